This design comes from an exercise in tuning for small area on the open sky130 flow, not from production work.
RTL that was checked went through simulation tests only; none was proved equivalent to the original.
Order is by start time. A run may have started before the one above it ended, and the first run may already hold edits.
Some runs may be left out. An edit can pass the tests and still lose a function that they never use.
For runs 3 and 4, only the layout was checked, not whether the RTL still works.
The flow treats the clock pin as an ideal source, which a real chip does not have.

File: config.mk
export PLATFORM = sky130hd
export DESIGN_NAME = multifunction_watch_top
export DESIGN_NICKNAME = multifunction_watch_top
export VERILOG_FILES = /design/flow/design.v
export SDC_FILE = /design/flow/constraint.sdc
export NUM_CORES = 4
export LEC_CHECK = 0
export CAP_MARGIN = 20
export CORE_MARGIN = 2
export CORE_UTILIZATION = 40
export SLEW_MARGIN = 20
File: constraint.sdc
create_clock -name core_clock -period 10.0 [get_ports {clk}]
set_input_delay 2.0000 -clock core_clock [delete_from_list [all_inputs] [get_ports {clk}]]
set_output_delay 2.0000 -clock core_clock [all_outputs]
set_load 0.01 [all_outputs]
File: design.v
`timescale 1ns / 1ps
module edge_detector_n(
    input clk, reset_p,
    input cp,
    output p_edge, n_edge);
    reg ff_cur, ff_old;
    always @(posedge clk, posedge reset_p)begin
        if(reset_p)begin
            ff_cur <= 0;
            ff_old <= 0;
        end
        else begin
            ff_old <= ff_cur;
            ff_cur <= cp;
        end
    end
    assign p_edge = ({ff_cur, ff_old} == 2'b10) ? 1 : 0;
    assign n_edge = ({ff_cur, ff_old} == 2'b01) ? 1 : 0;
endmodule
`timescale 1ns / 1ps
module seg_decoder(
    input [3:0] hex_value,
    output reg [7:0] seg);
    always @(hex_value)begin
        case(hex_value)
            4'd0: seg = 8'b1100_0000;    
            4'd1: seg = 8'b1111_1001;    
            4'd2: seg = 8'b1010_0100;    
            4'd3: seg = 8'b1011_0000;    
            4'd4: seg = 8'b1001_1001;    
            4'd5: seg = 8'b1001_0010;    
            4'd6: seg = 8'b1000_0010;    
            4'd7: seg = 8'b1111_1000;    
            4'd8: seg = 8'b1000_0000;    
            4'd9: seg = 8'b1001_0000;    
            4'd10: seg = 8'b1000_1000;    
            4'd11: seg = 8'b1000_0011;    
            4'd12: seg = 8'b1100_0110;    
            4'd13: seg = 8'b1010_0001;    
            4'd14: seg = 8'b1000_0110;    
            4'd15: seg = 8'b1000_1110;    
        endcase
    end
endmodule
module bin_to_dec(
    input [11:0] bin,
    output reg [15:0] bcd);
    integer i;
    always @(bin)begin
        bcd = 0;
        for(i=0;i<12;i=i+1)begin
            if(bcd[3:0] >= 5) bcd[3:0] = bcd[3:0] + 3;
            if(bcd[7:4] >= 5) bcd[7:4] = bcd[7:4] + 3;
            if(bcd[11:8] >= 5) bcd[11:8] = bcd[11:8] + 3;
            if(bcd[15:12] >= 5) bcd[15:12] = bcd[15:12] + 3;
            bcd = {bcd[14:0], bin[11-i]};
        end
    end
endmodule
`timescale 1ns / 1ps
module FND_cntr #(
    parameter DIV_BIT = 16)(
    input clk, reset_p,
    input [15:0] fnd_value,
    output [7:0] seg,
    output reg [3:0] com);
    reg [DIV_BIT:0] clk_div;
    always @(posedge clk, posedge reset_p)begin
        if(reset_p)clk_div <= 0;
        else clk_div <= clk_div + 1;
    end
    wire clk_div_ed;
    edge_detector_n ed_com(.clk(clk), .reset_p(reset_p),
                    .cp(clk_div[DIV_BIT]), .p_edge(clk_div_ed));
    always @(posedge clk or posedge reset_p)begin
        if(reset_p)com <= 4'b1110;
        else if(clk_div_ed)begin
            if(com[0] + com[1] + com[2] + com[3] != 3) com <= 4'b1110;
            else com <= {com[2:0], com[3]};
        end
    end
    reg [3:0] digit_value;
    always @(posedge clk, posedge reset_p)begin
        if(reset_p)digit_value <= 0;
        else begin
            case(com)
                4'b1110: digit_value <= fnd_value[3:0];
                4'b1101: digit_value <= fnd_value[7:4];
                4'b1011: digit_value <= fnd_value[11:8];
                4'b0111: digit_value <= fnd_value[15:12];
            endcase
        end
    end
    seg_decoder dec(.hex_value(digit_value), .seg(seg));
endmodule
module button_cntr #(
    parameter SAMPLE_BIT = 15)(
    input clk, reset_p, btn,
    output btn_pedge, btn_nedge);
    reg [15:0] cnt_sysclk;
    reg debounced_btn;
    always @(posedge clk, posedge reset_p)begin
        if(reset_p)begin
            cnt_sysclk <= 0;
            debounced_btn <= 0;
        end
        else begin
            if(cnt_sysclk[SAMPLE_BIT])begin
                debounced_btn <= btn;
                cnt_sysclk <= 0;
            end
            else cnt_sysclk <= cnt_sysclk + 1;
        end
    end
    edge_detector_n ed(.clk(clk), .reset_p(reset_p),
                       .cp(debounced_btn), .p_edge(btn_pedge), .n_edge(btn_nedge));
endmodule
`timescale 1ns / 1ps
module watch #(
    parameter SEC_TICKS = 100_000_000)(
    input clk, reset_p,
    input [2:0] btn,
    output reg [7:0] sec, min);
    reg set_watch;
    always @(posedge clk, posedge reset_p)begin
        if(reset_p)set_watch <= 0;
        else if(btn[0])set_watch <= ~set_watch;
    end
    integer cnt_sysclk;
    always @(posedge clk, posedge reset_p)begin
        if(reset_p)begin
            cnt_sysclk <= 0;
            sec <= 0;
            min <= 0;
        end
        else begin
            if(set_watch)begin
                if(btn[1])begin
                    if(sec >= 59)sec <= 0;
                    else sec <= sec + 1;
                end
                if(btn[2])begin
                    if(min >= 59)min <= 0;
                    else min <= min + 1;
                end
            end
            else begin
                if(cnt_sysclk >= SEC_TICKS - 1)begin
                    cnt_sysclk <= 0;
                    if(sec >= 59)begin
                        sec <= 0;
                        if(min >= 59)min <= 0;
                        else min <= min + 1;
                    end
                    else sec <= sec + 1;
                end
                else cnt_sysclk <= cnt_sysclk + 1;
            end
        end
    end
endmodule
module cook_timer #(
    parameter SEC_TICKS = 100_000_000)(
    input clk, reset_p,
    input btn_start, inc_sec, inc_min, alarm_off,
    output reg [7:0] sec, min,
    output reg alarm);
    reg [7:0] set_sec, set_min;
    reg dcnt_set;
    always @(posedge clk, posedge reset_p)begin
        if(reset_p)begin
            dcnt_set <= 0;
            alarm <= 0;
            set_sec <= 0;
            set_min <= 0;
        end
        else begin
            if(btn_start && !(sec==0 && min==0))begin
                dcnt_set <= ~dcnt_set;
                set_sec <= sec;
                set_min <= min;
            end
            if(sec == 0 && min == 0 && dcnt_set)begin
                dcnt_set <= 0;
                alarm <= 1;
            end
            if(alarm_off || inc_sec || inc_min)alarm <= 0;
        end
    end
    integer cnt_sysclk;
    always @(posedge clk, posedge reset_p)begin
        if(reset_p)begin
            cnt_sysclk <= 0;
            sec <= 0;
            min <= 0;
        end
        else begin
            if(dcnt_set)begin
                if(cnt_sysclk >= SEC_TICKS - 1)begin
                    cnt_sysclk <= 0;
                    if(sec == 0 && min)begin
                        sec <= 59;
                        min <= min - 1;
                    end
                    else sec <= sec - 1;
                end
                else cnt_sysclk <= cnt_sysclk + 1;
            end
            else if(alarm && (alarm_off || inc_sec || inc_min))begin
                sec <= set_sec;
                min <= set_min;
            end
            else begin
                if(inc_sec)begin
                    if(sec >=59)sec <= 0;
                    else sec <= sec + 1;
                end
                if(inc_min)begin
                    if(min >=59)min <= 0;
                    else min <= min + 1;
                end
            end
        end
    end
endmodule
module stop_watch #(
    parameter CSEC_TICKS = 1_000_000)(
    input clk, reset_p,
    input btn_start, btn_lap, btn_clear,
    output reg [7:0] fnd_sec, fnd_csec,
    output reg start_stop, lap);
    reg btn_start_prev, btn_lap_prev, btn_clear_prev;
    wire btn_start_edge, btn_lap_edge, btn_clear_edge;
    assign btn_start_edge = btn_start && !btn_start_prev;
    assign btn_lap_edge = btn_lap && !btn_lap_prev;
    assign btn_clear_edge = btn_clear && !btn_clear_prev;
    always @(posedge clk or posedge reset_p) begin
        if(reset_p) begin
            btn_start_prev <= 0;
            btn_lap_prev <= 0;
            btn_clear_prev <= 0;
        end
        else begin
            btn_start_prev <= btn_start;
            btn_lap_prev <= btn_lap;
            btn_clear_prev <= btn_clear;
        end
    end
    always @(posedge clk, posedge reset_p)begin
        if(reset_p)begin
            start_stop <= 0;
        end
        else begin
            if(btn_start_edge) start_stop <= ~start_stop;
            else if(btn_clear_edge) start_stop <= 0;
        end
    end
    reg [7:0] sec, csec, lap_sec, lap_csec;
    integer cnt_sysclk;
    always @(posedge clk, posedge reset_p)begin
        if(reset_p)begin
            cnt_sysclk <= 0;
            sec <= 0;
            csec <= 0;
        end
        else begin
            if(btn_clear_edge) begin
                sec <= 0;
                csec <= 0;
                cnt_sysclk <= 0;
            end
            else if(start_stop) begin
                if(cnt_sysclk >= CSEC_TICKS - 1)begin
                    cnt_sysclk <= 0;
                    if(csec >= 99)begin
                        csec <= 0;
                        if(sec >= 59)begin
                            sec <= 0;
                        end
                        else sec <= sec + 1;
                    end
                    else csec <= csec + 1;
                end
                else cnt_sysclk <= cnt_sysclk + 1;
            end
        end
    end
    always @(posedge clk, posedge reset_p)begin
        if(reset_p)begin
            lap_sec <= 0;
            lap_csec <= 0;
            lap <= 0;
        end
        else begin
            if(btn_clear_edge)begin
                lap <= 0;
                lap_sec <= 0;
                lap_csec <= 0;
            end
            else if(btn_lap_edge && start_stop)begin
                lap <= ~lap;
                lap_sec <= sec;
                lap_csec <= csec;
            end
        end
    end
    always @(posedge clk, posedge reset_p)begin
        if(reset_p)begin
            fnd_sec <= 0;
            fnd_csec <= 0;
        end
        else begin
            if(lap)begin
                fnd_sec <= lap_sec;
                fnd_csec <= lap_csec;
            end
            else begin
                fnd_sec <= sec;
                fnd_csec <= csec;
            end
        end
    end
endmodule
`timescale 1ns / 1ps
module multifunction_watch_top(
    input clk, reset_p,
    input [3:0] button,
    input [15:0] slide,
    output [7:0] seg,
    output [3:0] com,
    output [15:0] led,
    output buz);
    localparam WATCH = 3'b001;
    localparam COOK_TIMER = 3'b010;
    localparam STOPWATCH = 3'b100;
    localparam SEC_TICKS = 2000;
    localparam CSEC_TICKS = 20;
    localparam BTN_SAMPLE_BIT = 3;
    localparam FND_DIV_BIT = 4;
    wire [3:0] btn_pedge, btn_nedge;
    button_cntr #(.SAMPLE_BIT(BTN_SAMPLE_BIT)) btncntr0(.clk(clk), .reset_p(reset_p),
        .btn(button[0]), .btn_pedge(btn_pedge[0]), .btn_nedge(btn_nedge[0]));
    button_cntr #(.SAMPLE_BIT(BTN_SAMPLE_BIT)) btncntr1(.clk(clk), .reset_p(reset_p),
        .btn(button[1]), .btn_pedge(btn_pedge[1]), .btn_nedge(btn_nedge[1]));
    button_cntr #(.SAMPLE_BIT(BTN_SAMPLE_BIT)) btncntr2(.clk(clk), .reset_p(reset_p),
        .btn(button[2]), .btn_pedge(btn_pedge[2]), .btn_nedge(btn_nedge[2]));
    button_cntr #(.SAMPLE_BIT(BTN_SAMPLE_BIT)) btncntr3(.clk(clk), .reset_p(reset_p),
        .btn(button[3]), .btn_pedge(btn_pedge[3]), .btn_nedge(btn_nedge[3]));
    reg [2:0] mode, next_mode;
    assign led[7:5] = mode;
    always @(*)begin
        case(mode)
            WATCH: next_mode = COOK_TIMER;
            COOK_TIMER: next_mode = STOPWATCH;
            default: next_mode = WATCH;
        endcase
    end
    always @(posedge clk, posedge reset_p)begin
        if(reset_p)mode <= WATCH;
        else if(btn_pedge[3])begin
            mode <= next_mode;
        end
    end
    reg [2:0] watch_btn, cook_btn, stopwatch_btn;
    always @(*)begin
        case(mode)
            WATCH: begin
                watch_btn = btn_pedge[2:0];
                cook_btn = 0;
                stopwatch_btn = 0;
            end
            COOK_TIMER: begin
                watch_btn = 0;
                cook_btn = btn_pedge[2:0];
                stopwatch_btn = 0;
            end
            STOPWATCH: begin
                watch_btn = 0;
                cook_btn = 0;
                stopwatch_btn = btn_pedge[2:0];
            end
            default: begin
                watch_btn = 0;
                cook_btn = 0;
                stopwatch_btn = 0;
            end
        endcase
    end
    wire [7:0] watch_sec, watch_min;
    watch #(.SEC_TICKS(SEC_TICKS)) watch0(.clk(clk), .reset_p(reset_p),
                 .btn(watch_btn), .sec(watch_sec), .min(watch_min));
    wire [7:0] cook_sec, cook_min;
    wire alarm;
    cook_timer #(.SEC_TICKS(SEC_TICKS)) ctimer(.clk(clk), .reset_p(reset_p),
                      .btn_start(cook_btn[0]), .inc_sec(cook_btn[1]),
                      .inc_min(cook_btn[2]), .alarm_off(slide[0]),
                      .sec(cook_sec), .min(cook_min), .alarm(alarm));
    wire [7:0] stopwatch_sec, stopwatch_csec;
    wire start_stop, lap;
    assign led[0] = start_stop;
    assign led[1] = lap;
    stop_watch #(.CSEC_TICKS(CSEC_TICKS)) sw0(.clk(clk), .reset_p(reset_p),
                   .btn_start(stopwatch_btn[0]), .btn_lap(stopwatch_btn[1]),
                   .btn_clear(stopwatch_btn[2]),
                   .fnd_sec(stopwatch_sec), .fnd_csec(stopwatch_csec),
                   .start_stop(start_stop), .lap(lap));
    wire [15:0] bcd_low, bcd_high;
    wire [7:0] bin_low, bin_high;
    assign bin_low = mode == COOK_TIMER ? cook_sec :
                     mode == STOPWATCH ? stopwatch_csec : watch_sec;
    assign bin_high = mode == COOK_TIMER ? cook_min :
                      mode == STOPWATCH ? stopwatch_sec : watch_min;
    bin_to_dec btd_sec(.bin({4'd0, bin_low}), .bcd(bcd_low));
    bin_to_dec btd_min(.bin({4'd0, bin_high}), .bcd(bcd_high));
    FND_cntr #(.DIV_BIT(FND_DIV_BIT)) fnd(.clk(clk), .reset_p(reset_p),
                .fnd_value({bcd_high[7:0], bcd_low[7:0]}), .seg(seg), .com(com));
    assign buz = alarm;
    assign led[15] = alarm;
    assign led[4:2] = 3'b000;
    assign led[14:8] = 7'b0000000;
endmodule
File: run.sh
#!/bin/bash
# synth_recipe.tcl (not shown) runs the flow's synth.tcl, then flattens the netlist and writes it again
# the make line also repeats each setting of config.mk as NAME=value (left out here)
make -C /OpenROAD-flow-scripts/flow DESIGN_CONFIG=/design/flow/config.mk WORK_HOME=/design/flow/orfs CLKGATE_MAP_FILE= SYNTH_SCRIPT=/design/flow/synth_recipe.tcl finish
==> flow_metrics.py, run 1 <==
metrics = {
    "clocking": {
        "clock-sinks": 246,
        "numCtsBuffers": 28,
        "h-tree-depth": 1,
        "cts_resized": 0,
        "hold_buffers": 0,
        "clock_path_buffers": 3,
        "cts_tree": "built",
        "clk_latency_ns": 0.56,
        "cts.reportedPaths.clkPinSlew_ns": 0.06,
        "post_cts_buffers": 0,
        "root_buffer": "clkbuf_16",
    },
    "setup_path": {
        "cp-end-kind": "register",
        "start_kind": "register",
        "critPathMaxStageDelay_ns": 0.93,
        "cp.arrival_ns": 8.11,
        "cpMostUsedCell": "ha_1",
        "cpMaxStageDelayCell": "dfrtp_1",
        "worstPathMaxFanout": 26,
        "worstPathRequired_ns": 10.41,
        "path_class": "reg2reg",
    },
    "final_layout": {
        "final_cell_area_mm2": 0.0161,
        "fillers": 3457,
        "area_growth_syn_to_layout_pct": 10.4,
        "drive_above_1_share_pct": 8.98,
        "fin_nets": 1681,
        "num_antenna_cells": 0,
    },
    "run_status": {
        "outcome": "finished clean",
    },
    "yosys": {
        "yosysSeqAreaShare_pct": 42.3,
        "synth_edf_count": 0,
        "synth_cells": 1605,
        "synth.distinct_cells": 104,
        "ys_ff_latch": 246,
        "yosysTopAreaCellShare_pct": 41.6,
        "synth_area_leaders": "dfrtp_1 42%, ha_1 4.6%, nand2_1 4.6%",
        "synth_ff_type": "dfrtp_1",
        "async_flop_share_pct": 100,
        "synth_area_leader_cell": "dfrtp_1",
        "yosysWarnings": 9,
        "synth_area_per_cell_um2": 9.07,
        "syn_area_mm2": 0.0146,
    },
    "floorplanning": {
        "die_w_um": 195,
        "die-area_mm2": 0.0380,
        "ios": 51,
        "chipHeight_um": 195,
        "start_util_pct": 40.8,
        "rows": 69,
        "placeableCoreArea_mm2": 0.0357,
    },
    "global_route": {
        "grt_pass1_wl_um": 55200,
        "antenna_found_initial": 0,
        "grt_max_degree": 112,
        "grt-ovfl-total": 0,
        "grt.total_usage_pct": 17.0,
        "grt_pass1_vias": 11100,
    },
    "timing": {
        "tightest_slew_ns": 0.952,
        "maxSlewViolCount": 0,
        "fin_crit_ns": 7.69,
        "period_share_pct": 76.9,
        "tns_ns": 0,
        "finalSetupViolCount": 0,
        "fmax_ghz": 0.130,
        "fin_skew_ns": 0.0121,
        "hold_viol": 0,
        "rsz0062_at_grt": "false",
        "relSlewSlack_pct": 36.2,
        "layout_setup_ws_ns": 2.31,
        "holdWs_ns": 0.370,
    },
    "drt": {
        "drt_iter0_drc": 737,
        "num_vias": 11700,
        "vias_per_cell": 5.60,
        "ant_nets": 0,
        "wl_um": 32200,
        "drt_pass1_iterations": 5,
        "drc_errors": 0,
        "routedWlPerCell_um": 15.5,
    },
    "hold_path": {
        "hold_path.class": "reg2reg",
    },
    "placement": {
        "routabilityCongestion": 0.848,
        "place_ws_ns": 2.36,
        "numPortBuffers": 24,
        "place_area_mm2": 0.0151,
        "dpl.hpwl_um": 22000,
    },
    "job": {
        "drv_cap": 0,
    },
}
## cell usage after synthesis (5+ instances only)
cell       number
xnor2_1        38
a21oi_1        99
o31ai_1        20
nand2_1       178
a31o_2          6
a311oi_1        5
mux2i_1        22
a211oi_1       11
and4b_1         5
o211ai_1        8
a32oi_1         5
buf_4          16
nand4_1        20
or3_1          22
or4_1           5
a31oi_1        26
and3b_1         5
o21a_1          5
clkbuf_1       44
and3_1         43
mux2_2         37
o22a_1          5
o2111ai_1      11
dfrtp_1       242
ha_1           54
and2_1         12
nor2_1        153
nor3b_1         5
a221oi_1        6
a21o_1          7
o21ai_1         6
nor2b_1        24
nand2b_1       21
o21ai_0       121
nor3_1         33
nor4_1         19
xor2_1         29
inv_1          61
nand3_1        58
## routing by layer
metal	wire (µm)	track usage (%)
met5	0	0
met4	716	4.95
met3	1200	2.20
met2	14900	27.8
met1	15400	23.8
## worst max-delay path: cells and delay by family, from the launching register on
| family | cells | cell delay, ns |
|---|---|---|
| AOI/OAI and AO/OA | 5 | 1.36 |
| adders and majority gates | 6 | 1.42 |
| muxes | 2 | 0.56 |
| xor gates and xnor gates | 3 | 0.95 |
| buffers and inverters | 5 | 0.51 |
| DFF | 1 | 0.93 |
| and+or+nand+nor | 10 | 1.79 |
## stage by stage
stage	utilization [%]	instances
global route	45.0	2086
detailed placement	42.4	2035
floorplan	-	1614
global placement	42.4	2035
CTS	45.0	2086
finish	45.0	2086
## cells by family (layout without fill, tap and decap cells)
group | after synthesis | count (layout) | share of synthesized area [%]
AO/OA/AOI/OAI | 403 | 403 | 18.0
XOR/XNOR | 68 | 68 | 4.14
adder cells (fa/ha/maj) | 55 | 55 | 4.78
buffers and inverters | 134 | 145 | 4.10
flip-flops | 246 | 246 | 42.3
multiplexers | 64 | 64 | 4.93
other | 2 | 11 | 0.0516
AND/OR/NAND/NOR | 633 | 633 | 21.7
## final cells by class
type | instances | area [µm²] | area share (%)
Sequential cell | 246 | 6160 | 38.3
Clock buffer | 40 | 806 | 5.01
Inverter | 63 | 244 | 1.52
Clock inverter | 11 | 120 | 0.747
Multi-Input combinational cell | 1234 | 7880 | 49.0
Tap cell | 461 | 577 | 3.59
Timing Repair Buffer | 31 | 297 | 1.84
## layout by cell type, fill, tap and decap left out, drive strengths merged, types with 11 or more instances in the layout
cell type      instances
a211oi                13
a21oi                101
a31oi                 26
and2                  12
and3                  44
clkbuf                40
clkdlybuf4s50         24
conb                  11
dfrtp                242
ha                    54
inv                   63
mux2                  40
mux2i                 24
nand2                178
nand2b                21
nand3                 60
nand4                 20
nor2                 155
nor2b                 24
nor3                  35
nor4                  19
o2111ai               11
o21ai                129
o31ai                 21
or3                   22
xnor2                 39
xor2                  29
## sequential cells by signal, indices dropped and copies added, names as in the netlist, 5 cells and up
register and flops:
sw0.lap_csec 8, sw0.csec 8, ctimer.min 8, sw0.cnt_sysclk 32
watch0.min 8, ctimer.cnt_sysclk 32, sw0.sec 8, watch0.cnt_sysclk 32
ctimer.set_sec 8, sw0.lap_sec 8, sw0.fnd_csec 8, ctimer.sec 8
ctimer.set_min 8, sw0.fnd_sec 8, watch0.sec 8, fnd.clk_div 5
## final timing paths
kind / startpoint / endpoint / slack (ns) / cells past startpoint
setup / recovery: mode[2] / fnd.digit_value[3] / 2.31 / 31
hold / removal: btncntr2.debounced_btn / btncntr2.ed.ff_cur / 0.37 / 0
setup reg to reg: mode[2] / fnd.digit_value[3] / 2.31 / 31
hold reg to reg: btncntr2.debounced_btn / btncntr2.ed.ff_cur / 0.37 / 0
max in group asynchronous: reset_p / fnd.com[0] / 6.68 / 3
min in group asynchronous: reset_p / btncntr2.cnt_sysclk[0] / 2.00 / 2
Power of run 1 is not shown: the default activity estimate is doubtful for this run.
==> inputs of run 2 (changes only) <==
==> design.v (replaced) <==
`timescale 1ns / 1ps
module multifunction_watch_top(
    input clk, reset_p,
    input [3:0] button,
    input [15:0] slide,
    output [7:0] seg,
    output [3:0] com,
    output [15:0] led,
    output buz);
    reg [3:0] bc;
    wire bc8 = bc[3];
    wire bc1 = (bc == 4'd1);
    always @(posedge clk, posedge reset_p) begin
        if (reset_p) bc <= 0;
        else if (bc8) bc <= 0;
        else bc <= bc + 1'b1;
    end
    reg [3:0] bd, br;    
    always @(posedge clk, posedge reset_p) begin
        if (reset_p) begin
            bd <= 0;
            br <= 0;
        end
        else if (bc8) begin
            br <= button & ~bd;
            bd <= button;
        end
    end
    wire [3:0] pe = br & {4{bc1}};
    reg [2:0] mode;     
    always @(posedge clk, posedge reset_p) begin
        if (reset_p) mode <= 3'b001;
        else if (pe[3]) mode <= {mode[1], mode[0], mode[2]};
    end
    wire m_w = mode[0], m_c = mode[1], m_s = mode[2];
    wire [2:0] wb = pe[2:0] & {3{m_w}};
    wire [2:0] cb = pe[2:0] & {3{m_c}};
    wire [2:0] sb = pe[2:0] & {3{m_s}};
    reg set_watch;
    reg [10:0] wcnt;                 
    reg [3:0] ws1, wm1;              
    reg [2:0] ws10, wm10;            
    wire wtick = &{wcnt[10:6], wcnt[3:0]};
    wire ws59 = ws10[2] & ws10[0] & ws1[3] & ws1[0];
    wire wm59 = wm10[2] & wm10[0] & wm1[3] & wm1[0];
    wire ws_inc = set_watch ? wb[1] : wtick;
    wire wm_inc = set_watch ? wb[2] : (wtick & ws59);
    always @(posedge clk, posedge reset_p) begin
        if (reset_p) begin
            set_watch <= 0;
            wcnt <= 0;
            ws1 <= 0; ws10 <= 0; wm1 <= 0; wm10 <= 0;
        end
        else begin
            if (wb[0]) set_watch <= ~set_watch;
            if (!set_watch) wcnt <= wtick ? 11'd0 : wcnt + 1'b1;
            if (ws_inc) begin
                if (ws1[3] & ws1[0]) begin
                    ws1 <= 0;
                    ws10 <= ws59 ? 3'd0 : ws10 + 1'b1;
                end
                else ws1 <= ws1 + 1'b1;
            end
            if (wm_inc) begin
                if (wm1[3] & wm1[0]) begin
                    wm1 <= 0;
                    wm10 <= wm59 ? 3'd0 : wm10 + 1'b1;
                end
                else wm1 <= wm1 + 1'b1;
            end
        end
    end
    reg dcnt, alarm;
    reg [10:0] ccnt;
    reg [1:0] cs100;
    reg [3:0] cs10, cs1, cm1;
    reg [2:0] cm10;
    reg [1:0] ss100;                 
    reg [3:0] ss10, ss1, sm1;        
    reg [2:0] sm10;
    wire ctick = &{ccnt[10:6], ccnt[3:0]};
    wire cs_zero = (cs100 == 0) & (cs10 == 0) & (cs1 == 0);
    wire cm_zero = (cm10 == 0) & (cm1 == 0);
    wire c_zero = cs_zero & cm_zero;
    wire c_clr = slide[0] | cb[1] | cb[2];
    wire c_start = cb[0] & ~c_zero;
    wire cs_ge59 = (cs100 != 0) | (cs10 > 5) | ((cs10 == 5) & cs1[3] & cs1[0]);
    wire cm59 = cm10[2] & cm10[0] & cm1[3] & cm1[0];
    always @(posedge clk) begin
        if (c_start) begin
            ss100 <= cs100; ss10 <= cs10; ss1 <= cs1;
            sm10 <= cm10; sm1 <= cm1;
        end
    end
    always @(posedge clk, posedge reset_p) begin
        if (reset_p) begin
            dcnt <= 0;
            alarm <= 0;
        end
        else begin
            if (c_zero & dcnt) dcnt <= 0;
            else if (c_start) dcnt <= ~dcnt;
            if (c_clr) alarm <= 0;
            else if (c_zero & dcnt) alarm <= 1;
        end
    end
    always @(posedge clk, posedge reset_p) begin
        if (reset_p) begin
            ccnt <= 0;
            cs100 <= 0; cs10 <= 0; cs1 <= 0;
            cm10 <= 0; cm1 <= 0;
        end
        else if (dcnt) begin
            if (ctick) begin
                ccnt <= 0;
                if (cs_zero) begin
                    cs100 <= cm_zero ? 2'd2 : 2'd0;
                    cs10 <= 4'd5;
                    cs1 <= cm_zero ? 4'd5 : 4'd9;
                    if (!cm_zero) begin
                        if (cm1 == 0) begin
                            cm1 <= 4'd9;
                            cm10 <= cm10 - 1'b1;
                        end
                        else cm1 <= cm1 - 1'b1;
                    end
                end
                else begin
                    if (cs1 == 0) begin
                        cs1 <= 4'd9;
                        if (cs10 == 0) begin
                            cs10 <= 4'd9;
                            cs100 <= cs100 - 1'b1;
                        end
                        else cs10 <= cs10 - 1'b1;
                    end
                    else cs1 <= cs1 - 1'b1;
                end
            end
            else ccnt <= ccnt + 1'b1;
        end
        else if (alarm & c_clr) begin
            cs100 <= ss100; cs10 <= ss10; cs1 <= ss1;
            cm10 <= sm10; cm1 <= sm1;
        end
        else begin
            if (cb[1]) begin
                if (cs_ge59) begin
                    cs100 <= 0; cs10 <= 0; cs1 <= 0;
                end
                else if (cs1[3] & cs1[0]) begin
                    cs1 <= 0;
                    cs10 <= cs10 + 1'b1;
                end
                else cs1 <= cs1 + 1'b1;
            end
            if (cb[2]) begin
                if (cm1[3] & cm1[0]) begin
                    cm1 <= 0;
                    cm10 <= cm59 ? 3'd0 : cm10 + 1'b1;
                end
                else cm1 <= cm1 + 1'b1;
            end
        end
    end
    reg start_stop, lap;
    reg [4:0] scnt;                  
    reg [3:0] s1, c10, c1;
    reg [2:0] s10;
    reg [3:0] ls1, lc10, lc1;        
    reg [2:0] ls10;                  
    wire stick = scnt[4] & scnt[1] & scnt[0];
    wire c99 = c10[3] & c10[0] & c1[3] & c1[0];
    wire s59 = s10[2] & s10[0] & s1[3] & s1[0];
    always @(posedge clk, posedge reset_p) begin
        if (reset_p) start_stop <= 0;
        else if (sb[0]) start_stop <= ~start_stop;
        else if (sb[2]) start_stop <= 0;
    end
    always @(posedge clk, posedge reset_p) begin
        if (reset_p) begin
            scnt <= 0;
            s1 <= 0; s10 <= 0; c10 <= 0; c1 <= 0;
        end
        else if (sb[2]) begin
            scnt <= 0;
            s1 <= 0; s10 <= 0; c10 <= 0; c1 <= 0;
        end
        else if (start_stop) begin
            if (stick) begin
                scnt <= 0;
                if (c1[3] & c1[0]) begin
                    c1 <= 0;
                    if (c99) begin
                        c10 <= 0;
                        if (s1[3] & s1[0]) begin
                            s1 <= 0;
                            s10 <= s59 ? 3'd0 : s10 + 1'b1;
                        end
                        else s1 <= s1 + 1'b1;
                    end
                    else c10 <= c10 + 1'b1;
                end
                else c1 <= c1 + 1'b1;
            end
            else scnt <= scnt + 1'b1;
        end
    end
    always @(posedge clk, posedge reset_p) begin
        if (reset_p) lap <= 0;
        else if (sb[2]) lap <= 0;
        else if (sb[1] & start_stop) lap <= ~lap;
    end
    always @(posedge clk) begin
        if (sb[1] & start_stop) begin
            ls1 <= s1; ls10 <= s10; lc10 <= c10; lc1 <= c1;
        end
    end
    reg [6:0] fc;
    wire [6:0] fc_n = fc + 1'b1;
    always @(posedge clk, posedge reset_p) begin
        if (reset_p) fc <= 7'd14;
        else fc <= fc_n;
    end
    assign com = ~(4'b0001 << fc[6:5]);
    reg [3:0] sw_dig;
    wire lp = lap;
    always @(posedge clk) begin
        case (fc_n[6:5])
            2'd0: sw_dig <= lp ? lc1 : c1;
            2'd1: sw_dig <= lp ? lc10 : c10;
            2'd2: sw_dig <= lp ? ls1 : s1;
            default: sw_dig <= lp ? {1'b0, ls10} : {1'b0, s10};
        endcase
    end
    reg [3:0] dig_n;
    always @(*) begin
        case (fc[6:5])
            2'd0: dig_n = m_c ? cs1 : ws1;
            2'd1: dig_n = m_c ? cs10 : {1'b0, ws10};
            2'd2: dig_n = m_c ? cm1 : wm1;
            default: dig_n = m_c ? {1'b0, cm10} : {1'b0, wm10};
        endcase
        if (m_s) dig_n = sw_dig;
    end
    reg [3:0] digit;
    always @(posedge clk, posedge reset_p) begin
        if (reset_p) digit <= 0;
        else digit <= dig_n;
    end
    wire A = digit[3], B = digit[2], C = digit[1], D = digit[0];
    wire [6:0] lit;
    assign lit[0] = A | C | (B & D) | (~B & ~D);
    assign lit[1] = ~B | (~C & ~D) | (C & D);
    assign lit[2] = B | ~C | D;
    assign lit[3] = A | (~B & ~D) | (C & ~B) | (B & ~C & D) | (C & ~D);
    assign lit[4] = (~B & ~D) | (C & ~D);
    assign lit[5] = A | (~C & ~D) | (B & ~C) | (B & ~D);
    assign lit[6] = A | (~B & C) | (B & ~C) | (C & ~D);
    wire [6:0] seg7 = ~lit;
    assign seg = {1'b1, seg7};
    assign led = {alarm, 7'd0, mode, 3'd0, lap, start_stop};
    assign buz = alarm;
endmodule
==> flow_metrics.py, run 2 <==
metrics = {
    "clocking": {
        "hold_buffers": 0,
        "clock-sinks": 140,
        "numCtsBuffers": 17,
        "clock_path_buffers": 2,
        "post_cts_buffers": 0,
        "cts_tree": "built",
        "h-tree-depth": 4,
        "root_buffer": "clkbuf_16",
        "cts_resized": 0,
        "cts.reportedPaths.clkPinSlew_ns": 0.06,
        "clk_latency_ns": 0.42,
    },
    "timing": {
        "finalSetupViolCount": 0,
        "fin_crit_ns": 4.06,
        "layout_setup_ws_ns": 5.94,
        "hold_viol": 0,
        "maxSlewViolCount": 0,
        "tightest_slew_ns": 1.02,
        "relSlewSlack_pct": 31.8,
        "rsz0062_at_grt": "false",
        "fin_skew_ns": 0.0106,
        "tns_ns": 0,
        "period_share_pct": 40.6,
        "fmax_ghz": 0.246,
    },
    "drt": {
        "drt_pass1_iterations": 5,
        "num_vias": 5224,
        "met2WireLength_um": 6990,
        "wl_met3_um": 657,
        "top_layer_used": "met4",
        "ant_nets": 0,
        "drt_iter0_drc": 305,
        "vias_per_cell": 5.48,
        "routedWlPerCell_um": 16.0,
        "drc_errors": 0,
        "wl_um": 15200,
        "wl_met1_um": 7310,
    },
    "yosys": {
        "synth_ff_type": "dfrtp_1",
        "synth_cells": 696,
        "synth_area_leaders": "dfrtp_1 33%, edfxtp_1 13%, ha_1 4.2%",
        "yosysWarnings": 1,
        "async_flop_share_pct": 74.3,
        "yosysTopAreaCellShare_pct": 33.5,
        "synth_area_per_cell_um2": 10.7,
        "ys_ff_latch": 140,
        "synth_edf_count": 32,
        "synth_area_leader_cell": "dfrtp_1",
        "synthTopCellsByCount": "100 x dfrtp_1, 73 x nand2_1, 54 x nor2_1",
        "syn_area_mm2": 0.00747,
        "yosysMostFrequentCell": "dfrtp_1",
        "yosysSeqAreaShare_pct": 48.8,
        "synth.distinct_cells": 77,
    },
    "placement": {
        "routabilityCongestion": 0.840,
        "place_area_mm2": 0.00783,
        "numPortBuffers": 24,
        "place_ws_ns": 6.04,
        "dpl.hpwl_um": 10800,
    },
    "floorplanning": {
        "die_w_um": 141,
        "rows": 49,
        "ios": 51,
        "placeableCoreArea_mm2": 0.0181,
        "die-area_mm2": 0.0198,
        "chipHeight_um": 141,
        "start_util_pct": 41.2,
    },
    "final_layout": {
        "num_antenna_cells": 0,
        "top_regs": "ccnt: 11 flops, wcnt: 11 flops, fc: 7 flops",
        "final_common_cell": "dfrtp_1",
        "drive_above_1_share_pct": 11.0,
        "final_cell_area_mm2": 0.00840,
        "fin_nets": 759,
        "final_util_pct": 46.3,
        "layout_common_cells": "100 x dfrtp_1, 73 x nand2_1, 53 x nor2_1",
        "area_growth_syn_to_layout_pct": 12.4,
    },
    "setup_path": {
        "crit_chain": "nand2b_1, or2_2, a21oi_1, clkdlybuf4s50_1",
        "cpMaxStageDelayCell": "clkdlybuf4s50_1",
        "critPathBufInv": 1,
        "worstPathRequired_ns": 8.00,
        "crit_family": "buffers and inverters",
        "cp-end-kind": "output pin",
        "critPathMaxStageDelay_ns": 0.55,
        "worstPathMaxFanout": 6,
        "path_class": "reg2out",
        "start_kind": "register",
        "cp.arrival_ns": 2.06,
    },
    "global_route": {
        "grt_max_degree": 69,
        "grt_pass1_wl_um": 25900,
        "antenna_found_initial": 0,
        "grt_pass1_vias": 5141,
        "grt-ovfl-total": 0,
        "grt.total_usage_pct": 16.3,
    },
    "job": {
        "drv_cap": 0,
    },
    "hold_path": {
        "hold_path.class": "reg2reg",
    },
    "run_status": {
        "outcome": "finished clean",
    },
}
[run 2: cell types whose count changed after synthesis, sizes merged, moves of 26 or more]
cell	change
dfrtp	-142
edfxtp	+32
nor2	-101
nor3	-26
o21ai	-94
nand3	-38
a21oi	-71
and3	-36
inv	-29
clkbuf	-29
mux2	-27
ha	-29
nand2	-102
[run 2: layout make-up]
cell class	count	area [µm²]
clock buffers	18	429
clock inverters	14	134
fillers	1653	9750
inverters	35	134
multi-input cells	489	3490
flip-flops and latches	140	3650
well taps	229	287
repair buffers	29	278
[run 2: per-layer routing]
metal | vias to the layer above | GRT usage (%)
met3 | 18 | 3.74
met5 | - | 0
met2 | 111 | 25.5
met4 | 0 | 6.47
li1 | 2528 | -
met1 | 2567 | 22.1
[run 2: worst register-to-register path: cells and delay by family, from the launching register on]
family | cells | cell delay (ns)
fa+ha+maj | 1 | 0.30
compound gates | 1 | 0.69
mux | 1 | 0.33
buf+inv | 1 | 0.19
simple gates | 3 | 0.59
flops | 1 | 0.49
[run 2: per-stage QoR]
| stage | hold slack [ns] | instances |
|---|---|---|
| after floorplan | 0.414 | 705 |
| after global placement | 0.429 | 922 |
| after detailed placement | 0.426 | 922 |
| after CTS | 0.441 | 954 |
| after global routing | 0.460 | 954 |
| final | 0.438 | 954 |
[run 2: kinds of logic after synthesis]
family / share of synthesized area (%)
flip-flops: 48.8
other: 0.101
AND/OR/NAND/NOR: 16.5
multiplexers: 8.32
buffers and inverters: 4.97
adder cells (fa/ha/maj): 4.19
XOR/XNOR: 3.87
AO/OA/AOI/OAI: 13.2
[run 2: path summary, 6_finish.rpt]
kind | startpoint | end | slack, ns | cells after the start
max | digit[1] | seg[3] | 5.94 | 4
min | sw_dig[0] | digit[0] | 0.44 | 2
max reg2reg | cs1[0] | cm1[0] | 7.32 | 7
min reg2reg | sw_dig[0] | digit[0] | 0.44 | 2
max in group asynchronous | reset_p | cm1[3] | 6.80 | 3
min in group asynchronous | reset_p | ccnt[0] | 1.94 | 2
Power of run 2 is not shown: the default activity estimate is doubtful for this run.
==> inputs of run 3 (changes only) <==
--- a/design.v
+++ b/design.v
@@ -7,6 +7,8 @@
     output [3:0] com,
     output [15:0] led,
     output buz);
+    localparam [10:0] SEC_LAST = 11'd1999;   
+    localparam [4:0] CSEC_LAST = 5'd19;      
     reg [3:0] bc;
     wire bc8 = bc[3];
     wire bc1 = (bc == 4'd1);
@@ -40,7 +42,7 @@
     reg [10:0] wcnt;                 
     reg [3:0] ws1, wm1;              
     reg [2:0] ws10, wm10;            
-    wire wtick = &{wcnt[10:6], wcnt[3:0]};
+    wire wtick = (wcnt & SEC_LAST) == SEC_LAST;    
     wire ws59 = ws10[2] & ws10[0] & ws1[3] & ws1[0];
     wire wm59 = wm10[2] & wm10[0] & wm1[3] & wm1[0];
     wire ws_inc = set_watch ? wb[1] : wtick;
@@ -78,7 +80,7 @@
     reg [1:0] ss100;                 
     reg [3:0] ss10, ss1, sm1;        
     reg [2:0] sm10;
-    wire ctick = &{ccnt[10:6], ccnt[3:0]};
+    wire ctick = (ccnt & SEC_LAST) == SEC_LAST;
     wire cs_zero = (cs100 == 0) & (cs10 == 0) & (cs1 == 0);
     wire cm_zero = (cm10 == 0) & (cm1 == 0);
     wire c_zero = cs_zero & cm_zero;
@@ -169,7 +171,7 @@
     reg [2:0] s10;
     reg [3:0] ls1, lc10, lc1;        
     reg [2:0] ls10;                  
-    wire stick = scnt[4] & scnt[1] & scnt[0];
+    wire stick = (scnt & CSEC_LAST) == CSEC_LAST;
     wire c99 = c10[3] & c10[0] & c1[3] & c1[0];
     wire s59 = s10[2] & s10[0] & s1[3] & s1[0];
     always @(posedge clk, posedge reset_p) begin
--- a/config.mk
+++ b/config.mk
@@ -8,4 +8,5 @@
 export CAP_MARGIN = 20
 export CORE_MARGIN = 2
 export CORE_UTILIZATION = 40
+export CTS_BUF_LIST = sky130_fd_sc_hd__clkbuf_8
 export SLEW_MARGIN = 20
==> flow_metrics.py, run 3 <==
metrics = {
    "run_status": {
        "outcome": "finished clean",
    },
    "final_layout": {
        "layout_common_cells": "100 x dfrtp_1, 71 x nand2_1, 44 x nor2_1",
        "top_regs": "ccnt: 11 flops, wcnt: 11 flops, fc: 7 flops",
        "num_antenna_cells": 0,
        "fillers": 1747,
        "drive_above_1_share_pct": 9.61,
        "fin_nets": 783,
        "area_growth_syn_to_layout_pct": 9.57,
        "final_common_cell": "dfrtp_1",
    },
    "floorplanning": {
        "die_w_um": 141,
        "ios": 51,
        "chipHeight_um": 141,
        "start_util_pct": 40.5,
        "die-area_mm2": 0.0200,
        "rows": 50,
        "placeableCoreArea_mm2": 0.0186,
    },
    "job": {
        "drv_cap": 0,
    },
    "timing": {
        "fin_crit_ns": 4.07,
        "rsz0062_at_grt": "false",
        "finalSetupViolCount": 0,
        "hold_viol": 0,
        "period_share_pct": 40.7,
        "tightest_slew_ns": 1.08,
        "fmax_ghz": 0.246,
        "tns_ns": 0,
        "fin_skew_ns": 0.0114,
        "maxSlewViolCount": 0,
        "relSlewSlack_pct": 28.2,
    },
    "setup_path": {
        "cp.arrival_ns": 2.07,
        "worstPathRequired_ns": 8.00,
        "worstPathMaxFanout": 6,
        "start_kind": "register",
        "cp-end-kind": "output pin",
        "path_class": "reg2out",
    },
    "clocking": {
        "clock-sinks": 140,
        "hold_buffers": 0,
        "cts_resized": 0,
        "cts_tree": "built",
        "clock_path_buffers": 2,
        "h-tree-depth": 4,
        "numCtsBuffers": 17,
        "root_buffer": "clkbuf_8",
        "clk_latency_ns": 0.46,
        "cts.reportedPaths.clkPinSlew_ns": 0.08,
        "post_cts_buffers": 0,
    },
    "yosys": {
        "synth_area_leader_cell": "dfrtp_1",
        "syn_area_mm2": 0.00756,
        "synth_area_per_cell_um2": 10.3,
        "yosysMostFrequentCell": "dfrtp_1",
        "yosysWarnings": 1,
        "synth_edf_count": 32,
        "yosysSeqAreaShare_pct": 48.3,
        "synth_area_leaders": "dfrtp_1 33%, edfxtp_1 13%, ha_1 4.1%",
        "ys_ff_latch": 140,
        "synth_ff_type": "dfrtp_1",
        "synth_cells": 731,
        "async_flop_share_pct": 74.3,
        "synthTopCellsByCount": "100 x dfrtp_1, 71 x nand2_1, 45 x nor2_1",
        "yosysTopAreaCellShare_pct": 33.1,
        "synth.distinct_cells": 78,
    },
    "drt": {
        "vias_per_cell": 5.58,
        "ant_nets": 0,
        "drt_pass1_iterations": 5,
        "routedWlPerCell_um": 16.6,
        "drt_iter0_drc": 329,
        "wl_um": 16300,
        "drc_errors": 0,
        "num_vias": 5486,
    },
    "global_route": {
        "grt-ovfl-total": 0,
        "grt_max_degree": 73,
        "grt_pass1_vias": 5461,
        "antenna_found_initial": 0,
        "grt.total_usage_pct": 17.3,
        "grt_pass1_wl_um": 27600,
    },
    "placement": {
        "numPortBuffers": 24,
        "dpl.hpwl_um": 11500,
        "routabilityCongestion": 0.829,
    },
    "hold_path": {
        "hold_path.class": "reg2reg",
    },
}
run 3: cell count changes after synthesis, moves of 5 or more:
| cell | before | now |
|---|---|---|
| a21oi_1 | 30 | 36 |
| buf_2 | 6 | 1 |
| clkbuf_1 | 15 | 27 |
| nor2_1 | 54 | 45 |
| nor3_1 | 9 | 15 |
| o21ai_0 | 33 | 41 |
| or3_1 | 6 | 1 |
| xnor2_1 | 21 | 16 |
run 3: logic make-up after synthesis:
logic type               Yosys count  synth area share, %
multiplexers                      41                 7.22
buffers and inverters             81                 5.03
adder cells (fa/ha/maj)           25                 4.14
XOR/XNOR                          27                 3.13
AND/OR/NAND/NOR                  246                 17.0
AO/OA/AOI/OAI                    169                 15.1
other                              2               0.0994
flip-flops                       140                 48.3
run 3: layout make-up:
cell class / count / area [µm²] / area share [%]
Clock buffer: 17 / 234 / 2.83
Clock inverter: 15 / 163 / 1.96
Inverter: 32 / 123 / 1.48
Multi-Input combinational cell: 519 / 3560 / 43.0
Sequential cell: 140 / 3650 / 44.1
Tap cell: 234 / 293 / 3.54
Timing Repair Buffer: 26 / 255 / 3.08
run 3: path summary, 6_finish.rpt:
| path | startpoint | end | slack, ns | depth (start not counted) |
|---|---|---|---|---|
| hold / removal | sw_dig[0] | digit[0] | 0.45 | 2 |
| min in group asynchronous | reset_p | wcnt[7] | 1.89 | 2 |
| hold reg to reg | sw_dig[0] | digit[0] | 0.45 | 2 |
| setup reg to reg | mode[1] | cm10[1] | 7.05 | 5 |
| setup / recovery | digit[1] | seg[3] | 5.93 | 4 |
| max in group asynchronous | reset_p | cs100[0] | 6.85 | 3 |
run 3: critical path, cell delays in order (launching register included):
cell             delay, ns
dfrtp_1               0.44
nand2b_1              0.21
or2_2                 0.29
a21oi_1               0.14
clkdlybuf4s50_1       0.54
run 3: metal layers:
metal / GRT usage [%] / vias up / routed length [µm]
met3: 3.41 / 13 / 590
met5: 0 / - / 0
met2: 28.9 / 115 / 7960
li1: - / 2654 / -
met1: 23.0 / 2704 / 7610
met4: 5.21 / 0 / 177
run 3: per-stage QoR:
step           cells  hold WS (ns)  area, µm²  worst slack [ns]  utilization (%)
3_3_place_gp     951         0.425       7880              6.11             42.3
4_1_cts          983         0.453       8280              5.91             44.4
2_1_floorplan    740         0.414       7590              5.27                -
5_1_grt          983         0.481       8280              5.82             44.4
6_report         983         0.447       8280              5.93             44.4
3_5_place_dp     951         0.424       7880              6.08             42.3
Power of run 3 is not shown: the default activity estimate is doubtful for this run.
==> inputs of run 4 (changes only) <==
==> flow/run.sh (new file) <==
#!/bin/bash
# Standard ORFS layout, with an area-oriented ABC mapping in synthesis, small
# port buffers and a clock tree without dummy loads.
set -euo pipefail
here=$(pwd)
rm -rf "$here/scripts_area"
cp -r "$FLOW_HOME/scripts" "$here/scripts_area"
cp "$here/flow/abc_area.script" "$here/scripts_area/abc_speed.script"
bash standard.sh "SCRIPTS_DIR=$here/scripts_area" \
  "BUFFER_PORTS_ARGS=-buffer_cell sky130_fd_sc_hd__buf_1" \
  "CTS_ARGS=-sink_clustering_enable -repair_clock_nets -buf_list sky130_fd_sc_hd__clkbuf_8 -dont_use_dummy_load" \
  finish > "$here/make_finish.log" 2>&1
==> flow/abc_area.script (new file) <==
strash
&get -n
&deepsyn -T 30
&dch
&nf -R 1000 -p -a
&put
==> standard.sh (new file) <==
#!/bin/bash
# synth_recipe.tcl (not shown) runs the flow's synth.tcl, then flattens the netlist and writes it again
# the make line also repeats each setting of config.mk as NAME=value (left out here)
make -C /OpenROAD-flow-scripts/flow DESIGN_CONFIG=/design/flow/config.mk WORK_HOME=/design/flow/orfs CLKGATE_MAP_FILE= SYNTH_SCRIPT=/design/flow/synth_recipe.tcl "${@:-finish}"
--- a/config.mk
+++ b/config.mk
@@ -8,5 +8,4 @@
 export CAP_MARGIN = 20
 export CORE_MARGIN = 2
 export CORE_UTILIZATION = 40
-export CTS_BUF_LIST = sky130_fd_sc_hd__clkbuf_8
 export SLEW_MARGIN = 20
removed: run.sh
==> flow_metrics.py, run 4 <==
metrics = {
    "setup_path": {
        "worstRegToRegCells": 14,
        "worstPathMaxFanout": 9,
        "cp.arrival_ns": 4.26,
        "start_kind": "input pin",
        "r2r-end": "cs10[2]",
        "rr_startpoint": "bc[1]",
        "r2r_setup_slack_ns": 6.67,
        "cp-end-kind": "register",
        "worstPathRequired_ns": 10.31,
        "path_class": "in2reg",
    },
    "timing": {
        "rsz0062_at_grt": "false",
        "tightest_slew_ns": 0.930,
        "period_share_pct": 39.5,
        "hold_viol": 0,
        "finalSetupViolCount": 0,
        "fin_skew_ns": 0.0297,
        "maxSlewViolCount": 0,
        "tns_ns": 0,
        "relSlewSlack_pct": 37.5,
        "fin_crit_ns": 3.95,
        "fmax_ghz": 0.253,
    },
    "final_layout": {
        "final_common_cell": "dfrtp_1",
        "fillers": 1589,
        "fin_nets": 721,
        "seq_area_mm2": 0.00365,
        "drive_above_1_share_pct": 3.87,
        "multi_input_area_mm2": 0.00274,
        "top_regs": "ccnt: 11 flops, wcnt: 11 flops, fc: 7 flops",
        "area_growth_syn_to_layout_pct": 8.14,
        "num_antenna_cells": 0,
        "layout_common_cells": "100 x dfrtp_1, 63 x nor2_1, 59 x nand2_1",
    },
    "clocking": {
        "cts.reportedPaths.clkPinSlew_ns": 0.07,
        "cts_resized": 0,
        "clock-sinks": 140,
        "hold_buffers": 0,
        "cts_tree": "built",
        "numCtsBuffers": 17,
        "root_buffer": "clkbuf_8",
        "clock_path_buffers": 2,
        "clk_latency_ns": 0.45,
        "post_cts_buffers": 0,
        "h-tree-depth": 4,
    },
    "global_route": {
        "grt_pass1_vias": 4668,
        "antenna_found_initial": 0,
        "grt.total_usage_pct": 16.1,
        "grt-ovfl-total": 0,
        "grt_max_degree": 75,
        "grt_pass1_wl_um": 22700,
    },
    "yosys": {
        "syn_area_mm2": 0.00661,
        "yosysWarnings": 1,
        "yosysSeqAreaShare_pct": 55.2,
        "synth_area_leader_cell": "dfrtp_1",
        "synthTopCellsByCount": "100 x dfrtp_1, 63 x nor2_1, 59 x nand2_1",
        "synth.distinct_cells": 51,
        "async_flop_share_pct": 74.3,
        "yosysTopAreaCellShare_pct": 37.9,
        "synth_area_leaders": "dfrtp_1 38%, edfxtp_1 15%, ha_1 4.7%",
        "synth_edf_count": 32,
        "yosysMostFrequentCell": "dfrtp_1",
        "synth_cells": 635,
        "synth_area_per_cell_um2": 10.4,
        "ys_ff_latch": 140,
        "synth_ff_type": "dfrtp_1",
    },
    "hold_path": {
        "hp-start": "bd[3]",
        "min_to": "br[3]",
        "holdPathStages": 1,
        "hold_path.class": "reg2reg",
    },
    "floorplanning": {
        "chipHeight_um": 133,
        "ios": 51,
        "die_w_um": 133,
        "die-area_mm2": 0.0176,
        "placeableCoreArea_mm2": 0.0163,
        "start_util_pct": 40.4,
        "rows": 47,
    },
    "placement": {
        "routabilityCongestion": 0.840,
        "numPortBuffers": 24,
        "dpl.hpwl_um": 9420,
    },
    "job": {
        "drv_cap": 0,
    },
    "drt": {
        "wl_um": 13200,
        "num_vias": 4766,
        "routedWlPerCell_um": 14.8,
        "drt_iter0_drc": 289,
        "drt_pass1_iterations": 5,
        "vias_per_cell": 5.34,
        "drc_errors": 0,
        "ant_nets": 0,
    },
    "run_status": {
        "outcome": "finished clean",
    },
}
## run 4: per-stage QoR
stage	area (µm²)	hold WS (ns)	setup slack [ns]	utilization, %	instances
floorplan	6650	0.414	6.18	-	644
global placement	6920	0.438	5.68	42.3	875
detailed placement	6920	0.447	5.61	42.3	875
CTS	7150	0.451	6.07	43.7	892
global route	7150	0.467	5.87	43.7	892
finish	7150	0.447	6.05	43.7	892
## run 4: final cells by class
type                    instances  area share [%]
flip-flops and latches        140            51.0
multi-input cells             453            38.3
well taps                     220            3.85
clock buffers                  17            3.27
inverters                      34            1.82
repair buffers                 28            1.68
## run 4: kinds of logic (layout without fill, tap and decap cells)
kind of cell	count (synthesis)	after routing	share of synthesized area (%)
fa+ha+maj	25	25	4.73
buf+inv	51	79	3.86
compound gates	150	150	14.2
xor+xnor	23	23	3.05
mux	13	13	2.08
simple gates	231	231	16.8
flops	140	140	55.2
other cells	2	11	0.114
## run 4: layer usage
layer  routed length [µm]  share of wire [%]  track usage (%)  vias up
met3                  549                4.1             4.71       13
met5                    0                  0                0        -
met4                  161                1.2             4.54        0
met1                 6120                 46             20.8     2320
met2                 6410                 48             26.4       98
li1                     -                  -                -     2335
## run 4: how the worst max path moves through the flow
stage	start	to	depth (start not counted)
2_1_floorplan	slide[0]	cs10[2]	9
3_3_place_gp	slide[0]	cs10[2]	10
3_5_place_dp	slide[0]	cs10[2]	10
4_1_cts	slide[0]	cs10[2]	10
5_1_grt	slide[0]	cs10[2]	10
6_report	slide[0]	cs10[2]	10
## run 4: critical path, cell delays in order
cell	delay (ns)
buf_1	0.07
nand3b_1	0.15
and2_0	0.19
or2_0	0.30
nor3_1	0.80
nand2_1	0.15
nand2_1	0.25
a21oi_1	0.10
mux2i_1	0.18
nand2_1	0.07
Power of run 4 is not shown: the default activity estimate is doubtful for this run.
==> inputs of run 5 (changes only) <==
--- a/design.v
+++ b/design.v
@@ -7,8 +7,8 @@
     output [3:0] com,
     output [15:0] led,
     output buz);
-    localparam [10:0] SEC_LAST = 11'd1999;   
-    localparam [4:0] CSEC_LAST = 5'd19;      
+    localparam [10:0] SEC_LAST = 11'b10111010011;
+    localparam [4:0] CSEC_LAST = 5'b11101;
     reg [3:0] bc;
     wire bc8 = bc[3];
     wire bc1 = (bc == 4'd1);
@@ -29,12 +29,12 @@
         end
     end
     wire [3:0] pe = br & {4{bc1}};
-    reg [2:0] mode;     
-    always @(posedge clk, posedge reset_p) begin
-        if (reset_p) mode <= 3'b001;
-        else if (pe[3]) mode <= {mode[1], mode[0], mode[2]};
-    end
-    wire m_w = mode[0], m_c = mode[1], m_s = mode[2];
+    reg [1:0] mode;     
+    always @(posedge clk, posedge reset_p) begin
+        if (reset_p) mode <= 2'd0;
+        else if (pe[3]) mode <= {mode[0], ~(mode[0] | mode[1])};
+    end
+    wire m_c = mode[0], m_s = mode[1], m_w = ~(mode[0] | mode[1]);
     wire [2:0] wb = pe[2:0] & {3{m_w}};
     wire [2:0] cb = pe[2:0] & {3{m_c}};
     wire [2:0] sb = pe[2:0] & {3{m_s}};
@@ -42,7 +42,8 @@
     reg [10:0] wcnt;                 
     reg [3:0] ws1, wm1;              
     reg [2:0] ws10, wm10;            
-    wire wtick = (wcnt & SEC_LAST) == SEC_LAST;    
+    wire wtick = wcnt == SEC_LAST;
+    wire [10:0] wcnt_n = {wcnt[9:0], ~(wcnt[10] ^ wcnt[8])};
     wire ws59 = ws10[2] & ws10[0] & ws1[3] & ws1[0];
     wire wm59 = wm10[2] & wm10[0] & wm1[3] & wm1[0];
     wire ws_inc = set_watch ? wb[1] : wtick;
@@ -55,7 +56,7 @@
         end
         else begin
             if (wb[0]) set_watch <= ~set_watch;
-            if (!set_watch) wcnt <= wtick ? 11'd0 : wcnt + 1'b1;
+            if (!set_watch) wcnt <= wtick ? 11'd0 : wcnt_n;
             if (ws_inc) begin
                 if (ws1[3] & ws1[0]) begin
                     ws1 <= 0;
@@ -80,7 +81,8 @@
     reg [1:0] ss100;                 
     reg [3:0] ss10, ss1, sm1;        
     reg [2:0] sm10;
-    wire ctick = (ccnt & SEC_LAST) == SEC_LAST;
+    wire ctick = ccnt == SEC_LAST;
+    wire [10:0] ccnt_n = {ccnt[9:0], ~(ccnt[10] ^ ccnt[8])};
     wire cs_zero = (cs100 == 0) & (cs10 == 0) & (cs1 == 0);
     wire cm_zero = (cm10 == 0) & (cm1 == 0);
     wire c_zero = cs_zero & cm_zero;
@@ -139,7 +141,7 @@
                     else cs1 <= cs1 - 1'b1;
                 end
             end
-            else ccnt <= ccnt + 1'b1;
+            else ccnt <= ccnt_n;
         end
         else if (alarm & c_clr) begin
             cs100 <= ss100; cs10 <= ss10; cs1 <= ss1;
@@ -169,9 +171,10 @@
     reg [4:0] scnt;                  
     reg [3:0] s1, c10, c1;
     reg [2:0] s10;
-    reg [3:0] ls1, lc10, lc1;        
-    reg [2:0] ls10;                  
-    wire stick = (scnt & CSEC_LAST) == CSEC_LAST;
+    reg [3:0] ls1, lc10, lc1;
+    reg [2:0] ls10;
+    wire stick = scnt == CSEC_LAST;
+    wire [4:0] scnt_n = {scnt[3:0], ~(scnt[4] ^ scnt[2])};
     wire c99 = c10[3] & c10[0] & c1[3] & c1[0];
     wire s59 = s10[2] & s10[0] & s1[3] & s1[0];
     always @(posedge clk, posedge reset_p) begin
@@ -205,7 +208,7 @@
                 end
                 else c1 <= c1 + 1'b1;
             end
-            else scnt <= scnt + 1'b1;
+            else scnt <= scnt_n;
         end
     end
     always @(posedge clk, posedge reset_p) begin
@@ -214,36 +217,24 @@
         else if (sb[1] & start_stop) lap <= ~lap;
     end
     always @(posedge clk) begin
-        if (sb[1] & start_stop) begin
+        if (!lap) begin
             ls1 <= s1; ls10 <= s10; lc10 <= c10; lc1 <= c1;
         end
     end
     reg [6:0] fc;
-    wire [6:0] fc_n = fc + 1'b1;
     always @(posedge clk, posedge reset_p) begin
         if (reset_p) fc <= 7'd14;
-        else fc <= fc_n;
+        else fc <= fc + 1'b1;
     end
     assign com = ~(4'b0001 << fc[6:5]);
-    reg [3:0] sw_dig;
-    wire lp = lap;
-    always @(posedge clk) begin
-        case (fc_n[6:5])
-            2'd0: sw_dig <= lp ? lc1 : c1;
-            2'd1: sw_dig <= lp ? lc10 : c10;
-            2'd2: sw_dig <= lp ? ls1 : s1;
-            default: sw_dig <= lp ? {1'b0, ls10} : {1'b0, s10};
-        endcase
-    end
     reg [3:0] dig_n;
     always @(*) begin
         case (fc[6:5])
-            2'd0: dig_n = m_c ? cs1 : ws1;
-            2'd1: dig_n = m_c ? cs10 : {1'b0, ws10};
-            2'd2: dig_n = m_c ? cm1 : wm1;
-            default: dig_n = m_c ? {1'b0, cm10} : {1'b0, wm10};
+            2'd0: dig_n = m_c ? cs1 : m_s ? lc1 : ws1;
+            2'd1: dig_n = m_c ? cs10 : m_s ? lc10 : {1'b0, ws10};
+            2'd2: dig_n = m_c ? cm1 : m_s ? ls1 : wm1;
+            default: dig_n = {1'b0, m_c ? cm10 : m_s ? ls10 : wm10};
         endcase
-        if (m_s) dig_n = sw_dig;
     end
     reg [3:0] digit;
     always @(posedge clk, posedge reset_p) begin
@@ -261,6 +252,6 @@
     assign lit[6] = A | (~B & C) | (B & ~C) | (C & ~D);
     wire [6:0] seg7 = ~lit;
     assign seg = {1'b1, seg7};
-    assign led = {alarm, 7'd0, mode, 3'd0, lap, start_stop};
+    assign led = {alarm, 7'd0, m_s, m_c, m_w, 3'd0, lap, start_stop};
     assign buz = alarm;
 endmodule
==> flow_metrics.py, run 5 <==
metrics = {
    "global_route": {
        "grt-ovfl-total": 0,
        "grt_max_degree": 62,
        "grt_pass1_vias": 4233,
        "antenna_found_initial": 0,
        "grt.total_usage_pct": 16.2,
        "grt_pass1_wl_um": 21000,
    },
    "timing": {
        "relSlewSlack_pct": 42.6,
        "layout_setup_ws_ns": 5.93,
        "holdWs_ns": 0.455,
        "fmax_ghz": 0.246,
        "finalSetupViolCount": 0,
        "tns_ns": 0,
        "rsz0062_at_grt": "false",
        "maxSlewViolCount": 0,
        "fin_skew_ns": 0.0228,
        "tightest_slew_ns": 0.860,
        "hold_viol": 0,
        "period_share_pct": 40.7,
        "fin_crit_ns": 4.07,
    },
    "placement": {
        "dpl.hpwl_um": 8750,
        "numPortBuffers": 24,
        "routabilityCongestion": 0.799,
        "place_ws_ns": 5.73,
    },
    "final_layout": {
        "num_antenna_cells": 0,
        "final_common_cell": "dfrtp_1",
        "layout_common_cells": "100 x dfrtp_1, 64 x nand2_1, 53 x nor2_1",
        "fillers": 1469,
        "drive_above_1_share_pct": 4.24,
        "fin_nets": 660,
        "area_growth_syn_to_layout_pct": 8.06,
        "top_regs": "ccnt: 11 flops, wcnt: 11 flops, fc: 7 flops",
    },
    "clocking": {
        "hold_buffers": 0,
        "post_cts_buffers": 0,
        "h-tree-depth": 4,
        "clk_latency_ns": 0.44,
        "cts_resized": 0,
        "numCtsBuffers": 17,
        "clock_path_buffers": 2,
        "clock-sinks": 135,
        "root_buffer": "clkbuf_8",
        "cts.reportedPaths.clkPinSlew_ns": 0.07,
        "cts_tree": "built",
    },
    "setup_path": {
        "critPathMaxStageDelay_ns": 0.65,
        "worstRegToRegCells": 13,
        "worstPathRequired_ns": 8.00,
        "cpMaxStageDelayCell": "nor2_1",
        "startpoint": "fc[5]",
        "worstPathMaxFanout": 11,
        "path_class": "reg2out",
        "rr_startpoint": "bc[1]",
        "crit_chain": "nor2_1, clkinv_1, buf_1",
        "start_kind": "register",
        "cp.arrival_ns": 2.07,
        "cp-end-kind": "output pin",
    },
    "yosys": {
        "synth_area_per_cell_um2": 10.8,
        "synth_area_leaders": "dfrtp_1 40%, edfxtp_1 15%, ha_1 4.6%",
        "synth_edf_count": 32,
        "syn_area_mm2": 0.00624,
        "synth.distinct_cells": 49,
        "synth_cells": 576,
        "yosysTopAreaCellShare_pct": 40.1,
        "synth_ff_type": "dfrtp_1",
        "yosysMostFrequentCell": "dfrtp_1",
        "synth_area_leader_cell": "dfrtp_1",
        "ys_ff_latch": 135,
        "synthTopCellsByCount": "100 x dfrtp_1, 64 x nand2_1, 53 x nor2_1",
        "yosysSeqAreaShare_pct": 56.8,
        "yosysWarnings": 1,
        "async_flop_share_pct": 76.3,
    },
    "job": {
        "drv_cap": 0,
    },
    "drt": {
        "routedWlPerCell_um": 15.6,
        "ant_nets": 0,
        "vias_per_cell": 5.46,
        "drc_errors": 0,
        "num_vias": 4376,
        "drt_pass1_iterations": 5,
        "drt_iter0_drc": 254,
        "wl_um": 12500,
    },
    "floorplanning": {
        "die-area_mm2": 0.0166,
        "start_util_pct": 41.0,
        "chipHeight_um": 129,
        "rows": 45,
        "die_w_um": 129,
        "placeableCoreArea_mm2": 0.0152,
        "ios": 51,
    },
    "hold_path": {
        "holdPathStages": 1,
        "hp-start": "bd[1]",
        "hold_path.class": "reg2reg",
    },
    "run_status": {
        "outcome": "finished clean",
    },
}
run 5: changes by cell type after synthesis, sizes merged, moves of 5 or more:
| cell | previous run | this run |
|---|---|---|
| nand3 | 17 | 11 |
| a21oi | 56 | 30 |
| nor2 | 63 | 53 |
| and2 | 15 | 6 |
| nor3 | 23 | 16 |
| and3 | 16 | 8 |
| a22o | 4 | 11 |
| nand2b | 14 | 8 |
| nand2 | 59 | 64 |
run 5: cells by family (layout without fill, tap and decap cells):
logic type | count (synthesis) | after routing | share of synthesized area [%]
XOR/XNOR | 20 | 20 | 2.81
multiplexers | 15 | 15 | 2.61
buffers and inverters | 50 | 78 | 4.03
flip-flops | 135 | 135 | 56.8
adder cells (fa/ha/maj) | 23 | 23 | 4.61
other | 2 | 11 | 0.120
AO/OA/AOI/OAI | 135 | 135 | 14.3
AND/OR/NAND/NOR | 196 | 196 | 14.7
run 5: worst paths after layout:
check / end / slack [ns]
max reg2reg: s10[2] / 6.15
min reg2reg: br[1] / 0.46
min in group asynchronous: wcnt[5] / 1.59
min: br[1] / 0.46
max: com[0] / 5.93
max in group asynchronous: cm1[1] / 7.20
run 5: layer usage:
layer / vias to the layer above / wire length [µm] / GRT usage [%]
met1: 2142 / 5830 / 21.2
met5: - / 0 / 0
met2: 87 / 5890 / 25.9
met3: 16 / 549 / 4.45
li1: 2131 / - / -
met4: 0 / 212 / 5.88
run 5: area by class of cell:
| type | instances | area, µm² | area share, % |
|---|---|---|---|
| flip-flops and latches | 135 | 3540 | 52.6 |
| multi-input cells | 400 | 2480 | 36.8 |
| well taps | 188 | 235 | 3.49 |
| clock buffers | 17 | 234 | 3.47 |
| inverters | 33 | 126 | 1.87 |
| repair buffers | 28 | 120 | 1.78 |
run 5: per-stage QoR:
| step | std cells | area (µm²) | utilization, % |
|---|---|---|---|
| 2_1_floorplan | 585 | 6270 | - |
| 3_3_place_gp | 784 | 6510 | 42.8 |
| 3_5_place_dp | 784 | 6510 | 42.8 |
| 4_1_cts | 801 | 6740 | 44.3 |
| 5_1_grt | 801 | 6740 | 44.3 |
| 6_report | 801 | 6740 | 44.3 |
run 5: critical path: cells and delay by family, from the launching register on:
| kind | cells | cell delay (ns) |
|---|---|---|
| AND/OR/NAND/NOR | 1 | 0.65 |
| buffers and inverters | 2 | 0.56 |
| flip-flops | 1 | 0.42 |
Power of run 5 is not shown: the default activity estimate is doubtful for this run.
==> inputs of run 6 (changes only) <==
==> flow/run.sh (replaced) <==
#!/bin/bash
# Standard ORFS layout with three changes, all in a private copy of the ORFS
# scripts: synthesis maps adders through ABC with an area-oriented ABC script,
# ports get the smallest buffer, and the clock tree is built from small
# clock buffers without dummy loads, then leaf buffers are upsized only where
# the clock slew needs it.
set -euo pipefail
here=$(pwd)
rm -rf "$here/scripts_area"
cp -r "$FLOW_HOME/scripts" "$here/scripts_area"
cp "$here/flow/abc_area.script" "$here/scripts_area/abc_speed.script"
cp "$here/flow/upsize_clk.tcl" "$here/scripts_area/upsize_clk.tcl"
sed -i 's|^log_cmd clock_tree_synthesis {\*}\$cts_args$|&\nsource $::env(SCRIPTS_DIR)/upsize_clk.tcl\nupsize_clock_buffers 0.10|' "$here/scripts_area/cts.tcl"
grep -q upsize_clock_buffers "$here/scripts_area/cts.tcl"
bash standard.sh "SCRIPTS_DIR=$here/scripts_area" "ADDER_MAP_FILE=" \
  "BUFFER_PORTS_ARGS=-buffer_cell sky130_fd_sc_hd__buf_1" \
  "CTS_ARGS=-sink_clustering_enable -repair_clock_nets -buf_list sky130_fd_sc_hd__clkbuf_2 -dont_use_dummy_load" \
  finish > "$here/make_finish.log" 2>&1
==> flow/abc_area.script (replaced) <==
strash
&get -n
&deepsyn -T 30
&dch -f
&nf -R 1000 -p -a
&st
&dch -f
&nf -R 1000 -p -a
&put
==> flow/upsize_clk.tcl (new file) <==
# Upsize clock buffers whose output slew is over a limit (placement estimate).
proc upsize_clock_buffers { limit } {
  set order {sky130_fd_sc_hd__clkbuf_1 sky130_fd_sc_hd__clkbuf_2 sky130_fd_sc_hd__clkbuf_4 sky130_fd_sc_hd__clkbuf_8 sky130_fd_sc_hd__clkbuf_16}
  for {set pass 0} {$pass < 6} {incr pass} {
    estimate_parasitics -placement
    set changed 0
    foreach inst [get_cells *] {
      set m [get_property $inst ref_name]
      set i [lsearch $order $m]
      if {$i < 0 || $i >= [llength $order] - 1} { continue }
      set worst 0
      foreach p [get_pins -of_objects [get_nets -of_objects [get_pins -of_objects $inst -filter "direction == output"]]] {
        set s [get_property $p slew_max]
        if {$s > $worst} { set worst $s }
      }
      if {$worst > $limit} {
        replace_cell $inst [lindex $order [expr {$i + 1}]]
        incr changed
      }
    }
    puts "upsize_clock_buffers: pass $pass upsized $changed"
    if {$changed == 0} { break }
  }
}
==> flow_metrics.py, run 6 <==
metrics = {
    "run_status": {
        "outcome": "finished clean",
    },
    "timing": {
        "finalSetupViolCount": 0,
        "maxSlewViolCount": 0,
        "rsz0062_at_grt": "false",
        "hold_viol": 0,
        "period_share_pct": 42.8,
        "tightest_slew_ns": 0.985,
        "fin_skew_ns": 0.0299,
        "fin_crit_ns": 4.28,
        "tns_ns": 0,
        "fmax_ghz": 0.234,
        "relSlewSlack_pct": 34.1,
    },
    "setup_path": {
        "cp.arrival_ns": 4.55,
        "r2r_setup_slack_ns": 6.32,
        "crit_chain": "buf_1, a21oi_1, nor3_2, buf_4, nor2_1, nor4b_1, o21ai_0, a21o_1, o21a_1, a21oi_1, o22ai_1, a21oi_1",
        "path_class": "in2reg",
        "critPathMaxStageDelay_ns": 0.49,
        "worstPathRequired_ns": 10.27,
        "cpMostUsedCell": "a21oi_1",
        "rr_startpoint": "bc[3]",
        "cp-end-kind": "register",
        "cpMaxStageDelayCell": "nor4b_1",
        "crit_family": "compound AO/OA/AOI/OAI gates",
        "critical_path_cell_count": 12,
        "worstRegToRegCells": 14,
        "worstPathMaxFanout": 20,
        "critPathBufInv": 2,
        "r2r-end": "cs10[1]",
        "start_kind": "input pin",
    },
    "final_layout": {
        "layout_common_cells": "100 x dfrtp_1, 74 x nand2_1, 48 x a21oi_1",
        "multi_input_area_mm2": 0.00217,
        "final_common_cell": "dfrtp_1",
        "seq_area_mm2": 0.00354,
        "top_regs": "ccnt: 11 flops, wcnt: 11 flops, fc: 7 flops",
        "area_growth_syn_to_layout_pct": 7.76,
        "fillers": 1374,
        "fin_nets": 617,
        "drive_above_1_share_pct": 4.89,
        "num_antenna_cells": 0,
    },
    "yosys": {
        "yosysSeqAreaShare_pct": 60.0,
        "ys_ff_latch": 135,
        "yosysMostFrequentCell": "dfrtp_1",
        "synthTopCellsByCount": "100 x dfrtp_1, 74 x nand2_1, 48 x a21oi_1",
        "synth_edf_count": 32,
        "synth_area_leader_cell": "dfrtp_1",
        "yosysTopAreaCellShare_pct": 42.4,
        "synth_area_per_cell_um2": 10.7,
        "yosysWarnings": 1,
        "synth_area_leaders": "dfrtp_1 42%, edfxtp_1 16%, nand2_1 4.7%",
        "async_flop_share_pct": 76.3,
        "synth_cells": 554,
        "synth.distinct_cells": 49,
        "synth_ff_type": "dfrtp_1",
        "syn_area_mm2": 0.00590,
    },
    "global_route": {
        "grt_pass1_wl_um": 20500,
        "grt_max_degree": 74,
        "grt_pass1_vias": 4085,
        "grt-ovfl-total": 0,
        "grt.total_usage_pct": 16.4,
        "gr-max-usage-layer": "met2",
        "met1_usage_pct": 22.0,
        "antenna_found_initial": 0,
        "grtUsageMet3_pct": 5.26,
        "use_met2_pct": 25.5,
    },
    "drt": {
        "vias_per_cell": 5.44,
        "ant_nets": 0,
        "routedWlPerCell_um": 15.8,
        "num_vias": 4227,
        "wl_um": 12300,
        "drt_pass1_iterations": 5,
        "drt_iter0_drc": 344,
        "drc_errors": 0,
    },
    "floorplanning": {
        "ios": 51,
        "die_w_um": 125,
        "placeableCoreArea_mm2": 0.0145,
        "rows": 44,
        "start_util_pct": 40.8,
        "die-area_mm2": 0.0157,
        "chipHeight_um": 125,
    },
    "placement": {
        "dpl.hpwl_um": 8380,
        "numPortBuffers": 24,
        "routabilityCongestion": 0.822,
    },
    "clocking": {
        "hold_buffers": 0,
        "clock-sinks": 135,
        "cts_resized": 0,
        "cts_tree": "built",
        "cts.reportedPaths.clkPinSlew_ns": 0.07,
        "numCtsBuffers": 17,
        "post_cts_buffers": 0,
        "clk_latency_ns": 0.37,
    },
    "hold_path": {
        "hold_path.class": "reg2reg",
        "min_to": "br[0]",
        "holdPathStages": 1,
        "hp-start": "bd[0]",
    },
    "job": {
        "drv_cap": 0,
    },
}
[run 6: worst max-delay path by stage]
stage	from	to	slack, ns
3_3_place_gp	slide[0]	cs10[1]	5.52
6_report	slide[0]	cs10[1]	5.72
2_1_floorplan	slide[0]	cm10[2]	5.50
4_1_cts	slide[0]	cs10[1]	5.86
3_5_place_dp	slide[0]	cs10[1]	5.50
5_1_grt	slide[0]	cs10[1]	5.55
[run 6: final cells by class]
| class | count | area share (%) |
|---|---|---|
| inverters | 28 | 1.69 |
| well taps | 184 | 3.62 |
| flip-flops and latches | 135 | 55.7 |
| multi-input cells | 383 | 34.1 |
| clock buffers | 17 | 2.77 |
| repair buffers | 30 | 2.13 |
[run 6: cell families after synthesis]
group	Yosys count	synth area share [%]
simple gates	202	16.3
flops	135	60.0
other cells	2	0.127
compound gates	142	15.1
buf+inv	45	3.94
mux	9	1.72
xor+xnor	19	2.82
[run 6: stage by stage]
step	setup WS [ns]	instance area (µm²)	utilization, %	hold slack (ns)	std cells
2_1_floorplan	5.50	5930	-	0.431	563
3_3_place_gp	5.52	6180	42.7	0.445	760
3_5_place_dp	5.50	6180	42.7	0.451	760
4_1_cts	5.86	6360	43.9	0.461	777
5_1_grt	5.55	6360	43.9	0.485	777
6_report	5.72	6360	43.9	0.458	777
[run 6: layer usage]
metal  vias to the layer above  share of wire (%)
met4                         0                1.3
li1                       2048                  -
met5                         -                  0
met3                        13                5.1
met1                      2066                 47
met2                       100                 47
[run 6: worst reg2reg max path: stages (launching register included)]
cell and delay, ns:
dfrtp_1 0.62, nor4b_1 0.12, buf_4 0.18, and2_0 0.19, a21oi_1 0.26, nor3_2 0.06, buf_4 0.22, nor2_1 0.21
nor4b_1 0.49, o21ai_0 0.28, a21o_1 0.27, o21a_1 0.21, a21oi_1 0.23, o22ai_1 0.11, a21oi_1 0.14
Power of run 6 is not shown: the default activity estimate is doubtful for this run.
==> inputs of run 7 (changes only) <==
--- a/flow/run.sh
+++ b/flow/run.sh
@@ -3,7 +3,7 @@
 # scripts: synthesis maps adders through ABC with an area-oriented ABC script,
 # ports get the smallest buffer, and the clock tree is built from small
 # clock buffers without dummy loads, then leaf buffers are upsized only where
-# the clock slew needs it.
+# the clock slew needs it; constant outputs share one tie cell.
 set -euo pipefail
 here=$(pwd)
 rm -rf "$here/scripts_area"
@@ -12,7 +12,7 @@
 cp "$here/flow/upsize_clk.tcl" "$here/scripts_area/upsize_clk.tcl"
 sed -i 's|^log_cmd clock_tree_synthesis {\*}\$cts_args$|&\nsource $::env(SCRIPTS_DIR)/upsize_clk.tcl\nupsize_clock_buffers 0.10|' "$here/scripts_area/cts.tcl"
 grep -q upsize_clock_buffers "$here/scripts_area/cts.tcl"
-bash standard.sh "SCRIPTS_DIR=$here/scripts_area" "ADDER_MAP_FILE=" \
+bash standard.sh "SCRIPTS_DIR=$here/scripts_area" "ADDER_MAP_FILE=" "SKIP_REPAIR_TIE_FANOUT=1" \
   "BUFFER_PORTS_ARGS=-buffer_cell sky130_fd_sc_hd__buf_1" \
   "CTS_ARGS=-sink_clustering_enable -repair_clock_nets -buf_list sky130_fd_sc_hd__clkbuf_2 -dont_use_dummy_load" \
   finish > "$here/make_finish.log" 2>&1
==> flow_metrics.py, run 7 <==
metrics = {
    "timing": {
        "tightest_slew_ns": 1.01,
        "fin_skew_ns": 0.0217,
        "finalSetupViolCount": 0,
        "rsz0062_at_grt": "false",
        "fin_crit_ns": 4.85,
        "relSlewSlack_pct": 32.8,
        "fmax_ghz": 0.206,
        "period_share_pct": 48.5,
        "hold_viol": 0,
        "maxSlewViolCount": 0,
        "tns_ns": 0,
    },
    "drt": {
        "drc_errors": 0,
        "num_vias": 4241,
        "drt_iter0_drc": 383,
        "drt_pass1_iterations": 6,
        "ant_nets": 0,
        "wl_um": 12200,
        "routedWlPerCell_um": 15.9,
        "vias_per_cell": 5.52,
    },
    "run_status": {
        "outcome": "finished clean",
    },
    "global_route": {
        "grt_pass1_wl_um": 20400,
        "grt-ovfl-total": 0,
        "grt_pass1_vias": 4119,
        "grt.total_usage_pct": 16.2,
        "gr-max-usage-layer": "met2",
        "grtUsageMet3_pct": 4.58,
        "met1_usage_pct": 21.3,
        "antenna_found_initial": 0,
        "use_met2_pct": 25.8,
        "grt_max_degree": 82,
    },
    "final_layout": {
        "num_antenna_cells": 0,
        "drive_above_1_share_pct": 4.79,
        "layout_common_cells": "100 x dfrtp_1, 69 x nand2_1, 52 x nor2_1",
        "fin_nets": 608,
        "area_growth_syn_to_layout_pct": 7.38,
        "top_regs": "ccnt: 11 flops, wcnt: 11 flops, fc: 7 flops",
        "final_cells": 768,
        "final_common_cell": "dfrtp_1",
    },
    "placement": {
        "routabilityCongestion": 0.814,
        "numPortBuffers": 24,
        "dpl.hpwl_um": 8230,
        "dp.cells": 751,
    },
    "setup_path": {
        "worstRegToRegCells": 15,
        "r2r_setup_slack_ns": 5.38,
        "start_kind": "input pin",
        "path_class": "in2reg",
        "r2r-end": "cm10[2]",
        "cp-end-kind": "register",
        "worstPathMaxFanout": 6,
        "cp.arrival_ns": 5.16,
        "rr_startpoint": "bc[3]",
        "worstPathRequired_ns": 10.31,
    },
    "clocking": {
        "clock-sinks": 135,
        "clk_latency_ns": 0.37,
        "post_cts_buffers": 0,
        "cts_tree": "built",
        "numCtsBuffers": 17,
        "cts.reportedPaths.clkPinSlew_ns": 0.08,
        "cts_resized": 0,
        "hold_buffers": 0,
    },
    "hold_path": {
        "holdPathStages": 1,
        "hold_path.class": "reg2reg",
        "min_to": "cm10[2]",
        "hp-start": "sm10[2]",
    },
    "yosys": {
        "synth_ff_type": "dfrtp_1",
        "synth.distinct_cells": 49,
        "yosysMostFrequentCell": "dfrtp_1",
        "synth_cells": 555,
        "synth_area_per_cell_um2": 10.7,
        "async_flop_share_pct": 76.3,
        "yosysTopAreaCellShare_pct": 42.3,
        "synthTopCellsByCount": "100 x dfrtp_1, 69 x nand2_1, 53 x nor2_1",
        "yosysSeqAreaShare_pct": 59.9,
        "synth_area_leaders": "dfrtp_1 42%, edfxtp_1 16%, nand2_1 4.4%",
        "yosysWarnings": 1,
        "syn_area_mm2": 0.00591,
        "synth_edf_count": 32,
        "ys_ff_latch": 135,
        "synth_area_leader_cell": "dfrtp_1",
    },
    "floorplanning": {
        "die-area_mm2": 0.0158,
        "rows": 44,
        "die_w_um": 126,
        "placeableCoreArea_mm2": 0.0145,
        "ios": 51,
        "chipHeight_um": 126,
        "start_util_pct": 40.8,
    },
    "job": {
        "drv_cap": 0,
    },
}
run 7: critical path: stages:
cell      delay (ns)
buf_1           0.09
a21oi_1         0.05
nand2_1         0.10
and2_0          0.24
or2_0           0.39
a21oi_1         0.08
nor4b_1         0.65
o21ai_0         0.39
a211o_1         0.41
a211oi_1        0.41
a21oi_1         0.13
a21oi_1         0.14
a21o_1          0.10
run 7: metrics by stage:
| step | utilization, % | worst slack [ns] | hold WS (ns) | cell area (µm²) |
|---|---|---|---|---|
| 3_3_place_gp | 42.5 | 4.94 | 0.432 | 6150 |
| 4_1_cts | 43.8 | 5.24 | 0.433 | 6340 |
| 6_report | 43.9 | 5.15 | 0.439 | 6350 |
| 2_1_floorplan | - | 5.59 | 0.426 | 5910 |
| 5_1_grt | 43.9 | 4.80 | 0.460 | 6350 |
| 3_5_place_dp | 42.5 | 4.85 | 0.437 | 6150 |
run 7: per-layer routing:
layer  vias to the layer above  share of wire (%)
li1                       2036                  -
met1                      2098                 46
met2                        89                 48
met3                        18                4.5
met4                         0                1.4
met5                         -                  0
run 7: logic make-up after synthesis:
logic type	share of synthesized area, %
AO/OA/AOI/OAI	15.0
multiplexers	1.90
AND/OR/NAND/NOR	16.2
buffers and inverters	3.75
XOR/XNOR	3.11
flip-flops	59.9
other	0.127
run 7: worst max path at each step:
stage / cells after the start / from / to / slack, ns
after global placement: 13 / slide[0] / cm10[2] / 4.94
after global routing: 13 / slide[0] / cm10[2] / 4.80
after detailed placement: 13 / slide[0] / cm10[2] / 4.85
final: 13 / slide[0] / cm10[2] / 5.15
after CTS: 13 / slide[0] / cm10[2] / 5.24
after floorplan: 12 / slide[0] / cm10[2] / 5.59
run 7: area by class of cell:
| cell class | count | area (µm²) |
|---|---|---|
| multi-input combinational | 378 | 2150 |
| tap | 184 | 230 |
| inverter | 25 | 96.3 |
| sequential | 135 | 3540 |
| fill | 1390 | 8130 |
| clock buffer | 17 | 195 |
| timing repair buffer | 29 | 131 |
Power of run 7 is not shown: the default activity estimate is doubtful for this run.
==> inputs of run 8 (changes only) <==
--- a/flow/run.sh
+++ b/flow/run.sh
@@ -10,7 +10,7 @@
 cp -r "$FLOW_HOME/scripts" "$here/scripts_area"
 cp "$here/flow/abc_area.script" "$here/scripts_area/abc_speed.script"
 cp "$here/flow/upsize_clk.tcl" "$here/scripts_area/upsize_clk.tcl"
-sed -i 's|^log_cmd clock_tree_synthesis {\*}\$cts_args$|&\nsource $::env(SCRIPTS_DIR)/upsize_clk.tcl\nupsize_clock_buffers 0.10|' "$here/scripts_area/cts.tcl"
+sed -i 's|^log_cmd clock_tree_synthesis {\*}\$cts_args$|&\nsource $::env(SCRIPTS_DIR)/upsize_clk.tcl\nupsize_clock_buffers 0.12|' "$here/scripts_area/cts.tcl"
 grep -q upsize_clock_buffers "$here/scripts_area/cts.tcl"
 bash standard.sh "SCRIPTS_DIR=$here/scripts_area" "ADDER_MAP_FILE=" "SKIP_REPAIR_TIE_FANOUT=1" \
   "BUFFER_PORTS_ARGS=-buffer_cell sky130_fd_sc_hd__buf_1" \
==> flow_metrics.py, run 8 <==
metrics = {
    "job": {
        "drv_cap": 0,
    },
    "clocking": {
        "clk_latency_ns": 0.38,
        "post_cts_buffers": 0,
        "clock-sinks": 135,
        "hold_buffers": 0,
        "cts_resized": 0,
        "cts_tree": "built",
        "numCtsBuffers": 17,
        "cts.reportedPaths.clkPinSlew_ns": 0.11,
    },
    "floorplanning": {
        "die_w_um": 126,
        "chipHeight_um": 126,
        "die-area_mm2": 0.0158,
        "placeableCoreArea_mm2": 0.0145,
        "rows": 44,
        "ios": 51,
        "start_util_pct": 40.8,
    },
    "timing": {
        "fin_crit_ns": 4.86,
        "maxSlewViolCount": 0,
        "fmax_ghz": 0.206,
        "relSlewSlack_pct": 32.8,
        "finalSetupViolCount": 0,
        "rsz0062_at_grt": "false",
        "fin_skew_ns": 0.0361,
        "tightest_slew_ns": 1.01,
        "hold_viol": 0,
        "tns_ns": 0,
        "period_share_pct": 48.6,
    },
    "final_layout": {
        "top_regs": "ccnt: 11 flops, wcnt: 11 flops, fc: 7 flops",
        "fin_nets": 608,
        "final_cells": 768,
        "final_common_cell": "dfrtp_1",
        "area_growth_syn_to_layout_pct": 6.58,
        "num_antenna_cells": 0,
        "layout_common_cells": "100 x dfrtp_1, 69 x nand2_1, 52 x nor2_1",
        "drive_above_1_share_pct": 4.79,
    },
    "yosys": {
        "yosysTopAreaCellShare_pct": 42.3,
        "synth_area_per_cell_um2": 10.7,
        "async_flop_share_pct": 76.3,
        "ys_ff_latch": 135,
        "syn_area_mm2": 0.00591,
        "synth.distinct_cells": 49,
        "synth_ff_type": "dfrtp_1",
        "synth_area_leader_cell": "dfrtp_1",
        "synthTopCellsByCount": "100 x dfrtp_1, 69 x nand2_1, 53 x nor2_1",
        "synth_cells": 555,
        "yosysMostFrequentCell": "dfrtp_1",
        "synth_edf_count": 32,
        "yosysSeqAreaShare_pct": 59.9,
        "synth_area_leaders": "dfrtp_1 42%, edfxtp_1 16%, nand2_1 4.4%",
        "yosysWarnings": 1,
    },
    "global_route": {
        "grt_max_degree": 82,
        "grt.total_usage_pct": 16.2,
        "grt-ovfl-total": 0,
        "antenna_found_initial": 0,
        "grt_pass1_vias": 4139,
        "grt_pass1_wl_um": 20400,
    },
    "drt": {
        "ant_nets": 0,
        "routedWlPerCell_um": 16.0,
        "drt_iter0_drc": 365,
        "num_vias": 4250,
        "drt_pass1_iterations": 6,
        "vias_per_cell": 5.53,
        "drc_errors": 0,
        "wl_um": 12300,
    },
    "hold_path": {
        "hold_path.class": "reg2reg",
    },
    "placement": {
        "numPortBuffers": 24,
        "routabilityCongestion": 0.814,
        "dpl.hpwl_um": 8230,
        "dp.cells": 751,
    },
    "setup_path": {
        "path_class": "in2reg",
        "cp.arrival_ns": 5.17,
        "worstPathMaxFanout": 6,
        "worstPathRequired_ns": 10.30,
        "start_kind": "input pin",
        "cp-end-kind": "register",
    },
    "run_status": {
        "outcome": "finished clean",
    },
}
==> run 8: per-stage QoR <==
step	worst slack (ns)	utilization, %	cell area, µm²	hold slack [ns]
global placement	4.94	42.5	6150	0.432
floorplan	5.59	-	5910	0.426
global route	4.76	43.5	6300	0.482
CTS	5.21	43.5	6300	0.454
finish	5.14	43.5	6300	0.449
detailed placement	4.85	42.5	6150	0.437
==> run 8: kinds of logic (layout without fill, tap and decap cells) <==
group / count (synthesis) / in the layout / share of synthesized area, %
compound gates: 140 / 140 / 15.0
xor+xnor: 21 / 21 / 3.11
buf+inv: 42 / 71 / 3.75
flops: 135 / 135 / 59.9
mux: 10 / 10 / 1.90
other cells: 2 / 2 / 0.127
simple gates: 205 / 205 / 16.2
==> run 8: metal layers <==
layer	up-vias	track usage [%]	wire length, µm
met5	-	0	0
met4	0	6.14	146
met3	16	4.07	586
met2	94	25.9	5880
met1	2102	21.4	5640
li1	2038	-	-
==> run 8: final timing paths <==
check / startpoint / end / slack, ns / depth (start not counted)
setup reg to reg: bc[3] / cm10[2] / 5.33 / 15
min in group asynchronous: reset_p / ccnt[10] / 1.57 / 2
hold reg to reg: bd[3] / br[3] / 0.45 / 1
setup / recovery: slide[0] / cm10[2] / 5.14 / 13
max in group asynchronous: reset_p / s10[0] / 7.40 / 3
hold / removal: bd[3] / br[3] / 0.45 / 1
==> run 8: critical path, cell delays in order <==
cell,delay [ns]
buf_1,0.09
a21oi_1,0.05
nand2_1,0.10
and2_0,0.24
or2_0,0.39
a21oi_1,0.08
nor4b_1,0.65
o21ai_0,0.39
a211o_1,0.41
a211oi_1,0.42
a21oi_1,0.13
a21oi_1,0.14
a21o_1,0.10
==> run 8: area by class of cell <==
cell class	count	area, µm²
clock buffers	17	148
inverters	25	96.3
flip-flops and latches	135	3540
well taps	184	230
fillers	1398	8180
multi-input cells	378	2150
repair buffers	29	131
Power of run 8 is not shown: the default activity estimate is doubtful for this run.
==> inputs of run 9 (changes only) <==
--- a/design.v
+++ b/design.v
@@ -75,24 +75,24 @@
     end
     reg dcnt, alarm;
     reg [10:0] ccnt;
-    reg [1:0] cs100;
-    reg [3:0] cs10, cs1, cm1;
+    reg [4:0] cst;
+    reg [3:0] cs1, cm1;
     reg [2:0] cm10;
-    reg [1:0] ss100;                 
-    reg [3:0] ss10, ss1, sm1;        
+    reg [4:0] sst;                   
+    reg [3:0] ss1, sm1;              
     reg [2:0] sm10;
     wire ctick = ccnt == SEC_LAST;
     wire [10:0] ccnt_n = {ccnt[9:0], ~(ccnt[10] ^ ccnt[8])};
-    wire cs_zero = (cs100 == 0) & (cs10 == 0) & (cs1 == 0);
+    wire cs_zero = (cst == 0) & (cs1 == 0);
     wire cm_zero = (cm10 == 0) & (cm1 == 0);
     wire c_zero = cs_zero & cm_zero;
     wire c_clr = slide[0] | cb[1] | cb[2];
     wire c_start = cb[0] & ~c_zero;
-    wire cs_ge59 = (cs100 != 0) | (cs10 > 5) | ((cs10 == 5) & cs1[3] & cs1[0]);
+    wire cs_ge59 = (cst > 5) | ((cst == 5) & cs1[3] & cs1[0]);
     wire cm59 = cm10[2] & cm10[0] & cm1[3] & cm1[0];
     always @(posedge clk) begin
         if (c_start) begin
-            ss100 <= cs100; ss10 <= cs10; ss1 <= cs1;
+            sst <= cst; ss1 <= cs1;
             sm10 <= cm10; sm1 <= cm1;
         end
     end
@@ -111,15 +111,14 @@
     always @(posedge clk, posedge reset_p) begin
         if (reset_p) begin
             ccnt <= 0;
-            cs100 <= 0; cs10 <= 0; cs1 <= 0;
+            cst <= 0; cs1 <= 0;
             cm10 <= 0; cm1 <= 0;
         end
         else if (dcnt) begin
             if (ctick) begin
                 ccnt <= 0;
                 if (cs_zero) begin
-                    cs100 <= cm_zero ? 2'd2 : 2'd0;
-                    cs10 <= 4'd5;
+                    cst <= cm_zero ? 5'd25 : 5'd5;
                     cs1 <= cm_zero ? 4'd5 : 4'd9;
                     if (!cm_zero) begin
                         if (cm1 == 0) begin
@@ -132,11 +131,7 @@
                 else begin
                     if (cs1 == 0) begin
                         cs1 <= 4'd9;
-                        if (cs10 == 0) begin
-                            cs10 <= 4'd9;
-                            cs100 <= cs100 - 1'b1;
-                        end
-                        else cs10 <= cs10 - 1'b1;
+                        cst <= cst - 1'b1;
                     end
                     else cs1 <= cs1 - 1'b1;
                 end
@@ -144,17 +139,17 @@
             else ccnt <= ccnt_n;
         end
         else if (alarm & c_clr) begin
-            cs100 <= ss100; cs10 <= ss10; cs1 <= ss1;
+            cst <= sst; cs1 <= ss1;
             cm10 <= sm10; cm1 <= sm1;
         end
         else begin
             if (cb[1]) begin
                 if (cs_ge59) begin
-                    cs100 <= 0; cs10 <= 0; cs1 <= 0;
+                    cst <= 0; cs1 <= 0;
                 end
                 else if (cs1[3] & cs1[0]) begin
                     cs1 <= 0;
-                    cs10 <= cs10 + 1'b1;
+                    cst <= cst + 1'b1;
                 end
                 else cs1 <= cs1 + 1'b1;
             end
@@ -227,6 +222,7 @@
         else fc <= fc + 1'b1;
     end
     assign com = ~(4'b0001 << fc[6:5]);
+    wire [3:0] cs10 = (cst >= 20) ? cst - 5'd20 : (cst >= 10) ? cst - 5'd10 : cst;
     reg [3:0] dig_n;
     always @(*) begin
         case (fc[6:5])
--- a/flow/run.sh
+++ b/flow/run.sh
@@ -10,7 +10,7 @@
 cp -r "$FLOW_HOME/scripts" "$here/scripts_area"
 cp "$here/flow/abc_area.script" "$here/scripts_area/abc_speed.script"
 cp "$here/flow/upsize_clk.tcl" "$here/scripts_area/upsize_clk.tcl"
-sed -i 's|^log_cmd clock_tree_synthesis {\*}\$cts_args$|&\nsource $::env(SCRIPTS_DIR)/upsize_clk.tcl\nupsize_clock_buffers 0.12|' "$here/scripts_area/cts.tcl"
+sed -i 's|^log_cmd clock_tree_synthesis {\*}\$cts_args$|&\nsource $::env(SCRIPTS_DIR)/upsize_clk.tcl\nupsize_clock_buffers 0.11|' "$here/scripts_area/cts.tcl"
 grep -q upsize_clock_buffers "$here/scripts_area/cts.tcl"
 bash standard.sh "SCRIPTS_DIR=$here/scripts_area" "ADDER_MAP_FILE=" "SKIP_REPAIR_TIE_FANOUT=1" \
   "BUFFER_PORTS_ARGS=-buffer_cell sky130_fd_sc_hd__buf_1" \
--- a/config.mk
+++ b/config.mk
@@ -7,5 +7,6 @@
 export LEC_CHECK = 0
 export CAP_MARGIN = 20
 export CORE_MARGIN = 2
-export CORE_UTILIZATION = 40
+export CORE_UTILIZATION = 65
+export PLACE_DENSITY = 0.75
 export SLEW_MARGIN = 20
==> flow_metrics.py, run 9 <==
metrics = {
    "run_status": {
        "outcome": "finished clean",
    },
    "yosys": {
        "synth_cells": 552,
        "yosysMostFrequentCell": "dfrtp_1",
        "yosysWarnings": 1,
        "synth_ff_type": "dfrtp_1",
        "syn_area_mm2": 0.00585,
        "ys_ff_latch": 133,
        "synth_area_leaders": "dfrtp_1 42%, edfxtp_1 16%, nand2_1 4.2%",
        "synth_area_leader_cell": "dfrtp_1",
        "synthTopCellsByCount": "99 x dfrtp_1, 66 x nand2_1, 51 x nor2_1",
        "yosysSeqAreaShare_pct": 59.6,
        "yosysTopAreaCellShare_pct": 42.3,
        "async_flop_share_pct": 76.7,
        "synth.distinct_cells": 51,
        "synth_edf_count": 31,
        "synth_area_per_cell_um2": 10.6,
    },
    "floorplanning": {
        "die-area_mm2": 0.00978,
        "die_w_um": 98.9,
        "placeableCoreArea_mm2": 0.00872,
        "ios": 51,
        "chipHeight_um": 98.9,
        "rows": 34,
        "start_util_pct": 67.1,
    },
    "drt": {
        "ant_nets": 0,
        "routedWlPerCell_um": 16.3,
        "drt_pass1_iterations": 6,
        "num_vias": 4181,
        "drc_errors": 0,
        "drt_iter0_drc": 216,
        "vias_per_cell": 6.09,
        "wl_um": 11200,
    },
    "final_layout": {
        "fin_nets": 602,
        "layout_common_cells": "99 x dfrtp_1, 66 x nand2_1, 50 x nor2_1",
        "num_antenna_cells": 0,
        "final_cells": 686,
        "area_growth_syn_to_layout_pct": 4.58,
        "drive_above_1_share_pct": 4.15,
        "final_util_pct": 70.2,
        "final_cell_area_mm2": 0.00612,
        "top_regs": "ccnt: 11 flops, wcnt: 11 flops, fc: 7 flops",
        "final_common_cell": "dfrtp_1",
    },
    "hold_path": {
        "holdPathStages": 1,
        "hold_path.class": "reg2reg",
        "hp-start": "bd[3]",
        "min_to": "br[3]",
    },
    "placement": {
        "dpl.hpwl_um": 7690,
        "dp.cells": 669,
        "numPortBuffers": 24,
        "routabilityCongestion": 0.860,
        "place_area_mm2": 0.00597,
    },
    "global_route": {
        "grt_max_degree": 75,
        "antenna_found_initial": 0,
        "grt_pass1_wl_um": 19300,
        "grt-ovfl-total": 0,
        "grt_pass1_vias": 4147,
        "grt.total_usage_pct": 24.7,
    },
    "setup_path": {
        "path_class": "in2reg",
        "rr_startpoint": "bc[3]",
        "worstPathMaxFanout": 6,
        "cp-end-kind": "register",
        "start_kind": "input pin",
        "worstRegToRegCells": 14,
        "worstPathRequired_ns": 10.22,
        "cp.arrival_ns": 4.08,
        "r2r_setup_slack_ns": 6.50,
        "r2r-end": "cst[1]",
    },
    "clocking": {
        "cts_tree": "built",
        "numCtsBuffers": 17,
        "cts_resized": 0,
        "clk_latency_ns": 0.36,
        "cts.reportedPaths.clkPinSlew_ns": 0.10,
        "hold_buffers": 0,
        "clock-sinks": 133,
        "post_cts_buffers": 0,
    },
    "timing": {
        "rsz0062_at_grt": "false",
        "hold_viol": 0,
        "tns_ns": 0,
        "fmax_ghz": 0.259,
        "period_share_pct": 38.6,
        "finalSetupViolCount": 0,
        "relSlewSlack_pct": 40.6,
        "maxSlewViolCount": 0,
        "tightest_slew_ns": 0.891,
        "fin_crit_ns": 3.86,
        "fin_skew_ns": 0.0493,
    },
    "job": {
        "drv_cap": 0,
    },
}
## run 9: cell types whose count changed after synthesis, sizes merged, moves of 4 or more
cell and delta:
and3 -6, nand3 -4, nor2b +6, nand2b +8, a31oi +4
## run 9: cell type report
class / count / area [µm²]
clock buffer: 17 / 150
fill: 676 / 2600
inverter: 24 / 92.6
multi-input combinational: 378 / 2150
sequential: 133 / 3490
tap: 108 / 135
timing repair buffer: 26 / 105
## run 9: worst max-delay path by stage
stage / startpoint / endpoint / slack (ns) / depth (start not counted)
finish: slide[0] / cst[1] / 6.14 / 11
global route: slide[0] / cst[1] / 5.95 / 11
CTS: slide[0] / cst[1] / 6.18 / 11
detailed placement: slide[0] / cst[1] / 5.84 / 11
global placement: slide[0] / cst[1] / 5.86 / 11
floorplan: reset_p / alarm / 6.27 / 1
## run 9: cells by family (layout without fill, tap and decap cells)
logic type | after synthesis | in the layout | synth area share [%]
AND/OR/NAND/NOR | 202 | 202 | 16.1
XOR/XNOR | 17 | 17 | 2.54
multiplexers | 10 | 10 | 1.90
AO/OA/AOI/OAI | 147 | 147 | 16.0
other | 2 | 2 | 0.128
flip-flops | 133 | 133 | 59.6
buffers and inverters | 41 | 67 | 3.72
## run 9: through the flow
| stage | setup WS [ns] | hold WS, ns |
|---|---|---|
| 5_1_grt | 5.95 | 0.494 |
| 6_report | 6.14 | 0.463 |
| 2_1_floorplan | 6.27 | 0.426 |
| 4_1_cts | 6.18 | 0.467 |
| 3_3_place_gp | 5.86 | 0.438 |
| 3_5_place_dp | 5.84 | 0.452 |
## run 9: worst max-delay path, cell delays in order
cell and delay (ns):
buf_1 0.08, a21oi_1 0.12, nand2_1 0.10, a21oi_1 0.33
o211ai_1 0.24, o21bai_1 0.43, nand2b_1 0.25, nor2_1 0.10
nand2_1 0.09, nor4_1 0.05, a221o_1 0.28
## run 9: per-layer routing
layer | wire length (µm) | share of wire, % | track usage (%)
met1 | 4990 | 45 | 32.4
met4 | 221 | 2.0 | 9.06
met2 | 5480 | 49 | 40.2
met5 | 0 | 0 | 0
met3 | 512 | 4.6 | 6.31
Power of run 9 is not shown: the default activity estimate is doubtful for this run.
==> inputs of run 10 (changes only) <==
--- a/config.mk
+++ b/config.mk
@@ -7,6 +7,5 @@
 export LEC_CHECK = 0
 export CAP_MARGIN = 20
 export CORE_MARGIN = 2
-export CORE_UTILIZATION = 65
-export PLACE_DENSITY = 0.75
+export CORE_UTILIZATION = 40
 export SLEW_MARGIN = 20
==> flow_metrics.py, run 10 <==
metrics = {
    "run_status": {
        "outcome": "finished clean",
    },
    "yosys": {
        "ys_ff_latch": 133,
        "yosysWarnings": 1,
        "synth_area_per_cell_um2": 10.6,
        "async_flop_share_pct": 76.7,
        "synth_cells": 552,
        "synth_edf_count": 31,
        "syn_area_mm2": 0.00585,
        "synth_area_leaders": "dfrtp_1 42%, edfxtp_1 16%, nand2_1 4.2%",
        "synth_ff_type": "dfrtp_1",
        "yosysTopAreaCellShare_pct": 42.3,
        "synth_area_leader_cell": "dfrtp_1",
        "yosysSeqAreaShare_pct": 59.6,
        "yosysMostFrequentCell": "dfrtp_1",
        "synth.distinct_cells": 51,
        "synthTopCellsByCount": "99 x dfrtp_1, 66 x nand2_1, 51 x nor2_1",
    },
    "final_layout": {
        "top_regs": "ccnt: 11 flops, wcnt: 11 flops, fc: 7 flops",
        "layout_common_cells": "99 x dfrtp_1, 66 x nand2_1, 50 x nor2_1",
        "area_growth_syn_to_layout_pct": 6.29,
        "drive_above_1_share_pct": 4.15,
        "num_antenna_cells": 0,
        "final_common_cell": "dfrtp_1",
        "fin_nets": 602,
    },
    "hold_path": {
        "hold_path.class": "reg2reg",
        "min_to": "br[3]",
        "hp-start": "bd[3]",
        "holdPathStages": 1,
    },
    "floorplanning": {
        "start_util_pct": 40.6,
        "die-area_mm2": 0.0156,
        "placeableCoreArea_mm2": 0.0144,
        "rows": 44,
        "chipHeight_um": 125,
        "ios": 51,
        "die_w_um": 125,
    },
    "timing": {
        "hold_viol": 0,
        "fin_crit_ns": 3.84,
        "rsz0062_at_grt": "false",
        "fin_skew_ns": 0.0285,
        "relSlewSlack_pct": 50.2,
        "fmax_ghz": 0.261,
        "finalSetupViolCount": 0,
        "tightest_slew_ns": 0.746,
        "period_share_pct": 38.4,
        "maxSlewViolCount": 0,
        "tns_ns": 0,
    },
    "setup_path": {
        "cp-end-kind": "register",
        "start_kind": "input pin",
        "r2r-end": "cst[1]",
        "path_class": "in2reg",
        "worstRegToRegCells": 13,
        "cp.arrival_ns": 4.09,
        "r2r_setup_slack_ns": 6.53,
        "worstPathRequired_ns": 10.25,
        "rr_startpoint": "bc[3]",
        "startpoint": "slide[0]",
        "worstPathMaxFanout": 6,
    },
    "clocking": {
        "clk_latency_ns": 0.36,
        "clock-sinks": 133,
        "numCtsBuffers": 17,
        "cts.reportedPaths.clkPinSlew_ns": 0.10,
        "cts_resized": 0,
        "hold_buffers": 0,
        "cts_tree": "built",
        "post_cts_buffers": 0,
    },
    "drt": {
        "drt_pass1_iterations": 6,
        "drt_iter0_drc": 317,
        "ant_nets": 0,
        "wl_um": 11700,
        "vias_per_cell": 5.44,
        "drc_errors": 0,
        "routedWlPerCell_um": 15.4,
        "num_vias": 4147,
    },
    "placement": {
        "routabilityCongestion": 0.843,
        "dpl.hpwl_um": 8100,
        "numPortBuffers": 24,
    },
    "global_route": {
        "grt-ovfl-total": 0,
        "grt_pass1_vias": 4060,
        "grt_pass1_wl_um": 20000,
        "antenna_found_initial": 0,
        "grt_max_degree": 82,
        "grt.total_usage_pct": 15.9,
    },
    "job": {
        "drv_cap": 0,
    },
}
==> run 10: cell count changes in the layout (fill, tap and decap cells not counted) <==
cell and change:
clkbuf_8 -1, clkbuf_4 +4, buf_6 +1, buf_4 -1
clkbuf_2 -3
==> run 10: routing by layer <==
metal / up-vias / wire (µm) / part of all wire (%) / global-route usage [%]
met5: - / 0 / 0 / 0
met4: 0 / 91 / 0.78 / 5.16
li1: 2018 / - / - / -
met3: 7 / 451 / 3.8 / 4.41
met1: 2043 / 5460 / 47 / 21.0
met2: 79 / 5720 / 49 / 25.6
==> run 10: how the worst max path moves through the flow <==
stage,end,slack [ns],depth (start not counted)
2_1_floorplan,alarm,6.27,1
3_3_place_gp,cst[1],5.84,11
3_5_place_dp,cst[1],5.82,11
4_1_cts,com[2],6.18,3
5_1_grt,cst[1],5.99,11
6_report,cst[1],6.16,11
==> run 10: cell families (layout without fill, tap and decap cells) <==
| family | count (synthesis) | in the layout | synth area share [%] |
|---|---|---|---|
| AO/OA/AOI/OAI | 147 | 147 | 16.0 |
| XOR/XNOR | 17 | 17 | 2.54 |
| buffers and inverters | 41 | 67 | 3.72 |
| flip-flops | 133 | 133 | 59.6 |
| multiplexers | 10 | 10 | 1.90 |
| other | 2 | 2 | 0.128 |
| AND/OR/NAND/NOR | 202 | 202 | 16.1 |
==> run 10: layout make-up <==
| cell class | count | area [µm²] |
|---|---|---|
| well taps | 184 | 230 |
| inverters | 24 | 92.6 |
| clock buffers | 17 | 151 |
| fillers | 1433 | 8210 |
| repair buffers | 26 | 109 |
| multi-input cells | 378 | 2150 |
| flip-flops and latches | 133 | 3490 |
==> run 10: metrics by stage <==
stage | std cells | setup WS [ns] | instance area, µm² | utilization, % | hold slack, ns
2_1_floorplan | 552 | 6.27 | 5850 | - | 0.426
3_3_place_gp | 745 | 5.84 | 6060 | 42.0 | 0.437
3_5_place_dp | 745 | 5.82 | 6060 | 42.0 | 0.449
4_1_cts | 762 | 6.18 | 6210 | 43.1 | 0.462
5_1_grt | 762 | 5.99 | 6220 | 43.1 | 0.478
6_report | 762 | 6.16 | 6220 | 43.1 | 0.460
==> run 10: critical path: stages <==
cell      delay (ns)
buf_1           0.09
a21oi_1         0.11
nand2_1         0.11
a21oi_1         0.33
o211ai_1        0.25
o21bai_1        0.43
nand2b_1        0.25
nor2_1          0.10
nand2_1         0.10
nor4_1          0.05
a221o_1         0.27
Power of run 10 is not shown: the default activity estimate is doubtful for this run.
==> inputs of run 11 (changes only) <==
==> run.sh (new file) <==
#!/bin/bash
# synth_recipe.tcl (not shown) runs the flow's synth.tcl, then flattens the netlist and writes it again
# the make line also repeats each setting of config.mk as NAME=value (left out here)
make -C /OpenROAD-flow-scripts/flow DESIGN_CONFIG=/design/flow/config.mk WORK_HOME=/design/flow/orfs CLKGATE_MAP_FILE= SYNTH_SCRIPT=/design/flow/synth_recipe.tcl finish
--- a/config.mk
+++ b/config.mk
@@ -8,4 +8,5 @@
 export CAP_MARGIN = 20
 export CORE_MARGIN = 2
 export CORE_UTILIZATION = 40
+export CTS_BUF_LIST = sky130_fd_sc_hd__clkbuf_8
 export SLEW_MARGIN = 20
removed: flow/run.sh
removed: flow/abc_area.script
removed: flow/upsize_clk.tcl
removed: standard.sh
==> flow_metrics.py, run 11 <==
metrics = {
    "yosys": {
        "syn_area_mm2": 0.00716,
        "synthTopCellsByCount": "99 x dfrtp_1, 82 x nand2_1, 43 x o21ai_0",
        "synth_cells": 693,
        "synth.distinct_cells": 85,
        "yosysTopAreaCellShare_pct": 34.6,
        "yosysSeqAreaShare_pct": 48.7,
        "ys_ff_latch": 133,
        "yosysMostFrequentCell": "dfrtp_1",
        "synth_area_leaders": "dfrtp_1 35%, edfxtp_1 13%, ha_1 5.6%",
        "synth_area_per_cell_um2": 10.3,
        "async_flop_share_pct": 76.7,
        "synth_area_leader_cell": "dfrtp_1",
        "yosysWarnings": 1,
        "synth_edf_count": 31,
        "synth_ff_type": "dfrtp_1",
    },
    "placement": {
        "numPortBuffers": 24,
        "dpl.hpwl_um": 10600,
        "routabilityCongestion": 0.839,
    },
    "drt": {
        "drt_iter0_drc": 455,
        "drc_errors": 0,
        "routedWlPerCell_um": 16.1,
        "ant_nets": 0,
        "wl_um": 15100,
        "vias_per_cell": 5.47,
        "num_vias": 5121,
        "drt_pass1_iterations": 5,
    },
    "timing": {
        "tightest_slew_ns": 1.02,
        "tns_ns": 0,
        "relSlewSlack_pct": 32.1,
        "rsz0062_at_grt": "false",
        "finalSetupViolCount": 0,
        "fin_crit_ns": 4.28,
        "hold_viol": 0,
        "fin_skew_ns": 0.0123,
        "fmax_ghz": 0.234,
        "maxSlewViolCount": 0,
        "period_share_pct": 42.8,
    },
    "floorplanning": {
        "ios": 51,
        "start_util_pct": 41.1,
        "die_w_um": 138,
        "rows": 48,
        "die-area_mm2": 0.0190,
        "placeableCoreArea_mm2": 0.0174,
        "chipHeight_um": 138,
    },
    "final_layout": {
        "top_regs": "ccnt: 11 flops, wcnt: 11 flops, fc: 7 flops",
        "area_growth_syn_to_layout_pct": 10.3,
        "layout_common_cells": "99 x dfrtp_1, 82 x nand2_1, 43 x o21ai_0",
        "num_antenna_cells": 0,
        "fin_nets": 753,
        "final_common_cell": "dfrtp_1",
        "drive_above_1_share_pct": 9.69,
    },
    "hold_path": {
        "hold_path.class": "reg2reg",
    },
    "clocking": {
        "clock_path_buffers": 2,
        "post_cts_buffers": 0,
        "cts.reportedPaths.clkPinSlew_ns": 0.08,
        "h-tree-depth": 4,
        "clock-sinks": 133,
        "numCtsBuffers": 17,
        "hold_buffers": 0,
        "cts_resized": 0,
        "root_buffer": "clkbuf_8",
        "clk_latency_ns": 0.45,
        "cts_tree": "built",
    },
    "setup_path": {
        "cp.arrival_ns": 2.28,
        "start_kind": "register",
        "worstPathRequired_ns": 8.00,
        "path_class": "reg2out",
        "worstPathMaxFanout": 31,
        "crit_chain": "nor2_1, clkdlybuf4s50_1",
        "cp-end-kind": "output pin",
        "critPathMaxStageDelay_ns": 1.02,
        "cpMaxStageDelayCell": "dfrtp_1",
    },
    "run_status": {
        "outcome": "finished clean",
    },
    "job": {
        "drv_cap": 0,
    },
    "global_route": {
        "grt_pass1_vias": 5203,
        "grt.total_usage_pct": 17.5,
        "grt_pass1_wl_um": 25900,
        "grt-ovfl-total": 0,
        "grt_max_degree": 61,
        "antenna_found_initial": 0,
    },
}
## run 11: routing by layer
layer / vias to the layer above / GRT usage [%] / share of wire (%)
li1: 2472 / - / -
met4: 0 / 4.59 / 1.0
met5: - / 0 / 0
met1: 2529 / 22.4 / 45
met3: 14 / 4.64 / 3.4
met2: 106 / 29.5 / 50
## run 11: cells by family (layout without fill, tap and decap cells)
logic type,after synthesis,count (layout),share of synthesized area (%)
compound gates,171,171,15.9
other cells,2,11,0.105
buf+inv,87,97,5.96
fa+ha+maj,32,32,5.59
mux,31,31,5.22
flops,133,133,48.7
xor+xnor,27,27,3.30
simple gates,210,210,15.3
## run 11: worst paths after layout
kind	startpoint	end	slack [ns]	depth (start not counted)
hold reg to reg	sm10[0]	cm10[0]	0.46	2
max in group asynchronous	reset_p	cm1[0]	6.85	3
min in group asynchronous	reset_p	scnt[0]	1.96	2
setup / recovery	mode[0]	led[5]	5.72	2
setup reg to reg	mode[0]	cst[4]	7.14	5
hold / removal	sm10[0]	cm10[0]	0.46	2
## run 11: metrics by stage
stage	cell area, µm²	utilization (%)	instances	hold slack, ns	worst slack, ns
CTS	7900	45.4	937	0.462	5.70
global placement	7460	42.8	905	0.436	6.10
finish	7900	45.4	937	0.464	5.72
global route	7900	45.4	937	0.492	5.58
detailed placement	7460	42.8	905	0.447	6.07
floorplan	7190	-	702	0.420	5.33
## run 11: worst max-delay path: cells and delay by family, from the launching register on
family | cells | cell delay, ns
buf+inv | 1 | 0.56
simple gates | 1 | 0.26
flops | 1 | 1.02
## run 11: final cells by class
type | instances | area (µm²)
Clock buffer | 17 | 234
Clock inverter | 15 | 211
Fill cell | 1637 | 9520
Inverter | 39 | 149
Multi-Input combinational cell | 482 | 3280
Sequential cell | 133 | 3490
Tap cell | 225 | 282
Timing Repair Buffer | 26 | 255
Power of run 11 is not shown: the default activity estimate is doubtful for this run.

static timing again, ports no longer ideal:
How much do the figures lean on ideal ports? The routed layouts below were timed once more, with nothing changed but the port constraints.
Step 1 assumes that a clkbuf_16 drives the clock port and a buf_2 every other input.
Step 2 moves the port delays by t, midway between the first and last clock arrival at a register: inputs arrive t later, outputs are due t later. That takes back most of the time a late clock gives input paths.
Slacks: no drivers / after step 1 / after step 2; pairs: no drivers / after step 1.
run | t, ns | setup slack, ns | hold slack, ns | cell pins on the clock port's net
run 1 | 0.602 | 2.306 / 2.306 / 2.306 | 0.370 / 0.370 / 0.370 | 1
run 2 | 0.458 | 5.942 / 5.900 / 5.957 | 0.438 / 0.438 / 0.438 | 1
run 3 | 0.493 | 5.934 / 5.894 / 6.036 | 0.447 / 0.447 / 0.447 | 1
run 4 | 0.471 | 6.053 / 6.066 / 5.595 | 0.447 / 0.447 / 0.447 | 1
run 5 | 0.467 | 5.931 / 5.896 / 5.738 | 0.455 / 0.455 / 0.455 | 1
run 6 | 0.395 | 5.718 / 5.735 / 5.340 | 0.458 / 0.458 / 0.458 | 1
run 7 | 0.398 | 5.151 / 5.162 / 4.764 | 0.439 / 0.439 / 0.439 | 1
run 8 | 0.408 | 5.137 / 5.149 / 4.741 | 0.449 / 0.449 / 0.449 | 1
run 9 | 0.368 | 6.143 / 6.134 / 5.786 | 0.463 / 0.463 / 0.463 | 1
run 10 | 0.385 | 6.162 / 6.161 / 5.790 | 0.460 / 0.460 / 0.460 | 1
run 11 | 0.483 | 5.722 / 5.683 / 6.004 | 0.464 / 0.464 / 0.464 | 1
After both steps every run listed still meets setup and hold. For run 4, which loses most, drivers alone change the setup slack by +0.013 ns; drivers and shift together by -0.458 ns.
